Context: an optimization exercise on an open-source flow, tuned for small area. The choices shown serve that exercise and are no tape-out recipe. In this exercise RTL edits were held to simulation tests only and were not proved equivalent to the original. Runs are listed by start time; runs that overlapped did not see each other's results, and the first one shown may already differ from the original design. Not every run is shown, and edits may drop behaviour that the tests do not exercise. Power and IR drop assume default switching activity.

### design/flow/board.hex
00
00
00
00
00
00
00
00
00
00
00
00
00
00
00
00
00
00
00
00
00
00
00
00
00
00
00
00
00
00
00
00
00
00
00
00
00
00
00
00
00
00
00
00
00
00
00
00
00
00
00
00
00
00
00
00
00
00
00
00
00
00
00
00
00
00
00
00
00
00
00
00
00
00
00
00
00
00
00
00
00
00
00
00
01
01
01
01
01
01
01
01
01
01
01
01
01
01
01
01
01
01
01
01
01
01
01
01
01
01
01
01
01
00
00
00
00
00
00
00
00
00
00
00
00
01
01
00
00
00
00
00
00
00
00
00
00
00
00
01
01
00
01
01
01
01
00
01
01
01
01
01
00
01
01
00
01
01
01
01
01
00
01
01
01
01
00
01
01
00
01
00
00
01
00
01
00
00
00
01
00
01
01
00
01
00
00
00
01
00
01
00
00
01
00
01
01
00
01
01
01
01
00
01
01
01
01
01
00
01
01
00
01
01
01
01
01
00
01
01
01
01
00
01
01
00
00
00
00
00
00
00
00
00
00
00
00
00
00
00
00
00
00
00
00
00
00
00
00
00
00
01
01
00
01
01
01
01
00
01
01
00
01
01
01
01
01
01
01
01
00
01
01
00
01
01
01
01
00
01
01
00
01
01
01
01
00
01
01
00
01
01
01
01
01
01
01
01
00
01
01
00
01
01
01
01
00
01
01
00
00
00
00
00
00
01
01
00
00
00
00
01
01
00
00
00
00
01
01
00
00
00
00
00
00
01
01
01
01
01
01
01
00
01
01
01
01
01
00
01
01
00
01
01
01
01
01
00
01
01
01
01
01
01
00
00
00
00
00
01
00
01
01
01
01
01
00
01
01
00
01
01
01
01
01
00
01
00
00
00
00
00
00
00
00
00
00
01
00
01
01
00
00
00
00
00
00
00
00
00
00
01
01
00
01
00
00
00
00
00
00
00
00
00
00
01
00
01
01
00
01
01
01
01
01
01
01
01
00
01
01
00
01
00
00
00
00
00
01
01
01
01
01
01
00
01
01
00
01
00
00
00
00
00
00
01
00
01
01
00
01
01
01
01
01
01
00
00
00
00
00
00
00
00
00
00
01
00
00
00
00
00
00
01
00
00
00
00
00
00
00
00
00
00
01
01
01
01
01
01
00
01
01
00
01
00
00
00
00
00
00
01
00
01
01
00
01
01
01
01
01
01
00
00
00
00
00
01
00
01
01
00
01
01
01
01
01
01
01
01
00
01
01
00
01
00
00
00
00
00
00
00
00
00
00
01
00
01
01
00
00
00
00
00
00
00
00
00
00
01
01
00
01
00
00
00
00
00
00
00
00
00
00
01
00
01
01
00
01
01
01
01
01
01
01
01
00
01
01
00
01
00
00
00
00
00
01
01
01
01
01
01
00
01
01
00
01
01
01
01
01
01
01
01
00
01
01
00
01
01
01
01
01
01
01
00
00
00
00
00
00
00
00
00
00
00
00
01
01
00
00
00
00
00
00
00
00
00
00
00
00
01
01
00
01
01
01
01
00
01
01
01
01
01
00
01
01
00
01
01
01
01
01
00
01
01
01
01
00
01
01
00
01
01
01
01
00
01
01
01
01
01
00
01
01
00
01
01
01
01
01
00
01
01
01
01
00
01
01
00
00
00
01
01
00
00
00
00
00
00
00
00
00
00
00
00
00
00
00
00
01
01
00
00
00
01
01
01
01
00
01
01
00
01
01
00
01
01
01
01
01
01
01
01
00
01
01
00
01
01
00
01
01
01
01
01
01
00
01
01
00
01
01
00
01
01
01
01
01
01
01
01
00
01
01
00
01
01
00
01
01
01
01
00
00
00
00
00
00
01
01
00
00
00
00
01
01
00
00
00
00
01
01
00
00
00
00
00
00
01
01
00
01
01
01
01
01
01
01
01
01
01
00
01
01
00
01
01
01
01
01
01
01
01
01
01
00
01
01
00
01
01
01
01
01
01
01
01
01
01
00
01
01
00
01
01
01
01
01
01
01
01
01
01
00
01
01
00
00
00
00
00
00
00
00
00
00
00
00
00
00
00
00
00
00
00
00
00
00
00
00
00
00
01
01
01
01
01
01
01
01
01
01
01
01
01
01
01
01
01
01
01
01
01
01
01
01
01
01
01
01
01
00
00
00
00
00
00
00
00
00
00
00
00
00
00
00
00
00
00
00
00
00
00
00
00
00
00
00
00
00
00
00
00
00
00
00
00
00
00
00
00
00
00
00
00
00
00
00
00
00
00
00
00
00
00
00
00
### design/flow/run.sh
#!/bin/bash
# synth_recipe.tcl (not shown) runs the flow's synth.tcl, then flattens the netlist and writes it again
# the make line also repeats each setting of config.mk as NAME=value (left out here)
make -C /OpenROAD-flow-scripts/flow DESIGN_CONFIG=/design/flow/config.mk WORK_HOME=/design/flow/orfs CLKGATE_MAP_FILE= SYNTH_SCRIPT=/design/flow/synth_recipe.tcl finish
### design/flow/config.mk
export PLATFORM = sky130hd
export DESIGN_NAME = GhostAlgo_Blinky
export DESIGN_NICKNAME = GhostAlgo_Blinky
export VERILOG_FILES = /design/flow/design.v
export SDC_FILE = /design/flow/constraint.sdc
export NUM_CORES = 4
export LEC_CHECK = 0
export CAP_MARGIN = 20
export CORE_MARGIN = 2
export CORE_UTILIZATION = 40
export SLEW_MARGIN = 20
### design/flow/constraint.sdc
create_clock -name core_clock -period 20.0 [get_ports {i_clk}]
set_input_delay 4.0000 -clock core_clock [delete_from_list [all_inputs] [get_ports {i_clk}]]
set_output_delay 4.0000 -clock core_clock [all_outputs]
set_load 0.01 [all_outputs]
### design/flow/design.v
module Random (
	input        i_clk,
	input        i_rst,
	output [3:0] o_random_out
);
logic [15:0] counter_r;
logic counter_w;
assign o_random_out = counter_r[3:0];
always_comb begin
	counter_w = counter_r[10] ^ counter_r[12] ^ counter_r[13] ^ counter_r[15] ^ '1;
end
always_ff @(posedge i_clk) begin
	if (i_rst) begin
		counter_r <= 16'd0;
	end
	else begin
		counter_r <= {counter_r[14:0], counter_w};
	end
end
endmodule
module Random_direction (
    input i_clk,
    input i_rst,
    output logic [3:0] random_move
);
logic [3:0] o_random_out;
Random random_generator (
    .i_clk(i_clk),
    .i_rst(i_rst),
    .o_random_out(o_random_out)
);
always_comb begin
    case(o_random_out)
        4'd0: random_move = 4'd1;
        4'd1: random_move = 4'd2;
        4'd2: random_move = 4'd3;
        4'd3: random_move = 4'd1;
        4'd4: random_move = 4'd2;
        4'd5: random_move = 4'd3;
        4'd6: random_move = 4'd1;
        4'd7: random_move = 4'd2;
        4'd8: random_move = 4'd3;
        4'd9: random_move = 4'd1;
        4'd10: random_move = 4'd2;
        4'd11: random_move = 4'd3;
        4'd12: random_move = 4'd1;
        4'd13: random_move = 4'd2;
        4'd14: random_move = 4'd3;
        4'd15: random_move = 4'd1;
        default: random_move = 4'd2;
    endcase 
end
endmodule
module GhostAlgo_Blinky ( 
    input i_clk,  
    input i_rst,  
	 input i_pacman_reload,  
    input [9:0] pac_x,  
    input [9:0] pac_y,  
    input [3:0] i_mode,  
    output logic [9:0] o_x_location,  
    output logic [9:0] o_y_location,  
    output logic reach,  
	 output logic died_arrive_home,  
    output logic [1:0] next_direction,  
    output [9:0] test_distance,  
    output illegal,  
    output logic [3:0] case_num,  
    output [3:0] mode_state  
);
logic [3:0] random_move_2, random_move_3;
Random random_2_num (
	.i_clk(i_clk),
	.i_rst(i_rst),
	.o_random_out(random_move_2)
);
Random_direction random_3_num (
	.i_clk(i_clk),
	.i_rst(i_rst),
	.random_move(random_move_3)
);
parameter UP = 2'b00;
parameter DOWN = 2'b01;
parameter LEFT = 2'b10;
parameter RIGHT = 2'b11;
parameter MODE_IDLE = 4'd0;
parameter MODE_CHASE = 4'd1;
parameter MODE_SCATTER = 4'd2;
parameter MODE_FRIGHTENED = 4'd3;
parameter MODE_DIED = 4'd4;
logic right_next, left_next, up_next, down_next;
logic target1;  
logic [22:0] up_distance;  
logic [22:0] down_distance;
logic [22:0] left_distance;
logic [22:0] right_distance;
logic [22:0] up_distance2;  
logic [22:0] down_distance2;
logic [22:0] left_distance2;
logic [22:0] right_distance2;
logic [22:0] up_distance3;  
logic [22:0] down_distance3;
logic [22:0] left_distance3;
logic [22:0] right_distance3;
logic [3:0] count;
logic [3:0] state;
assign mode_state = state;
logic [3:0] tile;
parameter ROW = 6'd36;
parameter COL = 6'd28;
logic [7:0] board_rom [0:1007];
initial $readmemh("board.hex", board_rom);
function board_wall;
    input integer tx;
    input integer ty;
    begin
        if (tx < 0 || tx >= 36 || ty < 0 || ty >= 28) begin
            board_wall = 1'b1;
        end
        else begin
            board_wall = (board_rom[tx * 28 + ty] != 8'd0);
        end
    end
endfunction
assign illegal = board_wall((o_x_location + 4) >> 3, (o_y_location + 4) >> 3);
assign test_distance = distance(pac_x, pac_y, o_x_location, o_y_location);
function [11:0] distance;
	 input [9:0] pac_x;   
    input [9:0] pac_y;   
    input [9:0] o_x_location;  
    input [9:0] o_y_location;  
	 logic [5:0] pac_tile_x;
	 logic [5:0] pac_tile_y;
	 logic [5:0] ghost_tile_x;
	 logic [5:0] ghost_tile_y;
	 logic [5:0] abs_x;  
    logic [5:0] abs_y;  
	 pac_tile_x = (pac_x + 3'd4) >> 3;
	 pac_tile_y = (pac_y + 3'd4) >> 3;
	 ghost_tile_x = (o_x_location + 3'd4) >> 3;
	 ghost_tile_y = (o_y_location + 3'd4) >> 3;
	 if (pac_tile_x >= ghost_tile_x) begin
	     abs_x = pac_tile_x - ghost_tile_x;
	 end
	 else begin
		  abs_x = ghost_tile_x - pac_tile_x; 
	 end
	 if (pac_tile_y >= ghost_tile_y) begin
	     abs_y = pac_tile_y - ghost_tile_y;
	 end
	 else begin
		  abs_y = ghost_tile_y - pac_tile_y; 
	 end
	 distance = abs_x * abs_x + abs_y * abs_y;
endfunction
function [22:0] distance_pixel;
    input [9:0] pac_x;   
    input [9:0] pac_y;   
    input [9:0] o_x_location;  
    input [9:0] o_y_location;  
    logic [9:0] abs_x;  
    logic [9:0] abs_y;  
    begin
        if (o_x_location >= pac_x) begin
            abs_x = o_x_location - pac_x;
        end
	else begin
            abs_x = pac_x - o_x_location;
        end
        if (o_y_location >= pac_y) begin
            abs_y = o_y_location - pac_y;
        end
        else begin
            abs_y = pac_y - o_y_location;
        end
        distance_pixel = abs_x * abs_x + abs_y * abs_y;
    end
endfunction
function [3:0] tile_situation;
    input [9:0] o_x_location;  
    input [9:0] o_y_location;  
    input [1:0] next_direction;  
    logic [5:0] tile_x;  
    logic [5:0] tile_y;  
    logic up, down, left, right;  
    tile_x = ((o_x_location + 3'd4) >> 3);  
    tile_y = ((o_y_location + 3'd4) >> 3);
    if (tile_x - 1 >= 0) begin
        up = board_wall(tile_x - 1, tile_y);
    end
    else begin
        up = 1'b1;  
    end
    if (tile_x + 1 < ROW) begin
        down = board_wall(tile_x + 1, tile_y);  
    end
    else begin
        down = 1'b1;  
    end
    if (tile_y - 1 >= 0) begin
        left = board_wall(tile_x, tile_y - 1);  
    end
    else begin
        left = 1'b1;  
    end
    if (tile_y + 1 < COL) begin
        right = board_wall(tile_x, tile_y + 1);  
    end
    else begin
        right = 1'b1;  
    end
    tile_situation = {up, down, left, right};
endfunction
assign tile = tile_situation(o_x_location, o_y_location, next_direction);  
assign right_distance = distance(pac_x, pac_y, o_x_location, o_y_location + 4'd8);
assign left_distance = distance(pac_x, pac_y, o_x_location, o_y_location - 4'd8);
assign down_distance = distance(pac_x, pac_y, o_x_location + 4'd8, o_y_location);
assign up_distance = distance(pac_x, pac_y, o_x_location - 4'd8, o_y_location);
assign right_distance2 = distance(10'd28, 10'd204, o_x_location, o_y_location + 4'd8);
assign left_distance2 = distance(10'd28, 10'd204, o_x_location, o_y_location - 4'd8);
assign down_distance2 = distance(10'd28, 10'd204, o_x_location + 4'd8, o_y_location);
assign up_distance2 = distance(10'd28, 10'd204, o_x_location - 4'd8, o_y_location);
assign right_distance3 = distance(10'd108, 10'd100, o_x_location, o_y_location + 4'd8);
assign left_distance3 = distance(10'd108, 10'd100, o_x_location, o_y_location - 4'd8);
assign down_distance3 = distance(10'd108, 10'd100, o_x_location + 4'd8, o_y_location);
assign up_distance3 = distance(10'd108, 10'd100, o_x_location - 4'd8, o_y_location);
logic right_to_left, left_to_right;
assign right_to_left = (((o_x_location + 3'd4) >> 3) == 17 && ((o_y_location + 3'd4) >> 3) == 26 && next_direction == RIGHT)? 1'b1: 1'b0;
assign left_to_right = (((o_x_location + 3'd4) >> 3) == 17 && ((o_y_location + 3'd4) >> 3) == 1 && next_direction == LEFT)? 1'b1: 1'b0;
logic [9:0] blinky_target_x;
logic [9:0] blinky_target_y;
logic legal_test, legal_test2;
logic walk_through_home;
always_ff @(posedge i_clk) begin
    if (i_rst) begin
        o_x_location <= 9'd108;  
        o_y_location <= 9'd100;
        state <= MODE_IDLE;
        left_next <= 1'b0;
        right_next <= 1'b1;
        up_next <= 1'b0;
        down_next <= 1'b0;
        next_direction <= RIGHT;  
        reach <= 1'b0;  
        count <= 4'd0;
		  case_num <= 4'd0;
		  target1 <= 1'b0;
		  legal_test <= 1'b0;
		  legal_test2 <= 1'b0;
		  died_arrive_home <= 1'b0;
    end
	 else if (i_pacman_reload == 1'b1) begin
	     o_x_location <= 9'd108;  
        o_y_location <= 9'd100;
        state <= MODE_IDLE;
        left_next <= 1'b0;
        right_next <= 1'b1;
        up_next <= 1'b0;
        down_next <= 1'b0;
        next_direction <= RIGHT;  
        reach <= 1'b0;  
        count <= 4'd0;
		  case_num <= 4'd0;
		  target1 <= 1'b0;
		  legal_test <= 1'b0;
		  legal_test2 <= 1'b0;
		  died_arrive_home <= 1'b0;
	 end
    else begin
        case(state)
				MODE_IDLE: begin
				    o_x_location <= 9'd108;  
					 o_y_location <= 9'd100;
					 state <= MODE_IDLE;
					 left_next <= 1'b0;
					 right_next <= 1'b1;
					 up_next <= 1'b0;
					 down_next <= 1'b0;
					 next_direction <= RIGHT;  
					 reach <= 1'b0;  
					 count <= 4'd0;
					 case_num <= 4'd0;
					 target1 <= 1'b0;
					 died_arrive_home <= 1'b0;
					 if (i_mode == MODE_CHASE) begin
					     state <= MODE_CHASE;
						  left_next <= 1'b0;
						  right_next <= 1'b1;
						  up_next <= 1'b0;
						  down_next <= 1'b0;
						  count <= 4'd0;
						  next_direction <= RIGHT;  
					 end
					 else if (i_mode == MODE_SCATTER) begin
						  state <= MODE_SCATTER;
					     count <= 4'd8;
						  blinky_target_x <= 9'd28;
						  blinky_target_y <= 9'd204;
					 end
					 else if (i_mode == MODE_FRIGHTENED) begin
						  state <= MODE_FRIGHTENED;
						 count <= 4'd0;  
						 if (next_direction == LEFT) begin
							  next_direction <= RIGHT;
							  up_next <= 1'b0;
							  down_next <= 1'b0;
							  right_next <= 1'b1;
							  left_next <= 1'b0;
						 end
						 else if (next_direction == RIGHT) begin
							  next_direction <= LEFT;
							  up_next <= 1'b0;
							  down_next <= 1'b0;
							  right_next <= 1'b0;
							  left_next <= 1'b1;
						 end
						 else if (next_direction == UP) begin
							  next_direction <= DOWN;
							  up_next <= 1'b0;
							  down_next <= 1'b1;
							  right_next <= 1'b0;
							  left_next <= 1'b0;
						 end
						 else begin  
							  next_direction <= UP;
							  up_next <= 1'b1;
							  down_next <= 1'b0;
							  right_next <= 1'b0;
							  left_next <= 1'b0;
						 end
					end
				end
				MODE_DIED: begin 
						 if (count == 4'd8) begin  
							  state <= MODE_DIED;
							  if (i_mode == MODE_CHASE) begin
					            state <= MODE_CHASE;
									count <= 4'd8;
					        end
							  else if (i_mode == MODE_SCATTER) begin
								   state <= MODE_SCATTER;
								   count <= 4'd8;
								   blinky_target_x <= 9'd28;
								   blinky_target_y <= 9'd204;
							  end
							  else if (o_x_location == 9'd132 && o_y_location == 9'd100) begin  
								  died_arrive_home <= 1'b1;
								  o_x_location <= 9'd132;
								  o_y_location <= 9'd100;
								  count <= 4'd8;
							  end
							  else if (o_x_location == 9'd108 && o_y_location == 9'd100) begin 
								  count <= 4'd0;
								  next_direction <= DOWN;
								  left_next <= 1'b0;
								  right_next <= 1'b0;
								  up_next <= 1'b0;
								  down_next <= 1'b1;
							  end
							  else if (o_x_location == 9'd116 && o_y_location == 9'd100) begin 
								  count <= 4'd0;
								  next_direction <= DOWN;
								  left_next <= 1'b0;
								  right_next <= 1'b0;
								  up_next <= 1'b0;
								  down_next <= 1'b1;
							  end
							  else if (o_x_location == 9'd124 && o_y_location == 9'd100) begin 
								  count <= 4'd0;
								  next_direction <= DOWN;
								  left_next <= 1'b0;
								  right_next <= 1'b0;
								  up_next <= 1'b0;
								  down_next <= 1'b1;
							  end
							  else begin
							     count <= 4'd0;
								  case(next_direction)
									  UP: begin
											if (tile == 4'b0011) begin
												 next_direction <= UP;
												 down_next <= 1'b0;
												 up_next <= 1'b1;
												 right_next <= 1'b0;
												 left_next <= 1'b0;
												 case_num <= 4'd1;
											end
											else if (tile == 4'b1010) begin
												 next_direction <= RIGHT;
												 down_next <= 1'b0;
												 up_next <= 1'b0;
												 right_next <= 1'b1;
												 left_next <= 1'b0;
												 case_num <= 4'd2;
											end
											else if (tile == 4'b1001) begin
												 next_direction <= LEFT;
												 down_next <= 1'b0;
												 up_next <= 1'b0;
												 right_next <= 1'b0;
												 left_next <= 1'b1;
												 case_num <= 4'd3;
											end
											else if (tile == 4'b0010) begin
												 case_num <= 4'd4;
												 if (up_distance3 <= right_distance3) begin
													  next_direction <= UP;
													  down_next <= 1'b0;
													  up_next <= 1'b1;
													  right_next <= 1'b0;
													  left_next <= 1'b0;
												 end
												 else begin
													  next_direction <= RIGHT;
													  down_next <= 1'b0;
													  up_next <= 1'b0;
													  right_next <= 1'b1;
													  left_next <= 1'b0;
												 end
											end
											else if (tile == 4'b1000) begin
												 case_num <= 4'd5;
												 if (left_distance3 <= right_distance3) begin
													  next_direction <= LEFT;
													  down_next <= 1'b0;
													  up_next <= 1'b0;
													  right_next <= 1'b0;
													  left_next <= 1'b1;
												 end
												 else begin
													  next_direction <= RIGHT;
													  down_next <= 1'b0;
													  up_next <= 1'b0;
													  right_next <= 1'b1;
													  left_next <= 1'b0;
												 end
											end  
											else if (tile == 4'b0001) begin
												 case_num <= 4'd6;
												 if (up_distance3 <= left_distance3) begin
													  next_direction <= UP;
													  down_next <= 1'b0;
													  up_next <= 1'b1;
													  right_next <= 1'b0;
													  left_next <= 1'b0;
												 end
												 else begin
													  next_direction <= LEFT;
													  down_next <= 1'b0;
													  up_next <= 1'b0;
													  right_next <= 1'b0;
													  left_next <= 1'b1;
												 end
											end
											else if (tile == 4'b0000) begin
												 case_num <= 4'd7;
												 if (up_distance3 <= left_distance3 && up_distance3 <= right_distance3) begin
													  next_direction <= UP;
													  down_next <= 1'b0;
													  up_next <= 1'b1;
													  right_next <= 1'b0;
													  left_next <= 1'b0;
												 end
												 else if (left_distance3 <= up_distance3 && left_distance3 <= right_distance3) begin
													  next_direction <= LEFT;
													  down_next <= 1'b0;
													  up_next <= 1'b0;
													  right_next <= 1'b0;
													  left_next <= 1'b1;
												 end
												 else begin
													  next_direction <= RIGHT;
													  down_next <= 1'b0;
													  up_next <= 1'b0;
													  right_next <= 1'b1;
													  left_next <= 1'b0;
												 end
											end
											else if (tile == 4'b1011) begin
												 case_num <= 4'd8;
												 next_direction <= DOWN;
												 down_next <= 1'b1;
												 up_next <= 1'b0;
												 right_next <= 1'b0;
												 left_next <= 1'b0;
											end
										end  
									  LEFT: begin
											if (tile == 4'b1100) begin
												 next_direction <= LEFT;
												 down_next <= 1'b0;
												 up_next <= 1'b0;
												 right_next <= 1'b0;
												 left_next <= 1'b1;
												 case_num <= 4'd1;
											end
											else if (tile == 4'b0000) begin
												 case_num <= 4'd2;
												 if (up_distance3 <= down_distance3 && up_distance3 <= left_distance3) begin
													  next_direction <= UP;
													  down_next <= 1'b0;
													  up_next <= 1'b1;
													  right_next <= 1'b0;
													  left_next <= 1'b0;
												 end
												 else if (left_distance3 <= up_distance3 && left_distance3 <= down_distance3) begin
													  next_direction <= LEFT;
													  down_next <= 1'b0;
													  up_next <= 1'b0;
													  right_next <= 1'b0;
													  left_next <= 1'b1;
												 end
												 else begin
													  next_direction <= DOWN;
													  down_next <= 1'b1;
													  up_next <= 1'b0;
													  right_next <= 1'b0;
													  left_next <= 1'b0;
												 end
											end
											else if (tile == 4'b0010) begin
												 case_num <= 4'd3;
												 if (up_distance3 <= down_distance3) begin
													  next_direction <= UP;
													  down_next <= 1'b0;
													  up_next <= 1'b1;
													  right_next <= 1'b0;
													  left_next <= 1'b0;
												 end
												 else begin
													  next_direction <= DOWN;
													  down_next <= 1'b1;
													  up_next <= 1'b0;
													  right_next <= 1'b0;
													  left_next <= 1'b0;
												 end
											end
											else if (tile == 4'b0100) begin
												 case_num <= 4'd6;
												 if (up_distance3 <= left_distance3) begin
													  next_direction <= UP;
													  down_next <= 1'b0;
													  up_next <= 1'b1;
													  right_next <= 1'b0;
													  left_next <= 1'b0;
												 end
												 else begin
													  next_direction <= LEFT;
													  down_next <= 1'b0;
													  up_next <= 1'b0;
													  right_next <= 1'b0;
													  left_next <= 1'b1;
												 end
											end
											else if (tile == 4'b0000) begin
												 case_num <= 4'd7;
												 if (left_distance3 <= down_distance3) begin
													  next_direction <= LEFT;
													  down_next <= 1'b0;
													  up_next <= 1'b0;
													  right_next <= 1'b0;
													  left_next <= 1'b1;
												 end
												 else begin
													  next_direction <= DOWN;
													  down_next <= 1'b1;
													  up_next <= 1'b0;
													  right_next <= 1'b0;
													  left_next <= 1'b0;
												 end
											end
											else if (tile == 4'b1010) begin
												 case_num <= 4'd5;
												 next_direction <= DOWN;
												 down_next <= 1'b1;
												 up_next <= 1'b0;
												 right_next <= 1'b0;
												 left_next <= 1'b0;
											end
											else if (tile == 4'b0110) begin
												 case_num <= 4'd4;
												 next_direction <= UP;
												 down_next <= 1'b0;
												 up_next <= 1'b1;
												 right_next <= 1'b0;
												 left_next <= 1'b0;
											end
											else if (tile == 4'b1110) begin
												 next_direction <= RIGHT;
												 down_next <= 1'b0;
												 up_next <= 1'b0;
												 right_next <= 1'b1;
												 left_next <= 1'b0;
												 case_num <= 4'd8;
											end
									  end  
									  DOWN: begin
											if (tile == 4'b0011) begin
												 case_num <= 4'd1;
												 next_direction <= DOWN;
												 down_next <= 1'b1;
												 up_next <= 1'b0;
												 right_next <= 1'b0;
												 left_next <= 1'b0;
											end
											else if (tile == 4'b0110) begin
												 next_direction <= RIGHT;
												 down_next <= 1'b0;
												 up_next <= 1'b0;
												 right_next <= 1'b1;
												 left_next <= 1'b0;
												 case_num <= 4'd2;
											end
											else if (tile == 4'b0101) begin
												 next_direction <= LEFT;
												 down_next <= 1'b0;
												 up_next <= 1'b0;
												 right_next <= 1'b0;
												 left_next <= 1'b1;
												 case_num <= 4'd3;
											end
											else if (tile == 4'b0010) begin
												 case_num <= 4'd4;
												 if (down_distance3 <= right_distance3) begin
													  next_direction <= DOWN;
													  down_next <= 1'b1;
													  up_next <= 1'b0;
													  right_next <= 1'b0;
													  left_next <= 1'b0;
												 end
												 else begin
													  next_direction <= RIGHT;
													  down_next <= 1'b0;
													  up_next <= 1'b0;
													  right_next <= 1'b1;
													  left_next <= 1'b0;
												 end
											end
											else if (tile == 4'b0100) begin
												 case_num <= 4'd5;
												 if (left_distance3 <= right_distance3) begin
													  next_direction <= LEFT;
													  down_next <= 1'b0;
													  up_next <= 1'b0;
													  right_next <= 1'b0;
													  left_next <= 1'b1;
												 end
												 else begin
													  next_direction <= RIGHT;
													  down_next <= 1'b0;
													  up_next <= 1'b0;
													  right_next <= 1'b1;
													  left_next <= 1'b0;
												 end
											end
											else if (tile == 4'b0001) begin
												 case_num <= 4'd6;
												 if (left_distance3 <= down_distance3) begin
													  next_direction <= LEFT;
													  down_next <= 1'b0;
													  up_next <= 1'b0;
													  right_next <= 1'b0;
													  left_next <= 1'b1;
												 end
												 else begin
													  next_direction <= DOWN;
													  down_next <= 1'b1;
													  up_next <= 1'b0;
													  right_next <= 1'b0;
													  left_next <= 1'b0;
												 end
											end
											else if (tile == 4'b0000) begin
												 case_num <= 4'd7;
												 if (left_distance3 <= right_distance3 && left_distance3 <= down_distance3) begin
													  next_direction <= LEFT;
													  down_next <= 1'b0;
													  up_next <= 1'b0;
													  right_next <= 1'b0;
													  left_next <= 1'b1;
												 end
												 else if (down_distance3 <= left_distance3 && down_distance3 <= right_distance3) begin
													  next_direction <= DOWN;
													  down_next <= 1'b1;
													  up_next <= 1'b0;
													  right_next <= 1'b0;
													  left_next <= 1'b0;
												 end
												 else begin
													  next_direction <= RIGHT;
													  down_next <= 1'b0;
													  up_next <= 1'b0;
													  right_next <= 1'b1;
													  left_next <= 1'b0;
												 end
											end
											else if (tile == 4'b0111) begin
												 case_num <= 4'd8;
												 next_direction <= UP;
												 down_next <= 1'b0;
												 up_next <= 1'b1;
												 right_next <= 1'b0;
												 left_next <= 1'b0;
											end
									  end  
									  RIGHT: begin
											if (tile == 4'b1100) begin
													  next_direction <= RIGHT;
													  down_next <= 1'b0;
													  up_next <= 1'b0;
													  right_next <= 1'b1;
													  left_next <= 1'b0;
													  case_num <= 4'd1;
											end
											else if (tile == 4'b1001) begin
													  next_direction <= DOWN;
													  down_next <= 1'b1;
													  up_next <= 1'b0;
													  right_next <= 1'b0;
													  left_next <= 1'b0;
													  case_num <= 4'd2;
											end
											else if (tile == 4'b0101) begin
												 next_direction <= UP;
												 down_next <= 1'b0;
												 up_next <= 1'b1;
												 right_next <= 1'b0;
												 left_next <= 1'b0;
												 case_num <= 4'd3;
											end
											else if (tile == 4'b1000) begin
												 case_num <= 4'd4;
												 if (down_distance3 <= right_distance3) begin
													  next_direction <= DOWN;
													  down_next <= 1'b1;
													  up_next <= 1'b0;
													  right_next <= 1'b0;
													  left_next <= 1'b0;
												 end
												 else begin
													  next_direction <= RIGHT;
													  down_next <= 1'b0;
													  up_next <= 1'b0;
													  right_next <= 1'b1;
													  left_next <= 1'b0;
												 end
											end
											else if (tile == 4'b0001) begin
												 case_num <= 4'd5;
												 if (up_distance3 <= down_distance3) begin
													  next_direction <= UP;
													  down_next <= 1'b0;
													  up_next <= 1'b1;
													  right_next <= 1'b0;
													  left_next <= 1'b0;
												 end
												 else begin
													  next_direction <= DOWN;
													  down_next <= 1'b1;
													  up_next <= 1'b0;
													  right_next <= 1'b0;
													  left_next <= 1'b0;
												 end
											end
											else if (tile == 4'b0100) begin
												 case_num <= 4'd6;
												 if (up_distance3 <= right_distance3) begin
													  next_direction <= UP;
													  down_next <= 1'b0;
													  up_next <= 1'b1;
													  right_next <= 1'b0;
													  left_next <= 1'b0;
												 end
												 else begin
													  next_direction <= RIGHT;
													  down_next <= 1'b0;
													  up_next <= 1'b0;
													  right_next <= 1'b1;
													  left_next <= 1'b0;
												 end
											end
											else if (tile == 4'b0000) begin
												 case_num <= 4'd7;
												 if (up_distance3 <= right_distance3 && up_distance3 <= down_distance3) begin
													  next_direction <= UP;
													  down_next <= 1'b0;
													  up_next <= 1'b1;
													  right_next <= 1'b0;
													  left_next <= 1'b0;
												 end
												 else if (down_distance3 <= up_distance3 && down_distance3 <= right_distance3) begin
													  next_direction <= DOWN;
													  down_next <= 1'b1;
													  up_next <= 1'b0;
													  right_next <= 1'b0;
													  left_next <= 1'b0;
												 end
												 else begin
													  next_direction <= RIGHT;
													  down_next <= 1'b0;
													  up_next <= 1'b0;
													  right_next <= 1'b1;
													  left_next <= 1'b0;
												 end
											end
											else if (tile == 4'b1101) begin
												 case_num <= 4'd8;
												 next_direction <= LEFT;
												 down_next <= 1'b0;
												 up_next <= 1'b0;
												 right_next <= 1'b0;
												 left_next <= 1'b1;
											end
									  end  
								  endcase
						     end
						 end 
						  else begin
								  reach <= 1'b0;
								  o_x_location <= o_x_location + down_next - up_next;
								  o_y_location <= o_y_location + right_next - left_next;
								  count <= count + 1'b1;
							end
				end
            MODE_CHASE: begin
                if (o_x_location == pac_x && o_y_location == pac_y) begin  
                    reach <= 1'b1;
                    count <= 4'd0;
                end
                else begin
                    if (count == 4'd8) begin  
                        if (i_mode == MODE_SCATTER) begin
                            state <= MODE_SCATTER;
									 count <= 4'd8;
									 blinky_target_x <= 9'd28;
									 blinky_target_y <= 9'd204;
                        end
								else if (i_mode == MODE_IDLE) begin
									state <= MODE_IDLE;
								end
                        else if (i_mode == MODE_FRIGHTENED) begin
                            state <= MODE_FRIGHTENED;
									 count <= 4'd0;  
									 if (next_direction == LEFT) begin
									     next_direction <= RIGHT;
										  up_next <= 1'b0;
										  down_next <= 1'b0;
										  right_next <= 1'b1;
										  left_next <= 1'b0;
									 end
									 else if (next_direction == RIGHT) begin
									     next_direction <= LEFT;
										  up_next <= 1'b0;
										  down_next <= 1'b0;
										  right_next <= 1'b0;
										  left_next <= 1'b1;
									 end
									 else if (next_direction == UP) begin
									     next_direction <= DOWN;
										  up_next <= 1'b0;
										  down_next <= 1'b1;
										  right_next <= 1'b0;
										  left_next <= 1'b0;
									 end
									 else begin  
									     next_direction <= UP;
										  up_next <= 1'b1;
										  down_next <= 1'b0;
										  right_next <= 1'b0;
										  left_next <= 1'b0;
									 end
                        end
								else if (right_to_left == 1'b1) begin
								    o_x_location <= 10'd132; 
									 o_y_location <= 10'd4;
									 next_direction <= RIGHT;
									 up_next <= 1'b0;
									 down_next <= 1'b0;
									 right_next <= 1'b1;
									 left_next <= 1'b0;
								end
								else if (left_to_right == 1'b1) begin
									o_x_location <= 10'd132; 
									o_y_location <= 10'd212;
									next_direction <= LEFT;
									up_next <= 1'b0;
									down_next <= 1'b0;
									right_next <= 1'b0;
									left_next <= 1'b1;
								end
								else if (o_x_location == 9'd124 && o_y_location == 9'd100) begin
									  next_direction <= UP;
									  left_next <= 1'b0;
									  right_next <= 1'b0;
									  up_next <= 1'b1;
									  down_next <= 1'b0;
									  count <= 4'd0;
							   end
								else if (o_x_location == 9'd116 && o_y_location == 9'd100) begin
									  next_direction <= UP;
									  left_next <= 1'b0;
									  right_next <= 1'b0;
									  up_next <= 1'b1;
									  down_next <= 1'b0;
									  count <= 4'd0;
								end 
								else if (o_x_location == 9'd132 && o_y_location == 9'd100) begin
									  legal_test <= 1'b1;
									  next_direction <= UP;
									  left_next <= 1'b0;
									  right_next <= 1'b0;
									  up_next <= 1'b1;
									  down_next <= 1'b0;
									  count <= 4'd0;
								end
								else if (o_x_location == 9'd108 && o_y_location == 9'd100 && legal_test == 1'b1) begin
									  legal_test <= 1'b0;
									  if (left_distance <= right_distance) begin
										  next_direction <= LEFT;
										  left_next <= 1'b1;
										  right_next <= 1'b0;
										  up_next <= 1'b0;
										  down_next <= 1'b0;
										  count <= 4'd0;
									  end
									  else begin
									     next_direction <= RIGHT;
										  left_next <= 1'b0;
										  right_next <= 1'b1;
										  up_next <= 1'b0;
										  down_next <= 1'b0;
										  count <= 4'd0;
									  end
								end
                        else begin  
                            state <= MODE_CHASE;
                            count <= 4'd0;
                            case(next_direction)
                                UP: begin
                                    if (tile == 4'b0011) begin
                                        next_direction <= UP;
                                        down_next <= 1'b0;
                                        up_next <= 1'b1;
                                        right_next <= 1'b0;
                                        left_next <= 1'b0;
                                        case_num <= 4'd1;
                                    end
                                    else if (tile == 4'b1010) begin
                                        next_direction <= RIGHT;
                                        down_next <= 1'b0;
                                        up_next <= 1'b0;
                                        right_next <= 1'b1;
                                        left_next <= 1'b0;
                                        case_num <= 4'd2;
                                    end
                                    else if (tile == 4'b1001) begin
                                        next_direction <= LEFT;
                                        down_next <= 1'b0;
                                        up_next <= 1'b0;
                                        right_next <= 1'b0;
                                        left_next <= 1'b1;
                                        case_num <= 4'd3;
                                    end
                                    else if (tile == 4'b0010) begin
                                        case_num <= 4'd4;
                                        if (up_distance <= right_distance) begin
                                            next_direction <= UP;
                                            down_next <= 1'b0;
                                            up_next <= 1'b1;
                                            right_next <= 1'b0;
                                            left_next <= 1'b0;
                                        end
                                        else begin
                                            next_direction <= RIGHT;
                                            down_next <= 1'b0;
                                            up_next <= 1'b0;
                                            right_next <= 1'b1;
                                            left_next <= 1'b0;
                                        end
                                    end
                                    else if (tile == 4'b1000) begin
                                        case_num <= 4'd5;
                                        if (left_distance <= right_distance) begin
                                            next_direction <= LEFT;
                                            down_next <= 1'b0;
                                            up_next <= 1'b0;
                                            right_next <= 1'b0;
                                            left_next <= 1'b1;
                                        end
                                        else begin
                                            next_direction <= RIGHT;
                                            down_next <= 1'b0;
                                            up_next <= 1'b0;
                                            right_next <= 1'b1;
                                            left_next <= 1'b0;
                                        end
                                    end  
                                    else if (tile == 4'b0001) begin
                                        case_num <= 4'd6;
                                        if (up_distance <= left_distance) begin
                                            next_direction <= UP;
                                            down_next <= 1'b0;
                                            up_next <= 1'b1;
                                            right_next <= 1'b0;
                                            left_next <= 1'b0;
                                        end
                                        else begin
                                            next_direction <= LEFT;
                                            down_next <= 1'b0;
                                            up_next <= 1'b0;
                                            right_next <= 1'b0;
                                            left_next <= 1'b1;
                                        end
                                    end
                                    else if (tile == 4'b0000) begin
                                        case_num <= 4'd7;
                                        if (up_distance <= left_distance && up_distance <= right_distance) begin
                                            next_direction <= UP;
                                            down_next <= 1'b0;
                                            up_next <= 1'b1;
                                            right_next <= 1'b0;
                                            left_next <= 1'b0;
                                        end
                                        else if (left_distance <= up_distance && left_distance <= right_distance) begin
                                            next_direction <= LEFT;
                                            down_next <= 1'b0;
                                            up_next <= 1'b0;
                                            right_next <= 1'b0;
                                            left_next <= 1'b1;
                                        end
                                        else begin
                                            next_direction <= RIGHT;
                                            down_next <= 1'b0;
                                            up_next <= 1'b0;
                                            right_next <= 1'b1;
                                            left_next <= 1'b0;
                                        end
                                    end
                                    else if (tile == 4'b1011) begin
                                                case_num <= 4'd8;
                                        next_direction <= DOWN;
                                        down_next <= 1'b1;
                                        up_next <= 1'b0;
                                        right_next <= 1'b0;
                                        left_next <= 1'b0;
                                    end
                                end  
                                LEFT: begin
                                    if (tile == 4'b1100) begin
                                        next_direction <= LEFT;
                                        down_next <= 1'b0;
                                        up_next <= 1'b0;
                                        right_next <= 1'b0;
                                        left_next <= 1'b1;
                                        case_num <= 4'd1;
                                    end
                                    else if (tile == 4'b0000) begin
                                        case_num <= 4'd2;
                                        if (up_distance <= down_distance && up_distance <= left_distance) begin
                                            next_direction <= UP;
                                            down_next <= 1'b0;
                                            up_next <= 1'b1;
                                            right_next <= 1'b0;
                                            left_next <= 1'b0;
                                        end
                                        else if (left_distance <= up_distance && left_distance <= down_distance) begin
                                            next_direction <= LEFT;
                                            down_next <= 1'b0;
                                            up_next <= 1'b0;
                                            right_next <= 1'b0;
                                            left_next <= 1'b1;
                                        end
                                        else begin
                                            next_direction <= DOWN;
                                            down_next <= 1'b1;
                                            up_next <= 1'b0;
                                            right_next <= 1'b0;
                                            left_next <= 1'b0;
                                        end
                                    end
                                    else if (tile == 4'b0010) begin
                                        case_num <= 4'd3;
                                        if (up_distance <= down_distance) begin
                                            next_direction <= UP;
                                            down_next <= 1'b0;
                                            up_next <= 1'b1;
                                            right_next <= 1'b0;
                                            left_next <= 1'b0;
                                        end
                                        else begin
                                            next_direction <= DOWN;
                                            down_next <= 1'b1;
                                            up_next <= 1'b0;
                                            right_next <= 1'b0;
                                            left_next <= 1'b0;
                                        end
                                    end
                                    else if (tile == 4'b0100) begin
                                        case_num <= 4'd6;
                                        if (up_distance <= left_distance) begin
                                            next_direction <= UP;
                                            down_next <= 1'b0;
                                            up_next <= 1'b1;
                                            right_next <= 1'b0;
                                            left_next <= 1'b0;
                                        end
                                        else begin
                                            next_direction <= LEFT;
                                            down_next <= 1'b0;
                                            up_next <= 1'b0;
                                            right_next <= 1'b0;
                                            left_next <= 1'b1;
                                        end
                                    end
                                    else if (tile == 4'b0000) begin
                                        case_num <= 4'd7;
                                        if (left_distance <= down_distance) begin
                                            next_direction <= LEFT;
                                            down_next <= 1'b0;
                                            up_next <= 1'b0;
                                            right_next <= 1'b0;
                                            left_next <= 1'b1;
                                        end
                                        else begin
                                            next_direction <= DOWN;
                                            down_next <= 1'b1;
                                            up_next <= 1'b0;
                                            right_next <= 1'b0;
                                            left_next <= 1'b0;
                                        end
                                    end
                                    else if (tile == 4'b1010) begin
                                        case_num <= 4'd5;
                                        next_direction <= DOWN;
                                        down_next <= 1'b1;
                                        up_next <= 1'b0;
                                        right_next <= 1'b0;
                                        left_next <= 1'b0;
                                    end
                                    else if (tile == 4'b0110) begin
                                        case_num <= 4'd4;
                                        next_direction <= UP;
                                        down_next <= 1'b0;
                                        up_next <= 1'b1;
                                        right_next <= 1'b0;
                                        left_next <= 1'b0;
                                    end
                                    else if (tile == 4'b1110) begin
                                        next_direction <= RIGHT;
                                        down_next <= 1'b0;
                                        up_next <= 1'b0;
                                        right_next <= 1'b1;
                                        left_next <= 1'b0;
                                        case_num <= 4'd8;
                                    end
                                end  
                                DOWN: begin
                                    if (tile == 4'b0011) begin
                                        case_num <= 4'd1;
                                        next_direction <= DOWN;
                                        down_next <= 1'b1;
                                        up_next <= 1'b0;
                                        right_next <= 1'b0;
                                        left_next <= 1'b0;
                                    end
                                    else if (tile == 4'b0110) begin
                                        next_direction <= RIGHT;
                                        down_next <= 1'b0;
                                        up_next <= 1'b0;
                                        right_next <= 1'b1;
                                        left_next <= 1'b0;
                                        case_num <= 4'd2;
                                    end
                                    else if (tile == 4'b0101) begin
                                        next_direction <= LEFT;
                                        down_next <= 1'b0;
                                        up_next <= 1'b0;
                                        right_next <= 1'b0;
                                        left_next <= 1'b1;
                                        case_num <= 4'd3;
                                    end
                                    else if (tile == 4'b0010) begin
                                        case_num <= 4'd4;
                                        if (down_distance <= right_distance) begin
                                            next_direction <= DOWN;
                                            down_next <= 1'b1;
                                            up_next <= 1'b0;
                                            right_next <= 1'b0;
                                            left_next <= 1'b0;
                                        end
                                        else begin
                                            next_direction <= RIGHT;
                                            down_next <= 1'b0;
                                            up_next <= 1'b0;
                                            right_next <= 1'b1;
                                            left_next <= 1'b0;
                                        end
                                    end
                                    else if (tile == 4'b0100) begin
                                        case_num <= 4'd5;
                                        if (left_distance <= right_distance) begin
                                            next_direction <= LEFT;
                                            down_next <= 1'b0;
                                            up_next <= 1'b0;
                                            right_next <= 1'b0;
                                            left_next <= 1'b1;
                                        end
                                        else begin
                                            next_direction <= RIGHT;
                                            down_next <= 1'b0;
                                            up_next <= 1'b0;
                                            right_next <= 1'b1;
                                            left_next <= 1'b0;
                                        end
                                    end
                                    else if (tile == 4'b0001) begin
                                        case_num <= 4'd6;
                                        if (left_distance <= down_distance) begin
                                            next_direction <= LEFT;
                                            down_next <= 1'b0;
                                            up_next <= 1'b0;
                                            right_next <= 1'b0;
                                            left_next <= 1'b1;
                                        end
                                        else begin
                                            next_direction <= DOWN;
                                            down_next <= 1'b1;
                                            up_next <= 1'b0;
                                            right_next <= 1'b0;
                                            left_next <= 1'b0;
                                        end
                                    end
                                    else if (tile == 4'b0000) begin
                                        case_num <= 4'd7;
                                        if (left_distance <= right_distance && left_distance <= down_distance) begin
                                            next_direction <= LEFT;
                                            down_next <= 1'b0;
                                            up_next <= 1'b0;
                                            right_next <= 1'b0;
                                            left_next <= 1'b1;
                                        end
                                        else if (down_distance <= left_distance && down_distance <= right_distance) begin
                                            next_direction <= DOWN;
                                            down_next <= 1'b1;
                                            up_next <= 1'b0;
                                            right_next <= 1'b0;
                                            left_next <= 1'b0;
                                        end
                                        else begin
                                            next_direction <= RIGHT;
                                            down_next <= 1'b0;
                                            up_next <= 1'b0;
                                            right_next <= 1'b1;
                                            left_next <= 1'b0;
                                        end
                                    end
                                    else if (tile == 4'b0111) begin
                                        case_num <= 4'd8;
                                        next_direction <= UP;
                                        down_next <= 1'b0;
                                        up_next <= 1'b1;
                                        right_next <= 1'b0;
                                        left_next <= 1'b0;
                                    end
                                end  
                                RIGHT: begin
                                    if (tile == 4'b1100) begin
                                            next_direction <= RIGHT;
                                            down_next <= 1'b0;
                                            up_next <= 1'b0;
                                            right_next <= 1'b1;
                                            left_next <= 1'b0;
                                            case_num <= 4'd1;
                                    end
                                    else if (tile == 4'b1001) begin
                                            next_direction <= DOWN;
                                            down_next <= 1'b1;
                                            up_next <= 1'b0;
                                            right_next <= 1'b0;
                                            left_next <= 1'b0;
                                            case_num <= 4'd2;
                                    end
                                    else if (tile == 4'b0101) begin
                                        next_direction <= UP;
                                        down_next <= 1'b0;
                                        up_next <= 1'b1;
                                        right_next <= 1'b0;
                                        left_next <= 1'b0;
                                        case_num <= 4'd3;
                                    end
                                    else if (tile == 4'b1000) begin
                                        case_num <= 4'd4;
                                        if (down_distance <= right_distance) begin
                                            next_direction <= DOWN;
                                            down_next <= 1'b1;
                                            up_next <= 1'b0;
                                            right_next <= 1'b0;
                                            left_next <= 1'b0;
                                        end
                                        else begin
                                            next_direction <= RIGHT;
                                            down_next <= 1'b0;
                                            up_next <= 1'b0;
                                            right_next <= 1'b1;
                                            left_next <= 1'b0;
                                        end
                                    end
                                    else if (tile == 4'b0001) begin
                                        case_num <= 4'd5;
                                        if (up_distance <= down_distance) begin
                                            next_direction <= UP;
                                            down_next <= 1'b0;
                                            up_next <= 1'b1;
                                            right_next <= 1'b0;
                                            left_next <= 1'b0;
                                        end
                                        else begin
                                            next_direction <= DOWN;
                                            down_next <= 1'b1;
                                            up_next <= 1'b0;
                                            right_next <= 1'b0;
                                            left_next <= 1'b0;
                                        end
                                    end
                                    else if (tile == 4'b0100) begin
                                        case_num <= 4'd6;
                                        if (up_distance <= right_distance) begin
                                            next_direction <= UP;
                                            down_next <= 1'b0;
                                            up_next <= 1'b1;
                                            right_next <= 1'b0;
                                            left_next <= 1'b0;
                                        end
                                        else begin
                                            next_direction <= RIGHT;
                                            down_next <= 1'b0;
                                            up_next <= 1'b0;
                                            right_next <= 1'b1;
                                            left_next <= 1'b0;
                                        end
                                    end
                                    else if (tile == 4'b0000) begin
                                        case_num <= 4'd7;
                                        if (up_distance <= right_distance && up_distance <= down_distance) begin
                                            next_direction <= UP;
                                            down_next <= 1'b0;
                                            up_next <= 1'b1;
                                            right_next <= 1'b0;
                                            left_next <= 1'b0;
                                        end
                                        else if (down_distance <= up_distance && down_distance <= right_distance) begin
                                            next_direction <= DOWN;
                                            down_next <= 1'b1;
                                            up_next <= 1'b0;
                                            right_next <= 1'b0;
                                            left_next <= 1'b0;
                                        end
                                        else begin
                                            next_direction <= RIGHT;
                                            down_next <= 1'b0;
                                            up_next <= 1'b0;
                                            right_next <= 1'b1;
                                            left_next <= 1'b0;
                                        end
                                    end
                                    else if (tile == 4'b1101) begin
                                        case_num <= 4'd8;
                                        next_direction <= LEFT;
                                        down_next <= 1'b0;
                                        up_next <= 1'b0;
                                        right_next <= 1'b0;
                                        left_next <= 1'b1;
                                    end
                                end  
                            endcase
                        end 
                    end
                    else begin
                          reach <= 1'b0;
                          o_x_location <= o_x_location + down_next - up_next;
                          o_y_location <= o_y_location + right_next - left_next;
                          count <= count + 1'b1;
                     end
                end
            end  
            MODE_SCATTER: begin
                if (o_x_location == pac_x && o_y_location == pac_y) begin  
                    reach <= 1'b1;
                    count <= 4'd0;
                end
                if (count == 4'd8) begin
							if (i_mode == MODE_CHASE) begin
								state <= MODE_CHASE;
								count <= 4'd8;
							end
							else if (i_mode == MODE_IDLE) begin
							    state <= MODE_IDLE;
							end
							else if (i_mode == MODE_FRIGHTENED) begin
								state <= MODE_FRIGHTENED;
								count <= 4'd0;  
								if (next_direction == LEFT) begin
									 next_direction <= RIGHT;
									 up_next <= 1'b0;
									 down_next <= 1'b0;
									 right_next <= 1'b1;
									 left_next <= 1'b0;
								end
								else if (next_direction == RIGHT) begin
									 next_direction <= LEFT;
									 up_next <= 1'b0;
									 down_next <= 1'b0;
									 right_next <= 1'b0;
									 left_next <= 1'b1;
								end
								else if (next_direction == UP) begin
									 next_direction <= DOWN;
									 up_next <= 1'b0;
									 down_next <= 1'b1;
									 right_next <= 1'b0;
									 left_next <= 1'b0;
								end
								else begin  
									 next_direction <= UP;
									 up_next <= 1'b1;
									 down_next <= 1'b0;
									 right_next <= 1'b0;
									 left_next <= 1'b0;
								end
							end
							else if (o_x_location == 9'd28 && o_y_location == 9'd204) begin
								target1 <= 1'b1;
								count <= 4'd0;
								if (next_direction == RIGHT) begin
									next_direction <= DOWN;
									down_next <= 1'b1;
                           up_next <= 1'b0;
                           right_next <= 1'b0;
                           left_next <= 1'b0;
								end
								else begin  
									next_direction <= LEFT;
									down_next <= 1'b0;
                           up_next <= 1'b0;
                           right_next <= 1'b0;
                           left_next <= 1'b1;
								end
							end
							else if (o_x_location == 9'd28 && o_y_location == 9'd164 && target1 == 1'b1) begin
								count <= 4'd0;
								if (next_direction == LEFT) begin
									next_direction <= DOWN;
									down_next <= 1'b1;
                           up_next <= 1'b0;
                           right_next <= 1'b0;
                           left_next <= 1'b0;
								end
								else begin  
									next_direction <= RIGHT;
									down_next <= 1'b0;
                           up_next <= 1'b0;
                           right_next <= 1'b1;
                           left_next <= 1'b0;
								end
							end
							else if (o_x_location == 9'd60 && o_y_location == 9'd164 && target1 == 1'b1) begin
								count <= 4'd0;
								if (next_direction == RIGHT) begin
									next_direction <= UP;
									down_next <= 1'b0;
                           up_next <= 1'b1;
                           right_next <= 1'b0;
                           left_next <= 1'b0;
								end
								else begin  
									next_direction <= RIGHT;
									down_next <= 1'b0;
                           up_next <= 1'b0;
                           right_next <= 1'b1;
                           left_next <= 1'b0;
								end
							end
							else if (o_x_location == 9'd60 && o_y_location == 9'd204 && target1 == 1'b1) begin
								count <= 4'd0;
								if (next_direction == RIGHT) begin
									next_direction <= UP;
									down_next <= 1'b0;
                           up_next <= 1'b1;
                           right_next <= 1'b0;
                           left_next <= 1'b0;
								end
								else begin  
									next_direction <= LEFT;
									down_next <= 1'b0;
                           up_next <= 1'b0;
                           right_next <= 1'b0;
                           left_next <= 1'b1;
								end
							end
							else if (o_x_location == 9'd124 && o_y_location == 9'd100) begin
								  next_direction <= UP;
								  left_next <= 1'b0;
								  right_next <= 1'b0;
								  up_next <= 1'b1;
								  down_next <= 1'b0;
								  count <= 4'd0;
							end
							else if (o_x_location == 9'd132 && o_y_location == 9'd100) begin
									  legal_test2 <= 1'b1;
									  next_direction <= UP;
									  left_next <= 1'b0;
									  right_next <= 1'b0;
									  up_next <= 1'b1;
									  down_next <= 1'b0;
									  count <= 4'd0;
								end
							else if (o_x_location == 9'd116 && o_y_location == 9'd100) begin
								  next_direction <= UP;
								  left_next <= 1'b0;
								  right_next <= 1'b0;
								  up_next <= 1'b1;
								  down_next <= 1'b0;
								  count <= 4'd0;
							end
							else if (o_x_location == 9'd108 && o_y_location == 9'd100 && legal_test2 == 1'b1) begin
									  legal_test2 <= 1'b0;
									  if (left_distance <= right_distance) begin
										  next_direction <= LEFT;
										  left_next <= 1'b1;
										  right_next <= 1'b0;
										  up_next <= 1'b0;
										  down_next <= 1'b0;
										  count <= 4'd0;
									  end
									  else begin
									     next_direction <= RIGHT;
										  left_next <= 1'b0;
										  right_next <= 1'b1;
										  up_next <= 1'b0;
										  down_next <= 1'b0;
										  count <= 4'd0;
									  end
								end 
							else begin 
								state <= MODE_SCATTER;
								count <= 4'd0;
								case(next_direction)
                                UP: begin
                                    if (tile == 4'b0011) begin
                                        next_direction <= UP;
                                        down_next <= 1'b0;
                                        up_next <= 1'b1;
                                        right_next <= 1'b0;
                                        left_next <= 1'b0;
                                        case_num <= 4'd1;
                                    end
                                    else if (tile == 4'b1010) begin
                                        next_direction <= RIGHT;
                                        down_next <= 1'b0;
                                        up_next <= 1'b0;
                                        right_next <= 1'b1;
                                        left_next <= 1'b0;
                                        case_num <= 4'd2;
                                    end
                                    else if (tile == 4'b1001) begin
                                        next_direction <= LEFT;
                                        down_next <= 1'b0;
                                        up_next <= 1'b0;
                                        right_next <= 1'b0;
                                        left_next <= 1'b1;
                                        case_num <= 4'd3;
                                    end
                                    else if (tile == 4'b0010) begin
                                        case_num <= 4'd4;
                                        if (up_distance2 <= right_distance2) begin
                                            next_direction <= UP;
                                            down_next <= 1'b0;
                                            up_next <= 1'b1;
                                            right_next <= 1'b0;
                                            left_next <= 1'b0;
                                        end
                                        else begin
                                            next_direction <= RIGHT;
                                            down_next <= 1'b0;
                                            up_next <= 1'b0;
                                            right_next <= 1'b1;
                                            left_next <= 1'b0;
                                        end
                                    end
                                    else if (tile == 4'b1000) begin
                                        case_num <= 4'd5;
                                        if (left_distance2 <= right_distance2) begin
                                            next_direction <= LEFT;
                                            down_next <= 1'b0;
                                            up_next <= 1'b0;
                                            right_next <= 1'b0;
                                            left_next <= 1'b1;
                                        end
                                        else begin
                                            next_direction <= RIGHT;
                                            down_next <= 1'b0;
                                            up_next <= 1'b0;
                                            right_next <= 1'b1;
                                            left_next <= 1'b0;
                                        end
                                    end  
                                    else if (tile == 4'b0001) begin
                                        case_num <= 4'd6;
                                        if (up_distance2 <= left_distance2) begin
                                            next_direction <= UP;
                                            down_next <= 1'b0;
                                            up_next <= 1'b1;
                                            right_next <= 1'b0;
                                            left_next <= 1'b0;
                                        end
                                        else begin
                                            next_direction <= LEFT;
                                            down_next <= 1'b0;
                                            up_next <= 1'b0;
                                            right_next <= 1'b0;
                                            left_next <= 1'b1;
                                        end
                                    end
                                    else if (tile == 4'b0000) begin
                                        case_num <= 4'd7;
                                        if (up_distance2 <= left_distance2 && up_distance2 <= right_distance2) begin
                                            next_direction <= UP;
                                            down_next <= 1'b0;
                                            up_next <= 1'b1;
                                            right_next <= 1'b0;
                                            left_next <= 1'b0;
                                        end
                                        else if (left_distance2 <= up_distance2 && left_distance2 <= right_distance2) begin
                                            next_direction <= LEFT;
                                            down_next <= 1'b0;
                                            up_next <= 1'b0;
                                            right_next <= 1'b0;
                                            left_next <= 1'b1;
                                        end
                                        else begin
                                            next_direction <= RIGHT;
                                            down_next <= 1'b0;
                                            up_next <= 1'b0;
                                            right_next <= 1'b1;
                                            left_next <= 1'b0;
                                        end
                                    end
                                    else if (tile == 4'b1011) begin
                                        case_num <= 4'd8;
                                        next_direction <= DOWN;
                                        down_next <= 1'b1;
                                        up_next <= 1'b0;
                                        right_next <= 1'b0;
                                        left_next <= 1'b0;
                                    end
                                end  
                                LEFT: begin
                                    if (tile == 4'b1100) begin
                                        next_direction <= LEFT;
                                        down_next <= 1'b0;
                                        up_next <= 1'b0;
                                        right_next <= 1'b0;
                                        left_next <= 1'b1;
                                        case_num <= 4'd1;
                                    end
                                    else if (tile == 4'b0000) begin
                                        case_num <= 4'd2;
                                        if (up_distance2 <= down_distance2 && up_distance2 <= left_distance2) begin
                                            next_direction <= UP;
                                            down_next <= 1'b0;
                                            up_next <= 1'b1;
                                            right_next <= 1'b0;
                                            left_next <= 1'b0;
                                        end
                                        else if (left_distance2 <= up_distance2 && left_distance2 <= down_distance2) begin
                                            next_direction <= LEFT;
                                            down_next <= 1'b0;
                                            up_next <= 1'b0;
                                            right_next <= 1'b0;
                                            left_next <= 1'b1;
                                        end
                                        else begin
                                            next_direction <= DOWN;
                                            down_next <= 1'b1;
                                            up_next <= 1'b0;
                                            right_next <= 1'b0;
                                            left_next <= 1'b0;
                                        end
                                    end
                                    else if (tile == 4'b0010) begin
                                        case_num <= 4'd3;
                                        if (up_distance2 <= down_distance2) begin
                                            next_direction <= UP;
                                            down_next <= 1'b0;
                                            up_next <= 1'b1;
                                            right_next <= 1'b0;
                                            left_next <= 1'b0;
                                        end
                                        else begin
                                            next_direction <= DOWN;
                                            down_next <= 1'b1;
                                            up_next <= 1'b0;
                                            right_next <= 1'b0;
                                            left_next <= 1'b0;
                                        end
                                    end
                                    else if (tile == 4'b0100) begin
                                        case_num <= 4'd6;
                                        if (up_distance2 <= left_distance2) begin
                                            next_direction <= UP;
                                            down_next <= 1'b0;
                                            up_next <= 1'b1;
                                            right_next <= 1'b0;
                                            left_next <= 1'b0;
                                        end
                                        else begin
                                            next_direction <= LEFT;
                                            down_next <= 1'b0;
                                            up_next <= 1'b0;
                                            right_next <= 1'b0;
                                            left_next <= 1'b1;
                                        end
                                    end
                                    else if (tile == 4'b0000) begin
                                        case_num <= 4'd7;
                                        if (left_distance2 <= down_distance2) begin
                                            next_direction <= LEFT;
                                            down_next <= 1'b0;
                                            up_next <= 1'b0;
                                            right_next <= 1'b0;
                                            left_next <= 1'b1;
                                        end
                                        else begin
                                            next_direction <= DOWN;
                                            down_next <= 1'b1;
                                            up_next <= 1'b0;
                                            right_next <= 1'b0;
                                            left_next <= 1'b0;
                                        end
                                    end
                                    else if (tile == 4'b1010) begin
                                        case_num <= 4'd5;
                                        next_direction <= DOWN;
                                        down_next <= 1'b1;
                                        up_next <= 1'b0;
                                        right_next <= 1'b0;
                                        left_next <= 1'b0;
                                    end
                                    else if (tile == 4'b0110) begin
                                        case_num <= 4'd4;
                                        next_direction <= UP;
                                        down_next <= 1'b0;
                                        up_next <= 1'b1;
                                        right_next <= 1'b0;
                                        left_next <= 1'b0;
                                    end
                                    else if (tile == 4'b1110) begin
                                        next_direction <= RIGHT;
                                        down_next <= 1'b0;
                                        up_next <= 1'b0;
                                        right_next <= 1'b1;
                                        left_next <= 1'b0;
                                        case_num <= 4'd8;
                                    end
                                end  
                                DOWN: begin
                                    if (tile == 4'b0011) begin
                                        case_num <= 4'd1;
                                        next_direction <= DOWN;
                                        down_next <= 1'b1;
                                        up_next <= 1'b0;
                                        right_next <= 1'b0;
                                        left_next <= 1'b0;
                                    end
                                    else if (tile == 4'b0110) begin
                                        next_direction <= RIGHT;
                                        down_next <= 1'b0;
                                        up_next <= 1'b0;
                                        right_next <= 1'b1;
                                        left_next <= 1'b0;
                                        case_num <= 4'd2;
                                    end
                                    else if (tile == 4'b0101) begin
                                        next_direction <= LEFT;
                                        down_next <= 1'b0;
                                        up_next <= 1'b0;
                                        right_next <= 1'b0;
                                        left_next <= 1'b1;
                                        case_num <= 4'd3;
                                    end
                                    else if (tile == 4'b0010) begin
                                        case_num <= 4'd4;
                                        if (down_distance2 <= right_distance2) begin
                                            next_direction <= DOWN;
                                            down_next <= 1'b1;
                                            up_next <= 1'b0;
                                            right_next <= 1'b0;
                                            left_next <= 1'b0;
                                        end
                                        else begin
                                            next_direction <= RIGHT;
                                            down_next <= 1'b0;
                                            up_next <= 1'b0;
                                            right_next <= 1'b1;
                                            left_next <= 1'b0;
                                        end
                                    end
                                    else if (tile == 4'b0100) begin
                                        case_num <= 4'd5;
                                        if (left_distance2 <= right_distance2) begin
                                            next_direction <= LEFT;
                                            down_next <= 1'b0;
                                            up_next <= 1'b0;
                                            right_next <= 1'b0;
                                            left_next <= 1'b1;
                                        end
                                        else begin
                                            next_direction <= RIGHT;
                                            down_next <= 1'b0;
                                            up_next <= 1'b0;
                                            right_next <= 1'b1;
                                            left_next <= 1'b0;
                                        end
                                    end
                                    else if (tile == 4'b0001) begin
                                        case_num <= 4'd6;
                                        if (left_distance2 <= down_distance2) begin
                                            next_direction <= LEFT;
                                            down_next <= 1'b0;
                                            up_next <= 1'b0;
                                            right_next <= 1'b0;
                                            left_next <= 1'b1;
                                        end
                                        else begin
                                            next_direction <= DOWN;
                                            down_next <= 1'b1;
                                            up_next <= 1'b0;
                                            right_next <= 1'b0;
                                            left_next <= 1'b0;
                                        end
                                    end
                                    else if (tile == 4'b0000) begin
                                        case_num <= 4'd7;
                                        if (left_distance2 <= right_distance2 && left_distance2 <= down_distance2) begin
                                            next_direction <= LEFT;
                                            down_next <= 1'b0;
                                            up_next <= 1'b0;
                                            right_next <= 1'b0;
                                            left_next <= 1'b1;
                                        end
                                        else if (down_distance2 <= left_distance2 && down_distance2 <= right_distance2) begin
                                            next_direction <= DOWN;
                                            down_next <= 1'b1;
                                            up_next <= 1'b0;
                                            right_next <= 1'b0;
                                            left_next <= 1'b0;
                                        end
                                        else begin
                                            next_direction <= RIGHT;
                                            down_next <= 1'b0;
                                            up_next <= 1'b0;
                                            right_next <= 1'b1;
                                            left_next <= 1'b0;
                                        end
                                    end
                                    else if (tile == 4'b0111) begin
                                        case_num <= 4'd8;
                                        next_direction <= UP;
                                        down_next <= 1'b0;
                                        up_next <= 1'b1;
                                        right_next <= 1'b0;
                                        left_next <= 1'b0;
                                    end
                                end  
                                RIGHT: begin
                                    if (tile == 4'b1100) begin
                                            next_direction <= RIGHT;
                                            down_next <= 1'b0;
                                            up_next <= 1'b0;
                                            right_next <= 1'b1;
                                            left_next <= 1'b0;
                                            case_num <= 4'd1;
                                    end
                                    else if (tile == 4'b1001) begin
                                            next_direction <= DOWN;
                                            down_next <= 1'b1;
                                            up_next <= 1'b0;
                                            right_next <= 1'b0;
                                            left_next <= 1'b0;
                                            case_num <= 4'd2;
                                    end
                                    else if (tile == 4'b0101) begin
                                        next_direction <= UP;
                                        down_next <= 1'b0;
                                        up_next <= 1'b1;
                                        right_next <= 1'b0;
                                        left_next <= 1'b0;
                                        case_num <= 4'd3;
                                    end
                                    else if (tile == 4'b1000) begin
                                        case_num <= 4'd4;
                                        if (down_distance2 <= right_distance2) begin
                                            next_direction <= DOWN;
                                            down_next <= 1'b1;
                                            up_next <= 1'b0;
                                            right_next <= 1'b0;
                                            left_next <= 1'b0;
                                        end
                                        else begin
                                            next_direction <= RIGHT;
                                            down_next <= 1'b0;
                                            up_next <= 1'b0;
                                            right_next <= 1'b1;
                                            left_next <= 1'b0;
                                        end
                                    end
                                    else if (tile == 4'b0001) begin
                                        case_num <= 4'd5;
                                        if (up_distance2 <= down_distance2) begin
                                            next_direction <= UP;
                                            down_next <= 1'b0;
                                            up_next <= 1'b1;
                                            right_next <= 1'b0;
                                            left_next <= 1'b0;
                                        end
                                        else begin
                                            next_direction <= DOWN;
                                            down_next <= 1'b1;
                                            up_next <= 1'b0;
                                            right_next <= 1'b0;
                                            left_next <= 1'b0;
                                        end
                                    end
                                    else if (tile == 4'b0100) begin
                                        case_num <= 4'd6;
                                        if (up_distance2 <= right_distance2) begin
                                            next_direction <= UP;
                                            down_next <= 1'b0;
                                            up_next <= 1'b1;
                                            right_next <= 1'b0;
                                            left_next <= 1'b0;
                                        end
                                        else begin
                                            next_direction <= RIGHT;
                                            down_next <= 1'b0;
                                            up_next <= 1'b0;
                                            right_next <= 1'b1;
                                            left_next <= 1'b0;
                                        end
                                    end
                                    else if (tile == 4'b0000) begin
                                        case_num <= 4'd7;
                                        if (up_distance2 <= right_distance2 && up_distance2 <= down_distance2) begin
                                            next_direction <= UP;
                                            down_next <= 1'b0;
                                            up_next <= 1'b1;
                                            right_next <= 1'b0;
                                            left_next <= 1'b0;
                                        end
                                        else if (down_distance2 <= up_distance2 && down_distance2 <= right_distance2) begin
                                            next_direction <= DOWN;
                                            down_next <= 1'b1;
                                            up_next <= 1'b0;
                                            right_next <= 1'b0;
                                            left_next <= 1'b0;
                                        end
                                        else begin
                                            next_direction <= RIGHT;
                                            down_next <= 1'b0;
                                            up_next <= 1'b0;
                                            right_next <= 1'b1;
                                            left_next <= 1'b0;
                                        end
                                    end
                                    else if (tile == 4'b1101) begin
                                        case_num <= 4'd8;
                                        next_direction <= LEFT;
                                        down_next <= 1'b0;
                                        up_next <= 1'b0;
                                        right_next <= 1'b0;
                                        left_next <= 1'b1;
                                    end
                                end  
                            endcase
							end
					 end
					 else begin
							o_x_location <= o_x_location + down_next - up_next;
							o_y_location <= o_y_location + right_next - left_next;
							count <= count + 1'b1;
					 end
            end
            MODE_FRIGHTENED: begin
					if (count == 4'd8) begin
						if (i_mode == MODE_CHASE) begin
							state <= MODE_CHASE;
							count <= 4'd8;
						end
						else if (i_mode == MODE_IDLE) begin
							state <= MODE_IDLE;
						end
						else if (i_mode == MODE_DIED) begin
							state <= MODE_DIED;
							count <= 4'd8;  
							 if (next_direction == LEFT) begin
								  next_direction <= RIGHT;
								  up_next <= 1'b0;
								  down_next <= 1'b0;
								  right_next <= 1'b1;
								  left_next <= 1'b0;
							 end
							 else if (next_direction == RIGHT) begin
								  next_direction <= LEFT;
								  up_next <= 1'b0;
								  down_next <= 1'b0;
								  right_next <= 1'b0;
								  left_next <= 1'b1;
							 end
							 else if (next_direction == UP) begin
								  next_direction <= DOWN;
								  up_next <= 1'b0;
								  down_next <= 1'b1;
								  right_next <= 1'b0;
								  left_next <= 1'b0;
							 end
							 else begin  
								  next_direction <= UP;
								  up_next <= 1'b1;
								  down_next <= 1'b0;
								  right_next <= 1'b0;
								  left_next <= 1'b0;
							 end
						end
						else if (i_mode == MODE_SCATTER) begin
							state <= MODE_SCATTER;
							count <= 4'd8;
							blinky_target_x <= 9'd28;
							blinky_target_y <= 9'd204;
						end
						else if (right_to_left == 1'b1) begin
							o_x_location <= 10'd132; 
							o_y_location <= 10'd4;
							next_direction <= RIGHT;
							up_next <= 1'b0;
							down_next <= 1'b0;
							right_next <= 1'b1;
							left_next <= 1'b0;
						end
						else if (left_to_right == 1'b1) begin
							o_x_location <= 10'd132; 
							o_y_location <= 10'd212;
							next_direction <= LEFT;
							up_next <= 1'b0;
							down_next <= 1'b0;
							right_next <= 1'b0;
							left_next <= 1'b1;
						end
						else begin  
							count <= 4'd0;
							state <= MODE_FRIGHTENED;
							case(next_direction)
								UP: begin
									if (tile == 4'b0011) begin
										 next_direction <= UP;
										 down_next <= 1'b0;
										 up_next <= 1'b1;
										 right_next <= 1'b0;
										 left_next <= 1'b0;
										 case_num <= 4'd1;
									end
									else if (tile == 4'b1010) begin
										 next_direction <= RIGHT;
										 down_next <= 1'b0;
										 up_next <= 1'b0;
										 right_next <= 1'b1;
										 left_next <= 1'b0;
										 case_num <= 4'd2;
									end
									else if (tile == 4'b1001) begin
										 next_direction <= LEFT;
										 down_next <= 1'b0;
										 up_next <= 1'b0;
										 right_next <= 1'b0;
										 left_next <= 1'b1;
										 case_num <= 4'd3;
									end
									else if (tile == 4'b0010) begin
										 case_num <= 4'd4;
										 if (random_move_2 % 2 == 0) begin
											  next_direction <= UP;
											  down_next <= 1'b0;
											  up_next <= 1'b1;
											  right_next <= 1'b0;
											  left_next <= 1'b0;
										 end
										 else begin
											  next_direction <= RIGHT;
											  down_next <= 1'b0;
											  up_next <= 1'b0;
											  right_next <= 1'b1;
											  left_next <= 1'b0;
										 end
									end
									else if (tile == 4'b1000) begin
										 case_num <= 4'd5;
										 if (random_move_2 % 2 == 0) begin
											  next_direction <= LEFT;
											  down_next <= 1'b0;
											  up_next <= 1'b0;
											  right_next <= 1'b0;
											  left_next <= 1'b1;
										 end
										 else begin
											  next_direction <= RIGHT;
											  down_next <= 1'b0;
											  up_next <= 1'b0;
											  right_next <= 1'b1;
											  left_next <= 1'b0;
										 end
									end  
									else if (tile == 4'b0001) begin
										 case_num <= 4'd6;
										 if (random_move_2 % 2 == 0) begin
											  next_direction <= UP;
											  down_next <= 1'b0;
											  up_next <= 1'b1;
											  right_next <= 1'b0;
											  left_next <= 1'b0;
										 end
										 else begin
											  next_direction <= LEFT;
											  down_next <= 1'b0;
											  up_next <= 1'b0;
											  right_next <= 1'b0;
											  left_next <= 1'b1;
										 end
									end
									else if (tile == 4'b0000) begin
										 case_num <= 4'd7;
										 if (random_move_3 == 4'd1) begin
											  next_direction <= UP;
											  down_next <= 1'b0;
											  up_next <= 1'b1;
											  right_next <= 1'b0;
											  left_next <= 1'b0;
										 end
										 else if (random_move_3 == 4'd2) begin
											  next_direction <= LEFT;
											  down_next <= 1'b0;
											  up_next <= 1'b0;
											  right_next <= 1'b0;
											  left_next <= 1'b1;
										 end
										 else begin
											  next_direction <= RIGHT;
											  down_next <= 1'b0;
											  up_next <= 1'b0;
											  right_next <= 1'b1;
											  left_next <= 1'b0;
										 end
									end
									else if (tile == 4'b1011) begin
										 case_num <= 4'd8;
										 next_direction <= DOWN;
										 down_next <= 1'b1;
										 up_next <= 1'b0;
										 right_next <= 1'b0;
										 left_next <= 1'b0;
									end
							  end  
								LEFT: begin
									if (tile == 4'b1100) begin
										 next_direction <= LEFT;
										 down_next <= 1'b0;
										 up_next <= 1'b0;
										 right_next <= 1'b0;
										 left_next <= 1'b1;
										 case_num <= 4'd1;
									end
									else if (tile == 4'b0000) begin
										 case_num <= 4'd2;
										 if (random_move_3 == 4'd1) begin
											  next_direction <= UP;
											  down_next <= 1'b0;
											  up_next <= 1'b1;
											  right_next <= 1'b0;
											  left_next <= 1'b0;
										 end
										 else if (random_move_3 == 4'd2) begin
											  next_direction <= LEFT;
											  down_next <= 1'b0;
											  up_next <= 1'b0;
											  right_next <= 1'b0;
											  left_next <= 1'b1;
										 end
										 else begin
											  next_direction <= DOWN;
											  down_next <= 1'b1;
											  up_next <= 1'b0;
											  right_next <= 1'b0;
											  left_next <= 1'b0;
										 end
									end
									else if (tile == 4'b0010) begin
										 case_num <= 4'd3;
										 if (random_move_2 % 2 == 0) begin
											  next_direction <= UP;
											  down_next <= 1'b0;
											  up_next <= 1'b1;
											  right_next <= 1'b0;
											  left_next <= 1'b0;
										 end
										 else begin
											  next_direction <= DOWN;
											  down_next <= 1'b1;
											  up_next <= 1'b0;
											  right_next <= 1'b0;
											  left_next <= 1'b0;
										 end
									end
									else if (tile == 4'b0100) begin
										 case_num <= 4'd6;
										 if (random_move_2 % 2 == 0) begin
											  next_direction <= UP;
											  down_next <= 1'b0;
											  up_next <= 1'b1;
											  right_next <= 1'b0;
											  left_next <= 1'b0;
										 end
										 else begin
											  next_direction <= LEFT;
											  down_next <= 1'b0;
											  up_next <= 1'b0;
											  right_next <= 1'b0;
											  left_next <= 1'b1;
										 end
									end
									else if (tile == 4'b0000) begin
										 case_num <= 4'd7;
										 if (random_move_2 % 2 == 0) begin
											  next_direction <= LEFT;
											  down_next <= 1'b0;
											  up_next <= 1'b0;
											  right_next <= 1'b0;
											  left_next <= 1'b1;
										 end
										 else begin
											  next_direction <= DOWN;
											  down_next <= 1'b1;
											  up_next <= 1'b0;
											  right_next <= 1'b0;
											  left_next <= 1'b0;
										 end
									end
									else if (tile == 4'b1010) begin
										 case_num <= 4'd5;
										 next_direction <= DOWN;
										 down_next <= 1'b1;
										 up_next <= 1'b0;
										 right_next <= 1'b0;
										 left_next <= 1'b0;
									end
									else if (tile == 4'b0110) begin
										 case_num <= 4'd4;
										 next_direction <= UP;
										 down_next <= 1'b0;
										 up_next <= 1'b1;
										 right_next <= 1'b0;
										 left_next <= 1'b0;
									end
									else if (tile == 4'b1110) begin
										 next_direction <= RIGHT;
										 down_next <= 1'b0;
										 up_next <= 1'b0;
										 right_next <= 1'b1;
										 left_next <= 1'b0;
										 case_num <= 4'd8;
									end
							  end  
							   DOWN: begin
									if (tile == 4'b0011) begin
										 case_num <= 4'd1;
										 next_direction <= DOWN;
										 down_next <= 1'b1;
										 up_next <= 1'b0;
										 right_next <= 1'b0;
										 left_next <= 1'b0;
									end
									else if (tile == 4'b0110) begin
										 next_direction <= RIGHT;
										 down_next <= 1'b0;
										 up_next <= 1'b0;
										 right_next <= 1'b1;
										 left_next <= 1'b0;
										 case_num <= 4'd2;
									end
									else if (tile == 4'b0101) begin
										 next_direction <= LEFT;
										 down_next <= 1'b0;
										 up_next <= 1'b0;
										 right_next <= 1'b0;
										 left_next <= 1'b1;
										 case_num <= 4'd3;
									end
									else if (tile == 4'b0010) begin
										 case_num <= 4'd4;
										 if (random_move_2 % 2 == 0) begin
											  next_direction <= DOWN;
											  down_next <= 1'b1;
											  up_next <= 1'b0;
											  right_next <= 1'b0;
											  left_next <= 1'b0;
										 end
										 else begin
											  next_direction <= RIGHT;
											  down_next <= 1'b0;
											  up_next <= 1'b0;
											  right_next <= 1'b1;
											  left_next <= 1'b0;
										 end
									end
									else if (tile == 4'b0100) begin
										 case_num <= 4'd5;
										 if (random_move_2 % 2 == 0) begin
											  next_direction <= LEFT;
											  down_next <= 1'b0;
											  up_next <= 1'b0;
											  right_next <= 1'b0;
											  left_next <= 1'b1;
										 end
										 else begin
											  next_direction <= RIGHT;
											  down_next <= 1'b0;
											  up_next <= 1'b0;
											  right_next <= 1'b1;
											  left_next <= 1'b0;
										 end
									end
									else if (tile == 4'b0001) begin
										 case_num <= 4'd6;
										 if (random_move_2 % 2 == 0) begin
											  next_direction <= LEFT;
											  down_next <= 1'b0;
											  up_next <= 1'b0;
											  right_next <= 1'b0;
											  left_next <= 1'b1;
										 end
										 else begin
											  next_direction <= DOWN;
											  down_next <= 1'b1;
											  up_next <= 1'b0;
											  right_next <= 1'b0;
											  left_next <= 1'b0;
										 end
									end
									else if (tile == 4'b0000) begin
										 case_num <= 4'd7;
										 if (random_move_3 == 4'd1) begin
											  next_direction <= LEFT;
											  down_next <= 1'b0;
											  up_next <= 1'b0;
											  right_next <= 1'b0;
											  left_next <= 1'b1;
										 end
										 else if (random_move_3 == 4'd2) begin
											  next_direction <= DOWN;
											  down_next <= 1'b1;
											  up_next <= 1'b0;
											  right_next <= 1'b0;
											  left_next <= 1'b0;
										 end
										 else begin
											  next_direction <= RIGHT;
											  down_next <= 1'b0;
											  up_next <= 1'b0;
											  right_next <= 1'b1;
											  left_next <= 1'b0;
										 end
									end
									else if (tile == 4'b0111) begin
										 case_num <= 4'd8;
										 next_direction <= UP;
										 down_next <= 1'b0;
										 up_next <= 1'b1;
										 right_next <= 1'b0;
										 left_next <= 1'b0;
									end
							  end  
								RIGHT: begin
									if (tile == 4'b1100) begin
											  next_direction <= RIGHT;
											  down_next <= 1'b0;
											  up_next <= 1'b0;
											  right_next <= 1'b1;
											  left_next <= 1'b0;
											  case_num <= 4'd1;
									end
									else if (tile == 4'b1001) begin
											  next_direction <= DOWN;
											  down_next <= 1'b1;
											  up_next <= 1'b0;
											  right_next <= 1'b0;
											  left_next <= 1'b0;
											  case_num <= 4'd2;
									end
									else if (tile == 4'b0101) begin
										 next_direction <= UP;
										 down_next <= 1'b0;
										 up_next <= 1'b1;
										 right_next <= 1'b0;
										 left_next <= 1'b0;
										 case_num <= 4'd3;
									end
									else if (tile == 4'b1000) begin
										 case_num <= 4'd4;
										 if (random_move_2 % 2 == 0) begin
											  next_direction <= DOWN;
											  down_next <= 1'b1;
											  up_next <= 1'b0;
											  right_next <= 1'b0;
											  left_next <= 1'b0;
										 end
										 else begin
											  next_direction <= RIGHT;
											  down_next <= 1'b0;
											  up_next <= 1'b0;
											  right_next <= 1'b1;
											  left_next <= 1'b0;
										 end
									end
									else if (tile == 4'b0001) begin
										 case_num <= 4'd5;
										 if (random_move_2 % 2 == 0) begin
											  next_direction <= UP;
											  down_next <= 1'b0;
											  up_next <= 1'b1;
											  right_next <= 1'b0;
											  left_next <= 1'b0;
										 end
										 else begin
											  next_direction <= DOWN;
											  down_next <= 1'b1;
											  up_next <= 1'b0;
											  right_next <= 1'b0;
											  left_next <= 1'b0;
										 end
									end
									else if (tile == 4'b0100) begin
										 case_num <= 4'd6;
										 if (random_move_2 % 2 == 0) begin
											  next_direction <= UP;
											  down_next <= 1'b0;
											  up_next <= 1'b1;
											  right_next <= 1'b0;
											  left_next <= 1'b0;
										 end
										 else begin
											  next_direction <= RIGHT;
											  down_next <= 1'b0;
											  up_next <= 1'b0;
											  right_next <= 1'b1;
											  left_next <= 1'b0;
										 end
									end
									else if (tile == 4'b0000) begin
										 case_num <= 4'd7;
										 if (random_move_3 == 4'd1) begin
											  next_direction <= UP;
											  down_next <= 1'b0;
											  up_next <= 1'b1;
											  right_next <= 1'b0;
											  left_next <= 1'b0;
										 end
										 else if (random_move_3 == 4'd2) begin
											  next_direction <= DOWN;
											  down_next <= 1'b1;
											  up_next <= 1'b0;
											  right_next <= 1'b0;
											  left_next <= 1'b0;
										 end
										 else begin
											  next_direction <= RIGHT;
											  down_next <= 1'b0;
											  up_next <= 1'b0;
											  right_next <= 1'b1;
											  left_next <= 1'b0;
										 end
									end
									else if (tile == 4'b1101) begin
										 case_num <= 4'd8;
										 next_direction <= LEFT;
										 down_next <= 1'b0;
										 up_next <= 1'b0;
										 right_next <= 1'b0;
										 left_next <= 1'b1;
									end
							  end  
                     endcase
						end
					end
					else begin
						o_x_location <= o_x_location + down_next - up_next;
                  o_y_location <= o_y_location + right_next - left_next;
                  count <= count + 1'b1;
					end
				end
        endcase                      
    end
end
endmodule
==> results of run 1 <==
-- synthesized netlist by cell type, types with 26 or more instances --
cell type / instances
ha_1: 737
inv_1: 676
nor2_1: 528
a21oi_1: 452
nand2_1: 409
o21ai_0: 321
xnor2_1: 288
fa_1: 271
clkbuf_1: 152
a21o_1: 147
xor2_1: 145
nand3_1: 126
nor3_1: 100
or2_2: 84
o211ai_1: 82
dfxtp_1: 76
o21bai_1: 75
mux2i_1: 69
nand4_1: 69
a31oi_1: 61
nor2b_1: 59
a211oi_1: 56
buf_2: 48
nand2b_1: 48
o22ai_1: 42
and2_1: 38
and3_1: 31
mux2_2: 26
-- how the worst max path moves through the flow --
stage                        start          endpoint  depth (start not counted)
after global placement    pac_x[5]  test_distance[9]                         28
after CTS                 pac_x[3]  test_distance[9]                         27
after global routing      pac_x[3]  test_distance[9]                         31
after detailed placement  pac_x[3]  test_distance[9]                         27
after floorplan           pac_x[2]  test_distance[9]                         27
final                     pac_x[3]  test_distance[9]                         29
-- kinds of logic after synthesis --
group	after synthesis
other	1
and+or+nand+nor	1617
adders and majority gates	1033
DFF	76
xor gates and xnor gates	452
AOI/OAI and AO/OA	1595
muxes	116
buffers and inverters	933
-- metrics by stage --
stage / setup slack (ps) / cells / util / hold slack (ps)
detailed placement: 4100 / 7173 / 0.425 / 422
finish: 4100 / 7190 / 0.427 / 429
floorplan: 6030 / 5823 / - / 414
CTS: 4070 / 7189 / 0.427 / 432
global placement: 4140 / 7173 / 0.425 / 417
global route: 3470 / 7190 / 0.427 / 452
-- routing by layer --
layer	vias up	part of all wire	wire length [um]	track usage
met5	-	0	0	0
met1	20772	0.44	73000	0.397
met3	332	0.085	14100	0.0436
met4	0	0.039	6440	0.0977
li1	20355	-	-	-
met2	1997	0.44	72700	0.458
-- placed cells by master, fill, tap and decap left out, types with 69 or more instances in the layout --
cell type / Yosys / final
ha_1: 737 / 735
inv_1: 676 / 675
nor2_1: 528 / 527
a21oi_1: 452 / 452
nand2_1: 409 / 409
o21ai_0: 321 / 321
xnor2_1: 288 / 280
fa_1: 271 / 271
a21o_1: 147 / 147
xor2_1: 145 / 141
nand3_1: 126 / 126
buf_4: 10 / 111
nor3_1: 100 / 99
or2_2: 84 / 85
o211ai_1: 82 / 82
dfxtp_1: 76 / 76
o21bai_1: 75 / 75
nand4_1: 69 / 69
mux2i_1: 69 / 69
-- area by class of cell --
class,count,share of cell area
multi-input combinational,4814,0.834
timing repair buffer,179,0.0326
clock inverter,6,0.00137
tap,1414,0.0381
clock buffer,10,0.00493
inverter,691,0.0558
sequential,76,0.0327
-- worst reg2reg max path, delay by kind of cell, from the launching register on --
family / cells / cell delay [ps]
DFF: 1 / 810
AOI/OAI and AO/OA: 14 / 3740
xor gates and xnor gates: 5 / 1310
buffers and inverters: 5 / 1040
and+or+nand+nor: 10 / 2020
adders and majority gates: 9 / 4180
==> flow_metrics.py, run 1 <==
metrics = {
    "finish": {
        "multi_input_area_um2": 38800,
        "drive_gt1_frac": 0.0609,
        "seq_area_um2": 1520,
        "final.fill_count": 11143,
        "top_regs": "random_2_num.counter_r: 16 flops, random_3_num.random_generator.counter_r: 16 flops",
        "syn_to_final_growth_pct": 6.01,
        "stdcell_area_um2": 46500,
        "antenna_cells": 0,
        "nets": 6806,
    },
    "yosys": {
        "yosysUniqueCellTypes": 123,
        "synth.area.mux_share": 0.0332,
        "yosysTopAreaCellShare": 0.210,
        "avgSynthCellArea_um2": 7.53,
        "syn_area_um2": 43800,
        "ys_async_sr_fraction": 0,
        "synthAdderAreaFrac": 0.340,
        "synth-edff-count": 0,
        "ys_seq_elements": 76,
        "synth_area_leaders": "ha_1 21%, fa_1 12%, inv_1 5.8%, xnor2_1 5.8%, a21oi_1 5.2%",
        "synth_nets": 6858,
        "synth_warnings": 3,
        "synth_cells": 5823,
        "synth_top_family_by_area": "adder cells",
        "synth_top_area_cell": "ha_1",
        "synth_compound_area_frac": 0.237,
        "synth-main-ff-cell": "dfxtp_1",
        "synth_xor_area_frac": 0.0951,
        "yosys.area_share.simple": 0.176,
        "ys_seq_area_frac": 0.0347,
    },
    "global_route": {
        "antenna_found_initial": 2,
        "gr-usage-all-layers": 0.289,
        "grt_pass1_vias": 41866,
        "grt_max_degree": 58,
        "grt-ovfl-total": 0,
        "grt_pass1_wl_um": 253000,
    },
    "job": {
        "cap_violations": 0,
    },
    "min_path": {
        "holdPathEnd": "random_2_num.counter_r[15]$_SDFF_PP0_",
        "hp-class": "flop to flop",
        "hold_depth": 1,
        "min_from": "random_2_num.counter_r[14]$_SDFF_PP0_",
    },
    "clocking": {
        "cts_root_buffer": "clkbuf_16",
        "cts_setup_buffers": 0,
        "cts_max_path_buffers": 2,
        "htree_levels": 3,
        "clk_pin_slew_ps": 70,
        "clk_latency_ps": 370,
        "clock-sinks": 76,
        "cts.hold.buffers_added": 0,
        "cts-resized-gates": 0,
        "numCtsBuffers": 9,
        "cts_tree": "done",
    },
    "route": {
        "routed_wl_um": 166000,
        "drt_iter0_markers": 4446,
        "dr.pass1.iters": 6,
        "avgViaCountPerCell": 6.04,
        "drc": 0,
        "vias": 43456,
        "ant_nets": 0,
        "wl_per_cell_um": 23.1,
    },
    "worst_setup_path": {
        "reg2reg_slack_ps": 6800,
        "critPathArrivalTime_ps": 11900,
        "crit_type": "input port to output port",
        "path_delay_family": "adder cells",
        "cp_num_buf_inv": 6,
        "timing.rr.start": "o_x_location[2]$_SDFFE_PP1P_",
        "critPathMaxStageDelay_ps": 690,
        "crit_top_cell": "ha_1",
        "crit_path_max_fanout": 7,
        "critPathSlowestCell": "xor2_1",
        "cp-end-kind": "output port",
        "cp-start-kind": "input port",
        "r2r_cells": 43,
        "required_ps": 16000,
        "timing.rr.end": "next_direction[0]$_SDFFE_PP1P_",
    },
    "floorplanning": {
        "initial_core_util": 0.403,
        "fp.dieH_um": 335,
        "die_x_um": 335,
        "num_rows": 121,
        "coreArea_um2": 109000,
        "num_io_pins": 70,
        "die-area_um2": 112000,
    },
    "timing": {
        "final.setup_skew_ps": 14.4,
        "fin_crit_sh": 0.795,
        "finalCriticalPeriod_ps": 15900,
        "worst_pin_slew_ps": 1410,
        "hold_viol": 0,
        "fmax_ghz": 0.0629,
        "rsz0062_at_grt": "no",
        "maxSlewHeadroom": 0.0389,
        "drv_slew": 0,
        "finalSetupViolCount": 0,
        "tns_ps": 0,
    },
    "place": {
        "place_area_um2": 46100,
        "dp_hpwl_um": 133000,
        "portBuffers": 68,
        "gp_congestion": 1.01,
    },
    "status": {
        "outcome": "complete, no violations",
    },
}
Power of run 1 is not shown: the default activity estimate is doubtful for this run.
==> run 2, diff against run 1 <==
==> design/flow/design.v (replaced) <==
module Random (
	input        i_clk,
	input        i_rst,
	output [3:0] o_random_out
);
logic [15:0] counter_r;
assign o_random_out = counter_r[3:0];
always_ff @(posedge i_clk) begin
	if (i_rst) counter_r <= 16'd0;
	else       counter_r <= {counter_r[14:0], ~(counter_r[10] ^ counter_r[12] ^ counter_r[13] ^ counter_r[15])};
end
endmodule
module Random_direction (
    input  [3:0] o_random_out,
    output       sel1,
    output       sel2
);
assign sel1 = (o_random_out == 4'd0) | (o_random_out == 4'd3) | (o_random_out == 4'd6) |
              (o_random_out == 4'd9) | (o_random_out == 4'd12) | (o_random_out == 4'd15);
assign sel2 = (o_random_out == 4'd1) | (o_random_out == 4'd4) | (o_random_out == 4'd7) |
              (o_random_out == 4'd10) | (o_random_out == 4'd13);
endmodule
module GhostAlgo_Blinky (
    input i_clk,
    input i_rst,
    input i_pacman_reload,
    input [9:0] pac_x,
    input [9:0] pac_y,
    input [3:0] i_mode,
    output logic [9:0] o_x_location,
    output logic [9:0] o_y_location,
    output logic reach,
    output logic died_arrive_home,
    output logic [1:0] next_direction,
    output [9:0] test_distance,
    output illegal,
    output logic [3:0] case_num,
    output [3:0] mode_state
);
localparam [1:0] UP = 2'b00, DOWN = 2'b01, LEFT = 2'b10, RIGHT = 2'b11;
localparam [2:0] S_IDLE = 3'd0, S_CHASE = 3'd1, S_SCATTER = 3'd2, S_FRIGHT = 3'd3, S_DIED = 3'd4;
logic [3:0] rnd;
logic rnd3_1, rnd3_2;
Random random_gen (.i_clk(i_clk), .i_rst(i_rst), .o_random_out(rnd));
Random_direction random_dir (.o_random_out(rnd), .sel1(rnd3_1), .sel2(rnd3_2));
function [27:0] wall_row;
    input [5:0] r;
    begin
        case (r)
        6'd0: wall_row = 28'b0000000000000000000000000000;
        6'd1: wall_row = 28'b0000000000000000000000000000;
        6'd2: wall_row = 28'b0000000000000000000000000000;
        6'd3: wall_row = 28'b1111111111111111111111111111;
        6'd4: wall_row = 28'b1000000000000110000000000001;
        6'd5: wall_row = 28'b1011110111110110111110111101;
        6'd6: wall_row = 28'b1010010100010110100010100101;
        6'd7: wall_row = 28'b1011110111110110111110111101;
        6'd8: wall_row = 28'b1000000000000000000000000001;
        6'd9: wall_row = 28'b1011110110111111110110111101;
        6'd10: wall_row = 28'b1011110110111111110110111101;
        6'd11: wall_row = 28'b1000000110000110000110000001;
        6'd12: wall_row = 28'b1111110111110110111110111111;
        6'd13: wall_row = 28'b0000010111110110111110100000;
        6'd14: wall_row = 28'b0000010110000000000110100000;
        6'd15: wall_row = 28'b0000010110111111110110100000;
        6'd16: wall_row = 28'b1111110110100000010110111111;
        6'd17: wall_row = 28'b0000000000100000010000000000;
        6'd18: wall_row = 28'b1111110110100000010110111111;
        6'd19: wall_row = 28'b0000010110111111110110100000;
        6'd20: wall_row = 28'b0000010110000000000110100000;
        6'd21: wall_row = 28'b0000010110111111110110100000;
        6'd22: wall_row = 28'b1111110110111111110110111111;
        6'd23: wall_row = 28'b1000000000000110000000000001;
        6'd24: wall_row = 28'b1011110111110110111110111101;
        6'd25: wall_row = 28'b1011110111110110111110111101;
        6'd26: wall_row = 28'b1000110000000000000000110001;
        6'd27: wall_row = 28'b1110110110111111110110110111;
        6'd28: wall_row = 28'b1110110110111111110110110111;
        6'd29: wall_row = 28'b1000000110000110000110000001;
        6'd30: wall_row = 28'b1011111111110110111111111101;
        6'd31: wall_row = 28'b1011111111110110111111111101;
        6'd32: wall_row = 28'b1000000000000000000000000001;
        6'd33: wall_row = 28'b1111111111111111111111111111;
        6'd34: wall_row = 28'b0000000000000000000000000000;
        6'd35: wall_row = 28'b0000000000000000000000000000;
        default: wall_row = {28{1'b1}};
        endcase
    end
endfunction
function wall;
    input [6:0] a;
    input [6:0] b;
    logic [27:0] row;
    begin
        row = wall_row(a[5:0]);
        wall = (a >= 7'd36) || (b >= 7'd28) || row[b[4:0]];
    end
endfunction
logic [2:0] state;
logic [3:0] count;
logic target1, legal_test, legal_test2;
assign mode_state = {1'b0, state};
logic [9:0] gx4, gy4, px4, py4;
assign gx4 = o_x_location + 10'd4;
assign gy4 = o_y_location + 10'd4;
assign px4 = pac_x + 10'd4;
assign py4 = pac_y + 10'd4;
logic [5:0] tx, ty, ptx, pty;
assign tx  = gx4[8:3];
assign ty  = gy4[8:3];
assign ptx = px4[8:3];
assign pty = py4[8:3];
logic x_far, y_far;
assign x_far = (o_x_location >= 10'd508);
assign y_far = (o_y_location >= 10'd508);
assign illegal = x_far | y_far | wall({1'b0, tx}, {1'b0, ty});
logic w_up, w_down, w_left, w_right;
assign w_up    = (tx == 6'd0) | wall({1'b0, tx} - 7'd1, {1'b0, ty});
assign w_down  = wall({1'b0, tx} + 7'd1, {1'b0, ty});
assign w_left  = (ty == 6'd0) | wall({1'b0, tx}, {1'b0, ty} - 7'd1);
assign w_right = wall({1'b0, tx}, {1'b0, ty} + 7'd1);
logic [3:0] tile;
assign tile = {w_up, w_down, w_left, w_right};
function [5:0] absd;
    input [5:0] a;
    input [5:0] b;
    absd = (a >= b) ? a - b : b - a;
endfunction
function [11:0] sq;
    input [5:0] a;
    sq = a * a;
endfunction
logic [11:0] pdist;
assign pdist = sq(absd(ptx, tx)) + sq(absd(pty, ty));
assign test_distance = pdist[9:0];
logic at_108_100;
assign at_108_100 = (o_x_location == 10'd108) && (o_y_location == 10'd100);
logic usepac;
assign usepac = (state == S_CHASE) || (at_108_100 && legal_test2);
logic [6:0] e, f;
always_comb begin
    if (usepac) begin
        e = {1'b0, ptx} - {1'b0, tx};
        f = {1'b0, pty} - {1'b0, ty};
    end
    else if (state == S_SCATTER) begin
        e = 7'd4 - {1'b0, tx};
        f = 7'd26 - {1'b0, ty};
    end
    else begin
        e = 7'd14 - {1'b0, tx};
        f = 7'd13 - {1'b0, ty};
    end
end
function [1:0] ovf;    
    input [11:0] c;
    input [7:0] k;
    logic [13:0] s;
    begin
        s = {2'b00, c} + {{6{k[7]}}, k};
        ovf = {s[13:12] == 2'b01, s[13]};
    end
endfunction
logic [1:0] o_u, o_d, o_l, o_r;
assign o_u = usepac ? ovf(pdist, {e, 1'b1}) : 2'b00;
assign o_d = usepac ? ovf(pdist, 8'd1 - {e, 1'b0}) : 2'b00;
assign o_l = usepac ? ovf(pdist, {f, 1'b1}) : 2'b00;
assign o_r = usepac ? ovf(pdist, 8'd1 - {f, 1'b0}) : 2'b00;
function le;
    input [1:0] oa;
    input [1:0] ob;
    input kle;
    logic [1:0] va, vb;    
    begin
        va = oa[1] ? 2'd2 : oa[0] ? 2'd0 : 2'd1;
        vb = ob[1] ? 2'd2 : ob[0] ? 2'd0 : 2'd1;
        le = (va > vb) | ((va == vb) & kle);
    end
endfunction
logic [7:0] esum, ediff;
assign esum  = {e[6], e} + {f[6], f};
assign ediff = {e[6], e} - {f[6], f};
logic e_le0, f_le0, e_le_f, f_le_e, sum_le0;
assign e_le0   = e[6] | (e == 7'd0);
assign f_le0   = f[6] | (f == 7'd0);
assign e_le_f  = ediff[7] | (ediff == 8'd0);
assign f_le_e  = ~ediff[7];
assign sum_le0 = esum[7] | (esum == 8'd0);
logic fr;
assign fr = (state == S_FRIGHT);
logic c_ul, c_ur, c_ud, c_lr, c_ld, c_dr;
assign c_ul = le(o_u, o_l, e_le_f);
assign c_ur = le(o_u, o_r, sum_le0);
assign c_ud = le(o_u, o_d, e_le0);
assign c_lr = le(o_l, o_r, f_le0);
assign c_ld = le(o_l, o_d, sum_le0);
assign c_dr = le(o_d, o_r, f_le_e);
function [1:0] pick2;
    input [1:0] a;
    input [1:0] b;
    input c;
    pick2 = (fr ? ~rnd[0] : c) ? a : b;
endfunction
function [1:0] pick3;
    input [1:0] a;
    input [1:0] b;
    input [1:0] c;
    input cab;
    input cac;
    input cbc;
    begin
        if (fr) pick3 = rnd3_1 ? a : rnd3_2 ? b : c;
        else    pick3 = (cab & cac) ? a : (~cab & cbc) ? b : c;
    end
endfunction
logic hit;
logic [1:0] tdir;
logic [3:0] tcase;
always_comb begin
    hit = 1'b1;
    tdir = next_direction;
    tcase = case_num;
    case ({next_direction, tile})
        {UP, 4'b0011}:    begin tcase = 4'd1; tdir = UP; end
        {UP, 4'b1010}:    begin tcase = 4'd2; tdir = RIGHT; end
        {UP, 4'b1001}:    begin tcase = 4'd3; tdir = LEFT; end
        {UP, 4'b0010}:    begin tcase = 4'd4; tdir = pick2(UP, RIGHT, c_ur); end
        {UP, 4'b1000}:    begin tcase = 4'd5; tdir = pick2(LEFT, RIGHT, c_lr); end
        {UP, 4'b0001}:    begin tcase = 4'd6; tdir = pick2(UP, LEFT, c_ul); end
        {UP, 4'b0000}:    begin tcase = 4'd7; tdir = pick3(UP, LEFT, RIGHT, c_ul, c_ur, c_lr); end
        {UP, 4'b1011}:    begin tcase = 4'd8; tdir = DOWN; end
        {LEFT, 4'b1100}:  begin tcase = 4'd1; tdir = LEFT; end
        {LEFT, 4'b0000}:  begin tcase = 4'd2; tdir = pick3(UP, LEFT, DOWN, c_ul, c_ud, c_ld); end
        {LEFT, 4'b0010}:  begin tcase = 4'd3; tdir = pick2(UP, DOWN, c_ud); end
        {LEFT, 4'b0100}:  begin tcase = 4'd6; tdir = pick2(UP, LEFT, c_ul); end
        {LEFT, 4'b1010}:  begin tcase = 4'd5; tdir = DOWN; end
        {LEFT, 4'b0110}:  begin tcase = 4'd4; tdir = UP; end
        {LEFT, 4'b1110}:  begin tcase = 4'd8; tdir = RIGHT; end
        {DOWN, 4'b0011}:  begin tcase = 4'd1; tdir = DOWN; end
        {DOWN, 4'b0110}:  begin tcase = 4'd2; tdir = RIGHT; end
        {DOWN, 4'b0101}:  begin tcase = 4'd3; tdir = LEFT; end
        {DOWN, 4'b0010}:  begin tcase = 4'd4; tdir = pick2(DOWN, RIGHT, c_dr); end
        {DOWN, 4'b0100}:  begin tcase = 4'd5; tdir = pick2(LEFT, RIGHT, c_lr); end
        {DOWN, 4'b0001}:  begin tcase = 4'd6; tdir = pick2(LEFT, DOWN, c_ld); end
        {DOWN, 4'b0000}:  begin tcase = 4'd7; tdir = pick3(LEFT, DOWN, RIGHT, c_ld, c_lr, c_dr); end
        {DOWN, 4'b0111}:  begin tcase = 4'd8; tdir = UP; end
        {RIGHT, 4'b1100}: begin tcase = 4'd1; tdir = RIGHT; end
        {RIGHT, 4'b1001}: begin tcase = 4'd2; tdir = DOWN; end
        {RIGHT, 4'b0101}: begin tcase = 4'd3; tdir = UP; end
        {RIGHT, 4'b1000}: begin tcase = 4'd4; tdir = pick2(DOWN, RIGHT, c_dr); end
        {RIGHT, 4'b0001}: begin tcase = 4'd5; tdir = pick2(UP, DOWN, c_ud); end
        {RIGHT, 4'b0100}: begin tcase = 4'd6; tdir = pick2(UP, RIGHT, c_ur); end
        {RIGHT, 4'b0000}: begin tcase = 4'd7; tdir = pick3(UP, DOWN, RIGHT, c_ud, c_ur, c_dr); end
        {RIGHT, 4'b1101}: begin tcase = 4'd8; tdir = LEFT; end
        default:          hit = 1'b0;
    endcase
end
function at;
    input [9:0] x;
    input [9:0] y;
    at = (o_x_location == x) && (o_y_location == y);
endfunction
logic in_tunnel_row, right_to_left, left_to_right;
assign in_tunnel_row = (o_x_location >= 10'd132) && (o_x_location <= 10'd139);
assign right_to_left = in_tunnel_row && (o_y_location >= 10'd204) && (o_y_location <= 10'd211) && (next_direction == RIGHT);
assign left_to_right = in_tunnel_row && (o_y_location >= 10'd4) && (o_y_location <= 10'd11) && (next_direction == LEFT);
logic catch_pac;
assign catch_pac = (o_x_location == pac_x) && (o_y_location == pac_y);
logic [1:0] flip_dir;
assign flip_dir = {next_direction[1], ~next_direction[0]};
logic [9:0] x_step, y_step;
assign x_step = (next_direction == DOWN) ? 10'd1 : (next_direction == UP) ? 10'h3ff : 10'd0;
assign y_step = (next_direction == RIGHT) ? 10'd1 : (next_direction == LEFT) ? 10'h3ff : 10'd0;
logic cnt8;
assign cnt8 = (count == 4'd8);
always_ff @(posedge i_clk) begin
    if (i_rst || i_pacman_reload) begin
        o_x_location <= 10'd108;
        o_y_location <= 10'd100;
        state <= S_IDLE;
        next_direction <= RIGHT;
        reach <= 1'b0;
        count <= 4'd0;
        case_num <= 4'd0;
        target1 <= 1'b0;
        legal_test <= 1'b0;
        legal_test2 <= 1'b0;
        died_arrive_home <= 1'b0;
    end
    else begin
        case (state)
        S_IDLE: begin
            o_x_location <= 10'd108;
            o_y_location <= 10'd100;
            next_direction <= RIGHT;
            reach <= 1'b0;
            count <= 4'd0;
            case_num <= 4'd0;
            target1 <= 1'b0;
            died_arrive_home <= 1'b0;
            if (i_mode == 4'd1) state <= S_CHASE;
            else if (i_mode == 4'd2) begin
                state <= S_SCATTER;
                count <= 4'd8;
            end
            else if (i_mode == 4'd3) begin
                state <= S_FRIGHT;
                next_direction <= flip_dir;
            end
        end
        S_DIED: begin
            if (cnt8) begin
                if (i_mode == 4'd1) state <= S_CHASE;
                else if (i_mode == 4'd2) state <= S_SCATTER;
                else if (at(10'd132, 10'd100)) died_arrive_home <= 1'b1;
                else if (at(10'd108, 10'd100) || at(10'd116, 10'd100) || at(10'd124, 10'd100)) begin
                    count <= 4'd0;
                    next_direction <= DOWN;
                end
                else begin
                    count <= 4'd0;
                    next_direction <= tdir;
                    case_num <= tcase;
                end
            end
            else begin
                reach <= 1'b0;
                o_x_location <= o_x_location + x_step;
                o_y_location <= o_y_location + y_step;
                count <= count + 4'd1;
            end
        end
        S_CHASE: begin
            if (catch_pac) begin
                reach <= 1'b1;
                count <= 4'd0;
            end
            else if (cnt8) begin
                if (i_mode == 4'd2) state <= S_SCATTER;
                else if (i_mode == 4'd0) state <= S_IDLE;
                else if (i_mode == 4'd3) begin
                    state <= S_FRIGHT;
                    count <= 4'd0;
                    next_direction <= flip_dir;
                end
                else if (right_to_left) begin
                    o_x_location <= 10'd132;
                    o_y_location <= 10'd4;
                    next_direction <= RIGHT;
                end
                else if (left_to_right) begin
                    o_x_location <= 10'd132;
                    o_y_location <= 10'd212;
                    next_direction <= LEFT;
                end
                else if (at(10'd124, 10'd100) || at(10'd116, 10'd100)) begin
                    next_direction <= UP;
                    count <= 4'd0;
                end
                else if (at(10'd132, 10'd100)) begin
                    legal_test <= 1'b1;
                    next_direction <= UP;
                    count <= 4'd0;
                end
                else if (at_108_100 && legal_test) begin
                    legal_test <= 1'b0;
                    next_direction <= c_lr ? LEFT : RIGHT;
                    count <= 4'd0;
                end
                else begin
                    count <= 4'd0;
                    next_direction <= tdir;
                    case_num <= tcase;
                end
            end
            else begin
                reach <= 1'b0;
                o_x_location <= o_x_location + x_step;
                o_y_location <= o_y_location + y_step;
                count <= count + 4'd1;
            end
        end
        S_SCATTER: begin
            if (catch_pac) reach <= 1'b1;
            if (cnt8) begin
                if (i_mode == 4'd1) state <= S_CHASE;
                else if (i_mode == 4'd0) begin
                    state <= S_IDLE;
                    if (catch_pac) count <= 4'd0;
                end
                else if (i_mode == 4'd3) begin
                    state <= S_FRIGHT;
                    count <= 4'd0;
                    next_direction <= flip_dir;
                end
                else if (at(10'd28, 10'd204)) begin
                    target1 <= 1'b1;
                    count <= 4'd0;
                    next_direction <= (next_direction == RIGHT) ? DOWN : LEFT;
                end
                else if (at(10'd28, 10'd164) && target1) begin
                    count <= 4'd0;
                    next_direction <= (next_direction == LEFT) ? DOWN : RIGHT;
                end
                else if (at(10'd60, 10'd164) && target1) begin
                    count <= 4'd0;
                    next_direction <= (next_direction == RIGHT) ? UP : RIGHT;
                end
                else if (at(10'd60, 10'd204) && target1) begin
                    count <= 4'd0;
                    next_direction <= (next_direction == RIGHT) ? UP : LEFT;
                end
                else if (at(10'd124, 10'd100) || at(10'd116, 10'd100)) begin
                    next_direction <= UP;
                    count <= 4'd0;
                end
                else if (at(10'd132, 10'd100)) begin
                    legal_test2 <= 1'b1;
                    next_direction <= UP;
                    count <= 4'd0;
                end
                else if (at_108_100 && legal_test2) begin
                    legal_test2 <= 1'b0;
                    next_direction <= c_lr ? LEFT : RIGHT;
                    count <= 4'd0;
                end
                else begin
                    count <= 4'd0;
                    next_direction <= tdir;
                    case_num <= tcase;
                end
            end
            else begin
                o_x_location <= o_x_location + x_step;
                o_y_location <= o_y_location + y_step;
                count <= count + 4'd1;
            end
        end
        S_FRIGHT: begin
            if (cnt8) begin
                if (i_mode == 4'd1) state <= S_CHASE;
                else if (i_mode == 4'd0) state <= S_IDLE;
                else if (i_mode == 4'd4) begin
                    state <= S_DIED;
                    next_direction <= flip_dir;
                end
                else if (i_mode == 4'd2) state <= S_SCATTER;
                else if (right_to_left) begin
                    o_x_location <= 10'd132;
                    o_y_location <= 10'd4;
                    next_direction <= RIGHT;
                end
                else if (left_to_right) begin
                    o_x_location <= 10'd132;
                    o_y_location <= 10'd212;
                    next_direction <= LEFT;
                end
                else begin
                    count <= 4'd0;
                    next_direction <= tdir;
                    case_num <= tcase;
                end
            end
            else begin
                o_x_location <= o_x_location + x_step;
                o_y_location <= o_y_location + y_step;
                count <= count + 4'd1;
            end
        end
        default: ;
        endcase
    end
end
endmodule
--- a/design/flow/config.mk
+++ b/design/flow/config.mk
@@ -5,6 +5,7 @@
 export SDC_FILE = /design/flow/constraint.sdc
 export NUM_CORES = 4
 export LEC_CHECK = 0
+export ABC_AREA = 1
 export CAP_MARGIN = 20
 export CORE_MARGIN = 2
 export CORE_UTILIZATION = 40
removed: design/flow/board.hex
==> flow_metrics.py, run 2 <==
metrics = {
    "timing": {
        "fmax_ghz": 0.0621,
        "postLayoutSetupSlackWorst_ps": 3890,
        "final.setup_skew_ps": 13.2,
        "drv_slew": 0,
        "worst_pin_slew_ps": 1040,
        "tns_ps": 0,
        "maxSlewHeadroom": 0.301,
        "finalCriticalPeriod_ps": 16110,
        "rsz0062_at_grt": "no",
        "fin_crit_sh": 0.805,
        "hold_viol": 0,
        "finalSetupViolCount": 0,
    },
    "route": {
        "avgViaCountPerCell": 5.49,
        "drt_iter0_markers": 1398,
        "wl_per_cell_um": 16.7,
        "drc": 0,
        "vias": 16125,
        "ant_nets": 0,
        "dr.pass1.iters": 6,
        "routed_wl_um": 49100,
    },
    "floorplanning": {
        "die-area_um2": 37700,
        "fp.dieH_um": 194,
        "die_x_um": 194,
        "num_rows": 69,
        "num_io_pins": 70,
        "initial_core_util": 0.407,
        "coreArea_um2": 35600,
    },
    "min_path": {
        "hp-class": "flop to flop",
    },
    "worst_setup_path": {
        "crit_top_cell": "inv_1",
        "crit_path_max_fanout": 8,
        "cp_num_buf_inv": 8,
        "critPathArrivalTime_ps": 12110,
        "crit_type": "input port to output port",
        "path_delay_family": "adder cells",
        "cp-start-kind": "input port",
        "cp-end-kind": "output port",
        "critPathMaxStageDelay_ps": 560,
        "critPathSlowestCell": "clkdlybuf4s50_1",
        "required_ps": 16000,
    },
    "yosys": {
        "ys_seq_area_frac": 0.0747,
        "synth-edff-count": 0,
        "synth_cells": 2452,
        "ys_async_sr_fraction": 0,
        "yosysMostFrequentCell": "nand2_1",
        "yosysUniqueCellTypes": 59,
        "synth_warnings": 2,
        "synth_nets": 2704,
        "synth-main-ff-cell": "dfxtp_1",
        "synth_top_area_cell": "nand2_1",
        "avgSynthCellArea_um2": 5.90,
        "synth_area_leaders": "nand2_1 16%, ha_1 16%, nand3_1 9.0%, inv_1 8.7%, dfxtp_1 7.5%",
        "yosysTopAreaCellShare": 0.164,
        "netlist_top_cells_count": "634 x nand2_1, 334 x inv_1, 260 x nor2_1, 259 x nand3_1, 182 x ha_1",
        "ys_seq_elements": 54,
        "syn_area_um2": 14500,
    },
    "finish": {
        "top_regs": "random_gen.counter_r: 16 flops, o_x_location: 10 flops, o_y_location: 10 flops",
        "layout_commonest_cell": "nand2_1",
        "nets": 2727,
        "syn_to_final_growth_pct": 8.06,
        "largest_register_ffs": 16,
        "regMostFlops": "random_gen.counter_r",
        "drive_gt1_frac": 0.0380,
        "antenna_cells": 0,
        "layout_common_cells": "634 x nand2_1, 334 x inv_1, 260 x nor2_1",
        "final.fill_count": 3912,
        "stdcell_area_um2": 15600,
        "final_cells": 2937,
    },
    "global_route": {
        "grt_pass1_vias": 15341,
        "gr-usage-all-layers": 0.255,
        "grt_pass1_wl_um": 79300,
        "grt-ovfl-total": 0,
        "grt_max_degree": 28,
        "antenna_found_initial": 0,
    },
    "clocking": {
        "htree_levels": 2,
        "cts-resized-gates": 0,
        "cts.hold.buffers_added": 0,
        "cts_tree": "done",
        "clock-sinks": 54,
        "cts_root_buffer": "clkbuf_16",
        "clk_pin_slew_ps": 70,
        "cts_max_path_buffers": 2,
        "cts_setup_buffers": 0,
        "numCtsBuffers": 5,
        "clk_latency_ps": 310,
    },
    "place": {
        "dp_hpwl_um": 39300,
        "portBuffers": 68,
        "dp_slack_ps": 3960,
        "place_area_um2": 15500,
        "post-place-cells": 2929,
        "gp_congestion": 0.958,
    },
    "job": {
        "cap_violations": 0,
    },
    "status": {
        "outcome": "complete, no violations",
    },
}
run 2: cell types whose count changed after synthesis, sizes merged, moves of 139 or more:
cell / change
a21oi: -330
inv: -333
nor2: -261
a21o: -145
o21ai: -221
fa: -228
xnor2: -278
ha: -555
nand2: +249
nand3: +139
run 2: kinds of logic after synthesis:
kind of cell             Yosys count  synth area share
XOR/XNOR                         103            0.0623
AO/OA/AOI/OAI                    320             0.126
AND/OR/NAND/NOR                 1322             0.399
adder cells (fa/ha/maj)          225             0.217
flip-flops                        54            0.0747
buffers and inverters            424             0.118
other                              1          0.000259
multiplexers                       3           0.00207
run 2: cell type report:
class	count	area [um^2]	area share
clock inverters	3	43.8	0.00280
clock buffers	5	125	0.00800
multi-input cells	1974	11700	0.747
repair buffers	82	786	0.0502
well taps	461	577	0.0369
inverters	358	1340	0.0859
flip-flops and latches	54	1080	0.0691
run 2: tightest hold or removal path, cell delays in order (launching register included):
cell	delay (ps)
dfxtp_1	300
inv_1	40
nor2_1	30
run 2: path summary, 6_finish.rpt:
path	start	end	slack, ps	cells after the start
max	pac_x[2]	test_distance[9]	3890	34
min reg2reg	random_gen.counter_r[8]$_SDFF_PP0_	random_gen.counter_r[9]$_SDFF_PP0_	390	2
max reg2reg	o_y_location[4]$_SDFFE_PP0P_	next_direction[1]$_SDFFE_PP1P_	7630	64
min	random_gen.counter_r[8]$_SDFF_PP0_	random_gen.counter_r[9]$_SDFF_PP0_	390	2
run 2: layer usage:
layer	track usage	vias up	share of wire	wire length, um
met5	0	-	0	0
met4	0.0873	0	0.031	1520
met3	0.0330	99	0.076	3710
met2	0.398	649	0.42	20800
met1	0.361	7355	0.47	23000
li1	-	8022	-	-
run 2: stage by stage:
stage | utilization | hold slack, ps
after CTS | 0.440 | 395
after global routing | 0.440 | 410
final | 0.440 | 393
after detailed placement | 0.435 | 394
after floorplan | - | 388
after global placement | 0.435 | 389
Power of run 2 is left out: the tool's default activity adds up to more than one toggle a clock period on the data nets, which glitch-free logic cannot reach.
==> run 3: too many edits to list; what changed since run 2 <==
design/flow/design.v: 474 -> 13433 lines; modules unchanged: 2
  GhostAlgo_Blinky: edited, 452 -> 13411 lines, shown in part
==> module GhostAlgo_Blinky as of run 3, first 89 of 13411 lines <==
module GhostAlgo_Blinky(i_clk, i_rst, i_pacman_reload, pac_x, pac_y, i_mode, o_x_location, o_y_location, reach, died_arrive_home, next_direction, test_distance, illegal, case_num, mode_state);
  input i_clk;
  wire i_clk;
  input i_rst;
  wire i_rst;
  input i_pacman_reload;
  wire i_pacman_reload;
  input [9:0] pac_x;
  wire [9:0] pac_x;
  input [9:0] pac_y;
  wire [9:0] pac_y;
  input [3:0] i_mode;
  wire [3:0] i_mode;
  output [9:0] o_x_location;
  reg [9:0] o_x_location;
  output [9:0] o_y_location;
  reg [9:0] o_y_location;
  output reach;
  reg reach;
  output died_arrive_home;
  reg died_arrive_home;
  output [1:0] next_direction;
  reg [1:0] next_direction;
  output [9:0] test_distance;
  wire [9:0] test_distance;
  output illegal;
  wire illegal;
  output [3:0] case_num;
  reg [3:0] case_num;
  output [3:0] mode_state;
  wire [3:0] mode_state;
  wire _00000_;
  wire _00001_;
  wire _00002_;
  wire _00003_;
  wire _00004_;
  wire _00005_;
  wire _00006_;
  wire _00007_;
  wire _00008_;
  wire _00009_;
  wire _00010_;
  wire _00011_;
  wire _00012_;
  wire _00013_;
  wire _00014_;
  wire _00015_;
  wire _00016_;
  wire _00017_;
  wire _00018_;
  wire _00019_;
  wire _00020_;
  wire _00021_;
  wire _00022_;
  wire _00023_;
  wire _00024_;
  wire _00025_;
  wire _00026_;
  wire _00027_;
  wire _00028_;
  wire _00029_;
  wire _00030_;
  wire _00031_;
  wire _00032_;
  wire _00033_;
  wire _00034_;
  wire _00035_;
  wire _00036_;
  wire _00037_;
  wire _00038_;
  wire _00039_;
  wire _00040_;
  wire _00041_;
  wire _00042_;
  wire _00043_;
  wire _00044_;
  wire _00045_;
  wire _00046_;
  wire _00047_;
  wire _00048_;
  wire _00049_;
  wire _00050_;
  wire _00051_;
  wire _00052_;
  wire _00053_;
  wire _00054_;
  wire _00055_;
  wire _00056_;
  wire _00057_;
==> flow_metrics.py, run 3 <==
metrics = {
    "status": {
        "outcome": "complete, no violations",
    },
    "power_and_ir_drop": {
        "swShare": 0.496,
        "pwr_density_cell_nw_per_um2": 49.5,
        "comb_power_share": 0.629,
        "switchingPower_w": 0.000269,
        "ir_drop_uv": 91.5,
        "p_clk_frac": 0.168,
        "p_seq_frac": 0.202,
        "p_int_w": 0.000273,
        "leakagePower_nw": 5.29,
    },
    "floorplanning": {
        "initial_core_util": 0.405,
        "num_io_pins": 70,
        "die-area_um2": 25800,
        "fp.dieH_um": 161,
        "num_rows": 57,
        "die_x_um": 161,
        "coreArea_um2": 24200,
    },
    "yosys": {
        "netlist_top_cells_count": "409 x nand2_1, 302 x inv_1, 213 x nor2_1, 144 x nand3_1, 120 x o21ai_0",
        "synth_top_area_cell": "nand2_1",
        "ys_async_sr_fraction": 0,
        "synth_area_leaders": "nand2_1 16%, inv_1 12%, dfxtp_1 11%, nor2_1 8.1%, ha_1 7.8%",
        "yosysMostFrequentCell": "nand2_1",
        "synth-main-ff-cell": "dfxtp_1",
        "synth-edff-count": 2,
        "synth_nets": 1869,
        "ys_seq_area_frac": 0.112,
        "synth_cells": 1778,
        "synth_warnings": 1,
        "ys_seq_elements": 54,
        "syn_area_um2": 9820,
        "yosysTopAreaCellShare": 0.156,
        "avgSynthCellArea_um2": 5.53,
        "yosysUniqueCellTypes": 71,
    },
    "route": {
        "ant_nets": 0,
        "wl_per_cell_um": 20.5,
        "drc": 0,
        "vias": 12605,
        "routed_wl_um": 44200,
        "drt_iter0_markers": 1519,
        "dr.pass1.iters": 9,
        "met3_length_um": 3570,
        "met1_length_um": 18700,
        "avgViaCountPerCell": 5.85,
        "highest_layer": "met4",
        "dr_wl_met2_um": 19300,
    },
    "place": {
        "gp_congestion": 1.09,
        "dp_hpwl_um": 36500,
        "portBuffers": 68,
        "place_area_um2": 10800,
        "dp_slack_ps": 4890,
    },
    "finish": {
        "stdcell_area_um2": 10900,
        "nets": 1918,
        "layout_common_cells": "409 x nand2_1, 302 x inv_1, 213 x nor2_1",
        "seq_area_um2": 1100,
        "multi_input_area_um2": 7290,
        "syn_to_final_growth_pct": 11.2,
        "largest_register_ffs": 12,
        "final.fill_count": 2760,
        "layout_commonest_cell": "nand2_1",
        "drive_gt1_frac": 0.0596,
    },
    "global_route": {
        "grt_max_degree": 23,
        "grt_pass1_wl_um": 67800,
        "grt-ovfl-total": 0,
        "antenna_found_initial": 1,
        "grt_pass1_vias": 12009,
        "gr-usage-all-layers": 0.333,
    },
    "timing": {
        "worst_pin_slew_ps": 967,
        "drv_slew": 0,
        "maxSlewHeadroom": 0.351,
        "final.setup_skew_ps": 7.85,
        "postLayoutSetupSlackWorst_ps": 4860,
        "fin_crit_sh": 0.757,
        "tns_ps": 0,
        "hold_viol": 0,
        "rsz0062_at_grt": "no",
        "fmax_ghz": 0.0661,
        "finalCriticalPeriod_ps": 15140,
        "finalSetupViolCount": 0,
    },
    "clocking": {
        "numCtsBuffers": 5,
        "cts_root_buffer": "clkbuf_16",
        "cts.hold.buffers_added": 0,
        "clk_latency_ps": 300,
        "clock-sinks": 54,
        "cts_max_path_buffers": 2,
        "clk_pin_slew_ps": 70,
        "cts_setup_buffers": 0,
        "htree_levels": 2,
        "cts_tree": "done",
        "cts-resized-gates": 0,
    },
    "worst_setup_path": {
        "critPathArrivalTime_ps": 11140,
        "r2r_cells": 60,
        "cp-end-kind": "output port",
        "critPathMaxStageDelay_ps": 530,
        "crit_type": "input port to output port",
        "crit_top_cell": "inv_1",
        "cp-start-kind": "input port",
        "crit_path_max_fanout": 7,
        "critPathSlowestCell": "clkdlybuf4s50_1",
        "required_ps": 16000,
    },
    "min_path": {
        "hold_depth": 2,
        "hp-class": "flop to flop",
    },
    "job": {
        "cap_violations": 0,
    },
}
run 3: power groups by stage:
stage               Sequential (W)  Combinational [W]  Clock [W]
floorplan                 0.000112           0.000231          0
detailed placement        0.000112           0.000334          0
CTS                       0.000110           0.000336  0.0000930
finish                    0.000110           0.000341  0.0000909
global route              0.000110           0.000374  0.0000967
global placement          0.000112           0.000332          0
run 3: critical path, delay by kind of cell:
kind	cells	cell delay (ps)
compound gates	7	1040
xor+xnor	1	350
fa+ha+maj	7	1720
buf+inv	10	1670
simple gates	17	2370
run 3: final timing paths:
| path | slack (ps) | startpoint | to |
|---|---|---|---|
| setup reg to reg | 10350 | flop | next_direction[0]$_DFF_P_ |
| hold reg to reg | 400 | random_gen.counter_r_reg[4]$_DFF_P_ | random_gen.counter_r_reg[5]$_DFF_P_ |
| hold / removal | 400 | random_gen.counter_r_reg[4]$_DFF_P_ | random_gen.counter_r_reg[5]$_DFF_P_ |
| setup / recovery | 4860 | pac_y[2] | test_distance[9] |
run 3: per-stage QoR:
step                power, W  hold WS [ps]  utilization  instances
floorplan           0.000343           388            -       1778
global placement    0.000444           390        0.445       2144
detailed placement  0.000446           395        0.445       2144
CTS                 0.000538           404        0.450       2152
global route        0.000580           416        0.450       2152
finish              0.000541           403        0.451       2153
run 3: kinds of logic after synthesis:
family          Yosys count  share of synthesized area
compound gates          365                      0.225
flops                    54                      0.112
simple gates            905                      0.407
buf+inv                 362                      0.146
xor+xnor                 25                     0.0238
fa+ha+maj                65                     0.0848
mux                       1                    0.00102
other cells               1                   0.000382
run 3: layout make-up:
| class | instances | share of cell area |
|---|---|---|
| timing repair buffer | 77 | 0.0685 |
| inverter | 327 | 0.113 |
| antenna | 1 | 0.000229 |
| multi-input combinational | 1362 | 0.667 |
| tap | 324 | 0.0371 |
| clock buffer | 6 | 0.0118 |
| clock inverter | 2 | 0.00126 |
| sequential | 54 | 0.101 |
run 3: metal layers:
metal | GRT usage | vias up
li1 | - | 5978
met1 | 0.433 | 5765
met2 | 0.544 | 717
met3 | 0.0413 | 145
met4 | 0.167 | 0
met5 | 0 | -

-- separate check: timing with driven ports --
How much do the figures lean on ideal ports? The routed layouts below were timed once more, with nothing changed but the port constraints. Step 1 assumes that a clkbuf_16 drives the clock port and a buf_2 every other input. Step 2 times the ports against the registers' clock, not the clock port: input delays grow and output delays shrink by t, the midpoint of the rising clock arrivals with the driver on. Slacks: ideal ports / drivers / drivers and shift; pairs: ideal ports / drivers.
run | t (ns) | slack for setup (ns) | worst data-port slew with drivers (ns)
run 1 | 0.406 | 4.095 / 4.061 / 3.990 | 0.07
run 2 | 0.350 | 3.894 / 3.870 / 3.870 | 0.04
run 3 | 0.333 | 4.862 / 4.836 / 4.836 | 0.06
After both steps every run listed still meets setup and hold. The setup slack of run 1, which loses most, moves by -0.034 ns with the drivers and by -0.105 ns with both steps.
